Context: an optimization exercise on an open-source flow, tuned for small area, a short achievable clock period and few clock cycles per item. The choices shown serve that exercise and are no tape-out recipe.
Function was checked by simulation only, so behaviour that the tests miss may differ from the original.
The runs stand in the order in which they began. Some may have run side by side, so a run need not build on the results above it, and the first need not be the original design.
Some runs may be left out. An edit can pass the tests and still lose a function that they never use.

`flow/config.mk`:
```
export PLATFORM = sky130hd
export DESIGN_NAME = cache
export DESIGN_NICKNAME = cache
export VERILOG_FILES = /design/flow/design.v
export SDC_FILE = /design/flow/constraint.sdc
export NUM_CORES = 4
export LEC_CHECK = 0
export CAP_MARGIN = 20
export CORE_MARGIN = 2
export CORE_UTILIZATION = 40
export SLEW_MARGIN = 20
export SYNTH_MEMORY_MAX_BITS = 65536
```
`flow/constraint.sdc`:
```
create_clock -name core_clock -period 11.0 [get_ports {clk}]
set_input_delay 2.2000 -clock core_clock [delete_from_list [all_inputs] [get_ports {clk}]]
set_output_delay 2.2000 -clock core_clock [all_outputs]
set_load 0.01 [all_outputs]
```
`flow/design.v`:
```
module mp_cache_data_array(
    clk0,csb0,web0,wmask0,addr0,din0,dout0
  );
  parameter NUM_WMASKS = 32 ;
  parameter DATA_WIDTH = 256 ;
  parameter ADDR_WIDTH = 4 ;
  parameter RAM_DEPTH = 1 << ADDR_WIDTH;
  input  clk0;  
  input   csb0;  
  input  web0;  
  input [ADDR_WIDTH-1:0]  addr0;
  input [NUM_WMASKS-1:0]   wmask0;  
  input [DATA_WIDTH-1:0]  din0;
  output [DATA_WIDTH-1:0] dout0;
  reg  web0_reg;
  reg [NUM_WMASKS-1:0]   wmask0_reg;
  reg [ADDR_WIDTH-1:0]  addr0_reg;
  reg [DATA_WIDTH-1:0]  din0_reg;
  reg [DATA_WIDTH-1:0]  dout0;
  always @(posedge clk0)
  begin
    if( !csb0 ) begin
      web0_reg <= web0;
      wmask0_reg <= wmask0;
      addr0_reg <= addr0;
      din0_reg <= din0;
    end
  end
  wire [DATA_WIDTH*RAM_DEPTH-1:0] mem_flat;
  genvar r, b;
  generate
    for (r = 0; r < RAM_DEPTH; r = r + 1) begin : row
      reg [DATA_WIDTH-1:0] q;
      for (b = 0; b < NUM_WMASKS; b = b + 1) begin : lane
        always @(posedge clk0)
          if (!web0_reg && addr0_reg == r && wmask0_reg[b])
            q[b*8 +: 8] <= din0_reg[b*8 +: 8];
      end
      assign mem_flat[r*DATA_WIDTH +: DATA_WIDTH] = q;
    end
  endgenerate
  always @ (*)
  begin : MEM_READ0
    dout0 = mem_flat[addr0_reg*DATA_WIDTH +: DATA_WIDTH];
  end
endmodule
module mp_cache_tag_array(
    clk0,csb0,web0,addr0,din0,dout0
  );
  parameter DATA_WIDTH = 24 ;
  parameter ADDR_WIDTH = 4 ;
  parameter RAM_DEPTH = 1 << ADDR_WIDTH;
  input  clk0;  
  input   csb0;  
  input  web0;  
  input [ADDR_WIDTH-1:0]  addr0;
  input [DATA_WIDTH-1:0]  din0;
  output [DATA_WIDTH-1:0] dout0;
  reg  web0_reg;
  reg [ADDR_WIDTH-1:0]  addr0_reg;
  reg [DATA_WIDTH-1:0]  din0_reg;
  reg [DATA_WIDTH-1:0]  dout0;
  always @(posedge clk0)
  begin
    if( !csb0 ) begin
      web0_reg <= web0;
      addr0_reg <= addr0;
      din0_reg <= din0;
    end
  end
  wire [DATA_WIDTH*RAM_DEPTH-1:0] mem_flat;
  genvar r;
  generate
    for (r = 0; r < RAM_DEPTH; r = r + 1) begin : row
      reg [DATA_WIDTH-1:0] q;
      always @(posedge clk0)
        if (!web0_reg && addr0_reg == r)
          q <= din0_reg;
      assign mem_flat[r*DATA_WIDTH +: DATA_WIDTH] = q;
    end
  endgenerate
  always @ (*)
  begin : MEM_READ0
    dout0 = mem_flat[addr0_reg*DATA_WIDTH +: DATA_WIDTH];
  end
endmodule
module valid_array #(
            parameter               S_INDEX     = 4,
            parameter               WIDTH       = 1
)(
    input   logic                   clk0,
    input   logic                   rst0,
    input   logic                   csb0,
    input   logic                   web0,
    input   logic   [S_INDEX-1:0]   addr0,
    input   logic   [WIDTH-1:0]     din0,
    output  logic   [WIDTH-1:0]     dout0
);
            localparam              NUM_SETS    = 2**S_INDEX;
            logic                   web0_reg;
            logic   [S_INDEX-1:0]   addr0_reg;
            logic   [WIDTH-1:0]     din0_reg;
            logic   [WIDTH-1:0]     internal_array [NUM_SETS];
    always_ff @(posedge clk0) begin
        if (rst0) begin
            web0_reg  <= 1'b1;
            addr0_reg <= 'x;
            din0_reg  <= 'x;
        end else begin
            if (!csb0) begin
                web0_reg  <= web0;
                addr0_reg <= addr0;
                din0_reg  <= din0;
            end
        end
    end
    always_ff @(posedge clk0) begin
        if (rst0) begin
            for (int i = 0; i < NUM_SETS; i++) begin
                internal_array[i] <= '0;
            end
        end else begin
            if (!web0_reg) begin
                internal_array[addr0_reg] <= din0_reg;
            end
        end
    end
    always_comb begin
        dout0 = internal_array[addr0_reg];
    end
endmodule : valid_array
module lru_array #(
            parameter               S_INDEX     = 4,
            parameter               WIDTH       = 3
)(
    input   logic                   clk0,
    input   logic                   rst0,
    input   logic                   csb0,
    input   logic                   web0,
    input   logic   [S_INDEX-1:0]   addr0,
    input   logic   [WIDTH-1:0]     din0,
    output  logic   [WIDTH-1:0]     dout0,
    input   logic                   csb1,
    input   logic                   web1,
    input   logic   [S_INDEX-1:0]   addr1,
    input   logic   [WIDTH-1:0]     din1,
    output  logic   [WIDTH-1:0]     dout1
);
            localparam              NUM_SETS    = 2**S_INDEX;
            logic                   web0_reg;
            logic   [S_INDEX-1:0]   addr0_reg;
            logic   [WIDTH-1:0]     din0_reg;
            logic                   web1_reg;
            logic   [S_INDEX-1:0]   addr1_reg;
            logic   [WIDTH-1:0]     din1_reg;
            logic   [WIDTH-1:0]     internal_array [NUM_SETS];
    always_ff @(posedge clk0) begin
        if (rst0) begin
            web0_reg  <= 1'b1;
            addr0_reg <= 'x;
            din0_reg  <= 'x;
            web1_reg  <= 1'b1;
            addr1_reg <= 'x;
            din1_reg  <= 'x;
        end else begin
            if (!csb0) begin
                web0_reg  <= web0;
                addr0_reg <= addr0;
                din0_reg  <= din0;
            end
            if (!csb1) begin
                web1_reg  <= web1;
                addr1_reg <= addr1;
                din1_reg  <= din1;
            end
        end
    end
    always_ff @(posedge clk0) begin
        if (rst0) begin
            for (int i = 0; i < NUM_SETS; i++) begin
                internal_array[i] <= '0;
            end
        end else begin
            if (!web0_reg) begin
                internal_array[addr0_reg] <= din0_reg;
            end
            if (!web1_reg) begin
                internal_array[addr1_reg] <= din1_reg;
            end
        end
    end
    always_comb begin
        dout0 = (!web1_reg && (addr0_reg==addr1_reg)) ? din1_reg : internal_array[addr0_reg];
        dout1 = internal_array[addr1_reg];
    end
endmodule : lru_array
module cache (
    input   logic           clk,
    input   logic           rst,
    input   logic   [31:0]  ufp_addr,
    input   logic   [3:0]   ufp_rmask,
    input   logic   [3:0]   ufp_wmask,
    output  logic   [31:0]  ufp_rdata,
    input   logic   [31:0]  ufp_wdata,
    output  logic           ufp_resp,
    output  logic   [31:0]  dfp_addr,
    output  logic           dfp_read,
    output  logic           dfp_write,
    input   logic   [255:0] dfp_rdata,
    output  logic   [255:0] dfp_wdata,
    input   logic           dfp_resp
);
localparam  IDLE     = 3'H0 ;
localparam  CMP_TAG  = 3'H2 ;
localparam  RESP     = 3'H3 ;
localparam  ALLOCATE = 3'H4 ;
localparam  UPDATE   = 3'H5 ;
localparam  STALL    = 3'H6 ;
localparam  WR_BACK  = 3'H7 ;
logic [2:0] state_r ;
logic [2:0] state_nxt ;
logic [31:2]   ufp_addr_r  ;
logic [31:0]   ufp_wdata_r ;
logic [3:0]    ufp_wmask_r ;
logic [3:0]    ufp_rmask_r ;
wire ufp_ready ;
logic [0:0]    ufp_addr_set  ;
logic [0:0]    ufp_addr_set_r  ;
logic [25:0]   ufp_addr_tag_r        ;
logic [2:0]    ufp_addr_offset_r   ;
logic [255:0]  data_out       ;
logic [31:0]   dfp_addr_r     ;
wire x = |ufp_addr[1:0] ;
assign ufp_addr_set     = ufp_addr[5:5] ;
assign ufp_addr_set_r   = ufp_addr_r[5:5] ;
assign ufp_addr_tag_r   = ufp_addr_r[31:6] ;
assign ufp_addr_offset_r= ufp_addr_r[4:2] ;
logic       cache_line_csb ;
logic       cache_line_rd ;
logic [0:0] cache_line_addr ;
logic [3:0] cache_line_web ;
logic [3:0] update_write ;
logic [3:0] allocate_write ;
logic [255:0]  cache_data_out [0:3] ;
logic [255:0]  cache_data_din  ;
logic [31:0]   cache_data_wmask ;
logic [26:0]   cache_tag_out  [0:3] ;
logic [26:0]   cache_tag_din  ;
logic [3:0]    cache_valid_out ;
logic [3:0]    way_hit     ;
logic [3:0]    way_dirty   ;
logic          hit         ;
logic          dirty       ;
logic [3:0]    hit_write   ;
logic [2:0]    plru_cur ;
logic [2:0]    plru_nxt ;
logic [3:0]    way_sel  ;
logic [3:0]    way_sel_r;
logic ufp_access_valid ;
logic [1:0] way_num ;
assign way_num =  ((state_r == WR_BACK || state_r == ALLOCATE) ? way_sel_r[3] : way_sel[3]) ? 2'H3 :
                  ((state_r == WR_BACK || state_r == ALLOCATE) ? way_sel_r[2] : way_sel[2]) ? 2'H2 :
                  ((state_r == WR_BACK || state_r == ALLOCATE) ? way_sel_r[1] : way_sel[1]) ? 2'H1 :
                  ((state_r == WR_BACK || state_r == ALLOCATE) ? way_sel_r[0] : way_sel[0]) ? 2'H0 : 2'H0 ;
assign ufp_ready = ((state_r == IDLE) || ufp_resp || (state_r == STALL && ufp_access_valid)) ;
always_ff@(posedge clk)
begin
   if( rst )
   begin
      ufp_addr_r <= '0 ;
      ufp_wdata_r <= '0 ;
      ufp_rmask_r <= '0 ;
      ufp_wmask_r <= '0 ;
   end
   else if(ufp_ready)
   begin
      ufp_addr_r <= ufp_addr[31:2] ;
      ufp_wdata_r <= ufp_wdata ;
      ufp_rmask_r <= ufp_rmask ;
      ufp_wmask_r <= ufp_wmask ;
   end
end
assign ufp_rdata= data_out[ ufp_addr_offset_r*32 +: 32] ;
assign ufp_resp = (state_r == CMP_TAG) && hit || state_r == RESP ;
always_ff@(posedge clk)
begin
   if( rst )
      state_r <= IDLE ;
   else
      state_r <= state_nxt ;
end
assign ufp_access_valid =  |ufp_rmask || |ufp_wmask ;
always_comb
begin
   state_nxt = state_r ;
   unique case( state_r )
   IDLE : 
   begin
      if( ufp_access_valid )
         state_nxt = CMP_TAG ;
   end
   CMP_TAG :
   begin
      if( hit )
      begin
         if( |ufp_wmask_r )
            state_nxt = STALL ;
         else if( ~ufp_access_valid )
            state_nxt = IDLE ;
      end
      else
      begin
         state_nxt = dirty ? WR_BACK : ALLOCATE ;
      end
   end
   ALLOCATE :
      if( dfp_resp )
         state_nxt = UPDATE ;
   UPDATE :
      state_nxt = RESP ;
   RESP :
      if( |ufp_wmask_r )
         state_nxt = STALL ;
      else if( ufp_access_valid )
         state_nxt = CMP_TAG ;
      else
         state_nxt = IDLE ;
   STALL :
      if( |ufp_rmask_r || |ufp_wmask_r || ufp_access_valid )
         state_nxt = CMP_TAG ;
      else
         state_nxt = IDLE ;
   WR_BACK:
      if( dfp_resp )
         state_nxt = ALLOCATE ;
   default :
      state_nxt = state_r ;
   endcase
end
always_ff@(posedge clk)
begin
   if( rst )
      dfp_addr_r <= '0 ;
   else if( ufp_ready )
      dfp_addr_r <= {ufp_addr[31:5],5'H00} ;
   else if( state_r == CMP_TAG && dirty )
      dfp_addr_r[31:6] <= cache_tag_out[way_num][25:0] ;
   else if( state_r == WR_BACK && dfp_resp )
      dfp_addr_r[31:6] <= ufp_addr_r[31:6] ;
end
assign dfp_addr[5:0] =  dfp_addr_r[5:0] ;
assign dfp_addr[31:6] = dirty ? cache_tag_out[way_num][25:0] : dfp_addr_r[31:6] ;
assign dfp_read = (state_r == ALLOCATE) || (( state_r == CMP_TAG) && ~hit && ~dirty) ;
assign dfp_write = dirty || (state_r == WR_BACK ) ;
assign dfp_wdata =  cache_data_out[way_num] ;
assign hit     = |way_hit  ;
assign dirty   = ~hit && cache_valid_out[way_num] & way_dirty[way_num] & (state_r == CMP_TAG );
assign data_out = ({256{way_hit[0]||(way_sel_r[0]&&state_r==RESP)}} & cache_data_out[0]) |
                  ({256{way_hit[1]||(way_sel_r[1]&&state_r==RESP)}} & cache_data_out[1]) |
                  ({256{way_hit[2]||(way_sel_r[2]&&state_r==RESP)}} & cache_data_out[2]) |
                  ({256{way_hit[3]||(way_sel_r[3]&&state_r==RESP)}} & cache_data_out[3]) ;
assign way_sel[0] = plru_cur[1:0] == 2'B00 ;
assign way_sel[1] = plru_cur[1:0] == 2'B10 ;
assign way_sel[2] = {plru_cur[2],plru_cur[0]} == 2'B01 ;
assign way_sel[3] = {plru_cur[2],plru_cur[0]} == 2'B11 ;
always_ff@(posedge clk)
begin
   if( rst )
      way_sel_r <= '0 ;
   else if( state_r == CMP_TAG  )
      way_sel_r <= way_sel ;
end
assign cache_line_rd  = state_r == IDLE || state_r == RESP ||
                        (state_r == CMP_TAG && hit && |ufp_rmask_r ) ||  
                        (state_r == STALL && (|ufp_rmask_r || |ufp_wmask_r || ufp_access_valid )) ;
assign cache_line_csb = ~cache_line_rd & (&cache_line_web) ;
always_comb
begin
   cache_line_addr = ufp_addr_set_r ;
   unique case( state_r )
   IDLE,
   RESP:  cache_line_addr = ufp_addr_set ;
   STALL : cache_line_addr = ufp_access_valid ? ufp_addr_set : ufp_addr_set_r ;
   CMP_TAG: cache_line_addr = |hit_write ? ufp_addr_set_r : ufp_addr_set ;
   default: cache_line_addr = ufp_addr_set_r ;
   endcase
end
assign cache_tag_din = {(|hit_write)||(|update_write),ufp_addr_tag_r} ;
assign cache_data_din = (|hit_write)||(|update_write) ? {8{ufp_wdata_r}} : dfp_rdata ;
always_comb
begin
   if( (|hit_write) || (|update_write) )
   begin
   unique case( ufp_addr_offset_r )
   3'H0 : cache_data_wmask = {{28{1'H0}},ufp_wmask_r,{ 0{1'H0}}} ;
   3'H1 : cache_data_wmask = {{24{1'H0}},ufp_wmask_r,{ 4{1'H0}}} ;
   3'H2 : cache_data_wmask = {{20{1'H0}},ufp_wmask_r,{ 8{1'H0}}} ;
   3'H3 : cache_data_wmask = {{16{1'H0}},ufp_wmask_r,{12{1'H0}}} ;
   3'H4 : cache_data_wmask = {{12{1'H0}},ufp_wmask_r,{16{1'H0}}} ;
   3'H5 : cache_data_wmask = {{ 8{1'H0}},ufp_wmask_r,{20{1'H0}}} ;
   3'H6 : cache_data_wmask = {{ 4{1'H0}},ufp_wmask_r,{24{1'H0}}} ;
   3'H7 : cache_data_wmask = {{ 0{1'H0}},ufp_wmask_r,{28{1'H0}}} ;
   endcase
   end
   else
   begin
      cache_data_wmask = '1 ;
   end
end
    generate for (genvar i = 0; i < 4; i++) begin : arrays
        mp_cache_data_array #(.ADDR_WIDTH(1)) data_array (
            .clk0       ( clk                ),
            .csb0       ( cache_line_csb     ),
            .web0       ( cache_line_web[i]  ),
            .wmask0     ( cache_data_wmask   ),
            .addr0      ( cache_line_addr    ),
            .din0       ( cache_data_din     ),
            .dout0      ( cache_data_out[i]  )
        );
        mp_cache_tag_array #(.ADDR_WIDTH(1), .DATA_WIDTH(27)) tag_array (
            .clk0       ( clk                ),
            .csb0       ( cache_line_csb     ),
            .web0       ( cache_line_web[i]  ),
            .addr0      ( cache_line_addr    ),
            .din0       ( cache_tag_din      ),
            .dout0      ( cache_tag_out[i]   )
        );
        valid_array #(.S_INDEX(1)) valid_array (
            .clk0       ( clk                ),
            .rst0       ( rst                ),
            .csb0       ( 1'H0               ),
            .web0       ( ~allocate_write[i] ),
            .addr0      ( cache_line_addr    ),
            .din0       ( 1'H1               ),
            .dout0      ( cache_valid_out[i] )
        );
        assign way_hit[i] = (state_r == CMP_TAG) && cache_valid_out[i] && (cache_tag_out[i][25:0] == ufp_addr_tag_r) ;
        assign way_dirty[i] = cache_tag_out[i][26] ;
   assign update_write[i]  = ((state_r == UPDATE) && |ufp_wmask_r && way_sel_r[i]) ;
   assign allocate_write[i]= ((state_r == ALLOCATE) && dfp_resp && way_sel_r[i]) ;
   assign hit_write[i]     = way_hit[i] && |ufp_wmask_r ;
   assign cache_line_web[i]= ~(allocate_write[i] | hit_write[i] | update_write[i]) ;
    end endgenerate
logic       lru_rp_csb  ;
logic       lru_rp_web  ;
logic [0:0] lru_rp_addr ;
logic [2:0] lru_rp_din  ;
logic [2:0] lru_rp_dout ;
logic       lru_wp_csb  ;
logic       lru_wp_web  ;
logic [0:0] lru_wp_addr ;
logic [2:0] lru_wp_din  ;
logic [2:0] lru_wp_dout ;
always_comb
begin
   plru_nxt = plru_cur ;
   if( hit )
   begin
      unique case( way_hit )
      4'B0001 : plru_nxt = {plru_cur[2],2'B11} ;
      4'B0010 : plru_nxt = {plru_cur[2],2'B01} ;
      4'B0100 : plru_nxt = {1'B1,plru_cur[1],1'B0} ;
      4'B1000 : plru_nxt = {1'B0,plru_cur[1],1'B0} ;
      default : plru_nxt = plru_cur ;
      endcase
   end
   else
   begin
      casez( plru_cur ) 
      3'B?00 : plru_nxt = {plru_cur[2],2'B11} ;
      3'B?10 : plru_nxt = {plru_cur[2],2'B01} ;
      3'B0?1 : plru_nxt = {1'B1,plru_cur[1],1'B0} ;
      3'B1?1 : plru_nxt = {1'B0,plru_cur[1],1'B0} ;
      default: plru_nxt = plru_cur ;
      endcase
   end
end
assign lru_rp_csb = ~cache_line_rd ;
assign lru_rp_web = '1 ;
assign lru_rp_addr= cache_line_addr;
assign lru_rp_din = '0 ;
assign plru_cur   = lru_rp_dout ;
assign lru_wp_csb = '0 ;
assign lru_wp_web = ~(state_r == CMP_TAG) ;
assign lru_wp_addr= ufp_addr_set_r ; 
assign lru_wp_din = plru_nxt  ;
    lru_array #(.S_INDEX(1)) lru_array (
        .clk0       ( clk  ),
        .rst0       ( rst  ),
        .csb0       ( lru_rp_csb    ),
        .web0       ( lru_rp_web    ),
        .addr0      ( lru_rp_addr   ),
        .din0       ( lru_rp_din    ),
        .dout0      ( lru_rp_dout   ),
        .csb1       ( lru_wp_csb    ),
        .web1       ( lru_wp_web    ),
        .addr1      ( lru_wp_addr   ),
        .din1       ( lru_wp_din    ),
        .dout1      ( lru_wp_dout   )
    );
endmodule
```
`flow/run.sh`:
```
#!/bin/bash
# synth_recipe.tcl (not shown) runs the flow's synth.tcl, then flattens the netlist and writes it again
# the make line also repeats each setting of config.mk as NAME=value (left out here)
make -C /OpenROAD-flow-scripts/flow DESIGN_CONFIG=/design/flow/config.mk WORK_HOME=/design/flow/orfs CLKGATE_MAP_FILE= SYNTH_SCRIPT=/design/flow/synth_recipe.tcl finish
```
==> results of run 1 <==
placed cells by master, fill, tap and decap left out, types with 37 or more instances in the layout:
| cell | count |
|---|---|
| inv_1 | 41 |
| o211ai_1 | 41 |
| and2_1 | 265 |
| a21oi_1 | 445 |
| o22ai_1 | 388 |
| dfxtp_1 | 119 |
| nor2_1 | 228 |
| clkinv_1 | 65 |
| mux2_2 | 272 |
| clkbuf_16 | 304 |
| diode_2 | 37 |
| clkbuf_1 | 48 |
| edfxtp_1 | 2591 |
| clkdlybuf4s50_1 | 645 |
| nor4_1 | 44 |
| o22a_1 | 52 |
| nor3_1 | 48 |
| clkinv_2 | 52 |
| a2bb2o_1 | 64 |
| mux2i_1 | 877 |
| buf_4 | 151 |
| a211oi_1 | 265 |
| xnor2_1 | 105 |
| nand2_1 | 950 |
| o221ai_1 | 61 |
| o21ai_0 | 178 |
logic make-up (layout without fill, tap and decap cells):
group                      count (synthesis)  in the layout
muxes                                   1182           1182
and+or+nand+nor                         1693           1693
DFF                                     2713           2713
AOI/OAI and AO/OA                       1788           1788
buffers and inverters                    637           1389
adders and majority gates                  2              2
xor gates and xnor gates                 106            106
other                                      1             42
area by class of cell:
type / instances / area [um^2] / area share (%)
sequential: 2713 / 80300 / 58.9
multi-input combinational: 4776 / 33500 / 24.5
timing repair buffer: 821 / 8110 / 5.95
clock buffer: 354 / 7820 / 5.73
tap: 3880 / 4850 / 3.56
clock inverter: 169 / 1560 / 1.14
inverter: 45 / 170 / 0.125
antenna: 37 / 92.6 / 0.0679
stage by stage:
step | util [%] | hold slack (ns) | std cells
5_1_grt | 47.2 | 0.471 | 12800
3_3_place_gp | 43.9 | 0.438 | 12200
4_1_cts | 47.2 | 0.456 | 12800
2_1_floorplan | - | 0.377 | 8126
6_report | 47.2 | 0.456 | 12800
3_5_place_dp | 43.9 | 0.448 | 12200
worst max-delay path, delay by kind of cell, from the launching register on:
family,cells,cell delay [ns]
AND/OR/NAND/NOR,4,2.26
AO/OA/AOI/OAI,3,2.07
buffers and inverters,3,1.26
flip-flops,1,0.89
multiplexers,1,0.34
XOR/XNOR,1,0.11
final timing paths:
path                                                     from                           endpoint  slack (ns)  depth (start not counted)
worst max-delay path            arrays[0].tag_array.addr0_reg                      ufp_rdata[18]        0.91                         12
worst min-delay path                           ufp_wdata_r[4]                     ufp_wdata_r[4]        0.46                          2
worst max register to register  arrays[0].tag_array.addr0_reg  arrays[1].data_array.din0_reg[62]        4.10                         14
worst min register to register                 ufp_wdata_r[4]                     ufp_wdata_r[4]        0.46                          2
per-layer routing:
metal | vias up | share of wire (%) | track usage, %
met5 | - | 0.054 | 0
met2 | 6176 | 42 | 44.3
met4 | 40 | 7.6 | 19.8
met3 | 1126 | 14 | 9.34
li1 | 32600 | - | -
met1 | 40000 | 37 | 40.9
==> impl_metrics.csv, run 1 <==
group,metric,value,unit
run_status,outcome,"complete, no violations",
logic_synthesis,ys_ff_latch,2713,
grt,grtUsageTotal,31.0,%
floorplanning,core,289000,um^2
clock_tree,cts-hold-fix-buffers,0,
timing,setup_viol,0,
critical_path,cp-start-kind,"flop",
critical_path,crit_path_max_fanout,45,
detailed_routing,antenna_left,0,
timing,finalCritPeriodShare,91.8,%
clock_tree,cts_max_level,5,
place,gp_congestion,0.984,
clock_tree,cts_repair_resize_count,0,
grt,antenna_found_initial,62,
logic_synthesis,yosys.area_share.simple,6.55,%
critical_path,cp_slowest_cell,"o21ai_4",
clock_tree,worst_skew_pair.late_latency,0.90,ns
logic_synthesis,synth_edf_count,2591,
clock_tree,cts_tree,"built",
critical_path,criticalPathCategory,"reg2out",
cells_and_area,finalInstanceArea,136000,um^2
floorplanning,rows,197,
cells_and_area,fill_cells,24900,
logic_synthesis,yosysWarnings,7,
timing,finalHoldViolCount,0,
logic_synthesis,synth_compound_area_share,10.3,%
logic_synthesis,netlist-cell-type-count,90,
logic_synthesis,syn_inst,8122,
logic_synthesis,synth_xor_area_share,0.799,%
place,post-place-ws,2.08,ns
clock_tree,clk_pin_slew,0.06,ns
cells_and_area,num-nets-final,8986,
cells_and_area,area_growth,17.3,%
floorplanning,ios,654,
clock_tree,post_cts_buffers,0,
detailed_routing,drtPass1Iterations,9,
detailed_routing,drt_iter0_drc,12900,
grt,grt_pass1_vias,74900,
floorplanning,die_y,543,um
timing,layout_min_cycle_time,10.09,ns
logic_synthesis,synth_top_cell_area_share,67.0,%
logic_synthesis,synth_most_common_cell,"edfxtp_1",
floorplanning,start_util,40.3,%
timing,worst_slack,0.907,ns
detailed_routing,vias,79900,
cells_and_area,largest_reg_flops,2048,
timing,tightest_slew,1.42,ns
place,port_buffers,646,
grt,grt-ovfl-total,0,
critical_path,required,8.80,ns
detailed_routing,wl,471000,um
logic_synthesis,synthTopCellsByArea,"edfxtp_1, mux2i_1, nand2_1, mux2_2, dfxtp_1",
critical_path,cp_common_cell,"nor4_1",
logic_synthesis,avgSynthCellArea,14.3,um^2
critical_path,crit_chain,"buf_12 -> mux2i_1 -> xnor2_1 -> nor4_1 -> nand4_1 -> o21ai_4 -> a221oi_1 -> nor3_1 -> nor4_1 -> buf_4 -> a31oi_1 -> clkdlybuf4s50_1",
floorplanning,die_x,543,um
timing,rsz0062_at_grt,"no",
clock_tree,clock_sinks,2713,
hold_path,hold_path_class,"reg2reg",
timing,clock_skew,0.0864,ns
floorplanning,fp.dieArea,295000,um^2
place,place_area,127000,um^2
grt,grt_pass1_wl,625000,um
place,dp_hpwl,322000,um
logic_synthesis,synth_fa_ha_area_share,0.0215,%
timing,max_freq,99.1,MHz
detailed_routing,drcViolationCount,0,
logic_synthesis,ys_dominant_reg_cell,"edfxtp_1",
clock_tree,cts_made_buffers,296,
critical_path,end_kind,"primary output",
clock_tree,cts-root-buf,"clkbuf_16",
timing,max_slew_margin,5.59,%
critical_path,worstPathArrival,7.89,ns
logic_synthesis,yosys.area.top_type,"edfxtp_1",
clock_tree,clockBufferDepth,4,
critical_path,cpPeakStageDelay,1.24,ns
logic_synthesis,synth_top_family_by_area,"multiplexers",
detailed_routing,viasPerCell,6.25,
timing,finalMaxSlewViolations,0,
logic_synthesis,synthMuxAreaShare,10.8,%
detailed_routing,wire_per_inst,36.8,um
grt,grt_max_degree,168,
logic_synthesis,ys_seq_area_share,69.1,%
job,drv_cap,0,
logic_synthesis,yosys-top-cells-count,"edfxtp_1, nand2_1, mux2i_1",
cells_and_area,drive_above_1_share,11.1,%
timing,finalSetupTns,0,ns
logic_synthesis,synth_async_sr_flop_share,0,%
logic_synthesis,synth.cell_area,116000,um^2
Testbench counts, summed over its fixed seeds: cycles 105,753, requests 16,000.
Power of run 1 is not shown: the default activity estimate is doubtful for this run.
==> run 2, diff against run 1 <==
==> flow/design.v (replaced) <==
module mp_cache_data_array(
    clk0,csb0,web0,wmask0,addr0,din0,dout0
  );
  parameter NUM_WMASKS = 32 ;
  parameter DATA_WIDTH = 256 ;
  parameter ADDR_WIDTH = 4 ;
  parameter RAM_DEPTH = 1 << ADDR_WIDTH;
  input  clk0;  
  input   csb0;  
  input  web0;  
  input [ADDR_WIDTH-1:0]  addr0;
  input [NUM_WMASKS-1:0]   wmask0;  
  input [DATA_WIDTH-1:0]  din0;
  output [DATA_WIDTH-1:0] dout0;
  reg  web0_reg;
  reg [NUM_WMASKS-1:0]   wmask0_reg;
  reg [ADDR_WIDTH-1:0]  addr0_reg;
  reg [DATA_WIDTH-1:0]  din0_reg;
  reg [DATA_WIDTH-1:0]  dout0;
  always @(posedge clk0)
  begin
    if( !csb0 ) begin
      web0_reg <= web0;
      wmask0_reg <= wmask0;
      addr0_reg <= addr0;
      din0_reg <= din0;
    end
  end
  wire [DATA_WIDTH*RAM_DEPTH-1:0] mem_flat;
  genvar r, b;
  generate
    for (r = 0; r < RAM_DEPTH; r = r + 1) begin : row
      reg [DATA_WIDTH-1:0] q;
      for (b = 0; b < NUM_WMASKS; b = b + 1) begin : lane
        always @(posedge clk0)
          if (!web0_reg && addr0_reg == r && wmask0_reg[b])
            q[b*8 +: 8] <= din0_reg[b*8 +: 8];
      end
      assign mem_flat[r*DATA_WIDTH +: DATA_WIDTH] = q;
    end
  endgenerate
  always @ (*)
  begin : MEM_READ0
    dout0 = mem_flat[addr0_reg*DATA_WIDTH +: DATA_WIDTH];
  end
endmodule
module mp_cache_tag_array(
    clk0,csb0,web0,addr0,din0,dout0
  );
  parameter DATA_WIDTH = 24 ;
  parameter ADDR_WIDTH = 4 ;
  parameter RAM_DEPTH = 1 << ADDR_WIDTH;
  input  clk0;  
  input   csb0;  
  input  web0;  
  input [ADDR_WIDTH-1:0]  addr0;
  input [DATA_WIDTH-1:0]  din0;
  output [DATA_WIDTH-1:0] dout0;
  reg  web0_reg;
  reg [ADDR_WIDTH-1:0]  addr0_reg;
  reg [DATA_WIDTH-1:0]  din0_reg;
  reg [DATA_WIDTH-1:0]  dout0;
  always @(posedge clk0)
  begin
    if( !csb0 ) begin
      web0_reg <= web0;
      addr0_reg <= addr0;
      din0_reg <= din0;
    end
  end
  wire [DATA_WIDTH*RAM_DEPTH-1:0] mem_flat;
  genvar r;
  generate
    for (r = 0; r < RAM_DEPTH; r = r + 1) begin : row
      reg [DATA_WIDTH-1:0] q;
      always @(posedge clk0)
        if (!web0_reg && addr0_reg == r)
          q <= din0_reg;
      assign mem_flat[r*DATA_WIDTH +: DATA_WIDTH] = q;
    end
  endgenerate
  always @ (*)
  begin : MEM_READ0
    dout0 = mem_flat[addr0_reg*DATA_WIDTH +: DATA_WIDTH];
  end
endmodule
module valid_array #(
            parameter               S_INDEX     = 4,
            parameter               WIDTH       = 1
)(
    input   logic                   clk0,
    input   logic                   rst0,
    input   logic                   csb0,
    input   logic                   web0,
    input   logic   [S_INDEX-1:0]   addr0,
    input   logic   [WIDTH-1:0]     din0,
    output  logic   [WIDTH-1:0]     dout0
);
            localparam              NUM_SETS    = 2**S_INDEX;
            logic                   web0_reg;
            logic   [S_INDEX-1:0]   addr0_reg;
            logic   [WIDTH-1:0]     din0_reg;
            logic   [WIDTH-1:0]     internal_array [NUM_SETS];
    always_ff @(posedge clk0) begin
        if (rst0) begin
            web0_reg  <= 1'b1;
            addr0_reg <= 'x;
            din0_reg  <= 'x;
        end else begin
            if (!csb0) begin
                web0_reg  <= web0;
                addr0_reg <= addr0;
                din0_reg  <= din0;
            end
        end
    end
    always_ff @(posedge clk0) begin
        if (rst0) begin
            for (int i = 0; i < NUM_SETS; i++) begin
                internal_array[i] <= '0;
            end
        end else begin
            if (!web0_reg) begin
                internal_array[addr0_reg] <= din0_reg;
            end
        end
    end
    always_comb begin
        dout0 = internal_array[addr0_reg];
    end
endmodule : valid_array
module lru_array #(
            parameter               S_INDEX     = 4,
            parameter               WIDTH       = 3
)(
    input   logic                   clk0,
    input   logic                   rst0,
    input   logic                   csb0,
    input   logic                   web0,
    input   logic   [S_INDEX-1:0]   addr0,
    input   logic   [WIDTH-1:0]     din0,
    output  logic   [WIDTH-1:0]     dout0,
    input   logic                   csb1,
    input   logic                   web1,
    input   logic   [S_INDEX-1:0]   addr1,
    input   logic   [WIDTH-1:0]     din1,
    output  logic   [WIDTH-1:0]     dout1
);
            localparam              NUM_SETS    = 2**S_INDEX;
            logic                   web0_reg;
            logic   [S_INDEX-1:0]   addr0_reg;
            logic   [WIDTH-1:0]     din0_reg;
            logic                   web1_reg;
            logic   [S_INDEX-1:0]   addr1_reg;
            logic   [WIDTH-1:0]     din1_reg;
            logic   [WIDTH-1:0]     internal_array [NUM_SETS];
    always_ff @(posedge clk0) begin
        if (rst0) begin
            web0_reg  <= 1'b1;
            addr0_reg <= 'x;
            din0_reg  <= 'x;
            web1_reg  <= 1'b1;
            addr1_reg <= 'x;
            din1_reg  <= 'x;
        end else begin
            if (!csb0) begin
                web0_reg  <= web0;
                addr0_reg <= addr0;
                din0_reg  <= din0;
            end
            if (!csb1) begin
                web1_reg  <= web1;
                addr1_reg <= addr1;
                din1_reg  <= din1;
            end
        end
    end
    always_ff @(posedge clk0) begin
        if (rst0) begin
            for (int i = 0; i < NUM_SETS; i++) begin
                internal_array[i] <= '0;
            end
        end else begin
            if (!web0_reg) begin
                internal_array[addr0_reg] <= din0_reg;
            end
            if (!web1_reg) begin
                internal_array[addr1_reg] <= din1_reg;
            end
        end
    end
    always_comb begin
        dout0 = (!web1_reg && (addr0_reg==addr1_reg)) ? din1_reg : internal_array[addr0_reg];
        dout1 = internal_array[addr1_reg];
    end
endmodule : lru_array
module cache (
    input   logic           clk,
    input   logic           rst,
    input   logic   [31:0]  ufp_addr,
    input   logic   [3:0]   ufp_rmask,
    input   logic   [3:0]   ufp_wmask,
    output  logic   [31:0]  ufp_rdata,
    input   logic   [31:0]  ufp_wdata,
    output  logic           ufp_resp,
    output  logic   [31:0]  dfp_addr,
    output  logic           dfp_read,
    output  logic           dfp_write,
    input   logic   [255:0] dfp_rdata,
    output  logic   [255:0] dfp_wdata,
    input   logic           dfp_resp
);
logic [255:0] line_q  [8];
logic [25:0]  tag_q   [8];
logic [7:0]   valid_q ;
logic [7:0]   dirty_q ;
logic [2:0]   plru_q  [2];
logic         st_wb ;       
logic         st_rd ;       
logic         resp_r ;
logic [31:0]  rdata_r ;
logic [255:0] wb_r ;
logic [25:0]  dtag_r ;      
logic [31:2]  addr_r ;
logic [31:0]  wdata_r ;
logic [3:0]   wmask_r ;
logic [7:0]   lsel_r ;      
wire ready  = ~st_wb & ~st_rd ;
wire accept = ready & ((|ufp_rmask) | (|ufp_wmask)) ;
wire is_wr  = |ufp_wmask ;
wire        in_set = ufp_addr[5] ;
wire [25:0] in_tag = ufp_addr[31:6] ;
wire [2:0]  in_off = ufp_addr[4:2] ;
logic [7:0] hit8 ;
logic [3:0] hitv ;
logic [3:0] vic ;
logic [2:0] p ;
logic [2:0] pnext ;
logic [3:0] wayv ;
logic [7:0] lsel ;
logic       hit ;
logic       vdirty ;
logic [25:0] vtag ;
always_comb
begin
   for (int l = 0; l < 8; l++)
      hit8[l] = valid_q[l] && (tag_q[l] == in_tag) ;
   hitv = in_set ? hit8[7:4] : hit8[3:0] ;
   hit  = |hitv ;
   p    = in_set ? plru_q[1] : plru_q[0] ;
   vic[0] = p[1:0] == 2'b00 ;
   vic[1] = p[1:0] == 2'b10 ;
   vic[2] = {p[2],p[0]} == 2'b01 ;
   vic[3] = {p[2],p[0]} == 2'b11 ;
   wayv = hit ? hitv : vic ;
   lsel = in_set ? {wayv, 4'b0000} : {4'b0000, wayv} ;
   vdirty = 1'b0 ;
   vtag   = '0 ;
   for (int w = 0; w < 4; w++) begin
      if (vic[w]) begin
         vdirty = vdirty | (in_set ? valid_q[4+w] & dirty_q[4+w] : valid_q[w] & dirty_q[w]) ;
         vtag   = vtag | (in_set ? tag_q[4+w] : tag_q[w]) ;
      end
   end
   pnext = p ;
   if (wayv[0]) pnext = {p[2], 2'b11} ;
   if (wayv[1]) pnext = {p[2], 2'b01} ;
   if (wayv[2]) pnext = {1'b1, p[1], 1'b0} ;
   if (wayv[3]) pnext = {1'b0, p[1], 1'b0} ;
end
logic [31:0] wword [4] ;
logic [31:0] hword ;
always_comb
begin
   hword = '0 ;
   for (int w = 0; w < 4; w++) begin
      wword[w] = in_set ? line_q[4+w][in_off*32 +: 32] : line_q[w][in_off*32 +: 32] ;
      hword = hword | ({32{hitv[w]}} & wword[w]) ;
   end
end
logic [255:0] vline ;
always_comb
begin
   vline = '0 ;
   for (int w = 0; w < 4; w++)
      vline = vline | ({256{vic[w]}} & (in_set ? line_q[4+w] : line_q[w])) ;
end
wire fill = st_rd & dfp_resp ;
logic [31:0]  wbyte ;        
logic [255:0] din ;
always_comb
begin
   for (int b = 0; b < 32; b++) begin
      if (st_rd)
         wbyte[b] = (addr_r[4:2] == b/4) && wmask_r[b%4] ;
      else
         wbyte[b] = 1'b1 ;
      din[b*8 +: 8] = wbyte[b] ? (st_rd ? wdata_r[(b%4)*8 +: 8] : ufp_wdata[(b%4)*8 +: 8])
                               : dfp_rdata[b*8 +: 8] ;
   end
end
wire hitwr = accept & hit & is_wr ;
logic [31:0] hbyte ;         
always_comb
   for (int b = 0; b < 32; b++)
      hbyte[b] = (in_off == b/4) && ufp_wmask[b%4] ;
generate for (genvar l = 0; l < 8; l++) begin : lines
   for (genvar b = 0; b < 32; b++) begin : bytes
      always_ff @(posedge clk)
         if ((fill && lsel_r[l]) || (hitwr && lsel[l] && hbyte[b]))
            line_q[l][b*8 +: 8] <= din[b*8 +: 8] ;
   end
   always_ff @(posedge clk)
      if (fill && lsel_r[l])
         tag_q[l] <= addr_r[31:6] ;
   always_ff @(posedge clk)
      if (rst)
         valid_q[l] <= 1'b0 ;
      else if (fill && lsel_r[l])
         valid_q[l] <= 1'b1 ;
   always_ff @(posedge clk)
      if (fill && lsel_r[l])
         dirty_q[l] <= |wmask_r ;
      else if (hitwr && lsel[l])
         dirty_q[l] <= 1'b1 ;
end endgenerate
always_ff @(posedge clk)
begin
   if (rst) begin
      st_wb  <= 1'b0 ;
      st_rd  <= 1'b0 ;
      resp_r <= 1'b0 ;
      plru_q[0] <= '0 ;
      plru_q[1] <= '0 ;
   end
   else begin
      resp_r <= 1'b0 ;
      if (accept) begin
         plru_q[in_set] <= pnext ;
         if (hit)
            resp_r <= 1'b1 ;
         else begin
            st_wb <= vdirty ;
            st_rd <= ~vdirty ;
         end
      end
      if (st_wb && dfp_resp) begin
         st_wb <= 1'b0 ;
         st_rd <= 1'b1 ;
      end
      if (fill) begin
         st_rd  <= 1'b0 ;
         resp_r <= 1'b1 ;
      end
   end
end
always_ff @(posedge clk)
begin
   if (ready) begin
      addr_r  <= ufp_addr[31:2] ;
      wdata_r <= ufp_wdata ;
      wmask_r <= ufp_wmask ;
      lsel_r  <= lsel ;
      wb_r    <= vline ;
      dtag_r  <= vdirty ? vtag : in_tag ;
   end
   else if (st_wb && dfp_resp)
      dtag_r  <= addr_r[31:6] ;
end
always_ff @(posedge clk)
   rdata_r <= st_rd ? dfp_rdata[addr_r[4:2]*32 +: 32] : hword ;
assign ufp_resp  = resp_r ;
assign ufp_rdata = rdata_r ;
assign dfp_read  = st_rd ;
assign dfp_write = st_wb ;
assign dfp_addr  = {dtag_r, addr_r[5], 5'b00000} ;
assign dfp_wdata = wb_r ;
endmodule
==> run 2 against run 1 <==
Against the previous run:
- flip-flop and latch count shrank 44
- critical path depth shrank 5
- wire length grew 2.4%
- synthesized cell count shrank 4.8%
- non-clock buffer count grew 189
- die area grew 4.7%
- global-route usage shrank 0.73 points
- largest cell class unchanged
==> impl_metrics.csv, run 2 <==
group,metric,value,unit
detailed_routing,wl_met2,196000,um
detailed_routing,wire_per_inst,38.0,um
logic_synthesis,ys_ff_latch,2669,
floorplanning,ios,654,
place,dp_hpwl,333000,um
timing,tightest_slew,1.24,ns
clock_tree,worst_skew_pair.late_latency,0.95,ns
cells_and_area,drive_above_1_share,18.3,%
detailed_routing,antenna_left,0,
clock_tree,cts-root-buf,"clkbuf_16",
place,port_buffers,646,
logic_synthesis,synth_xor_area_share,1.50,%
timing,finalSetupTns,0,ns
job,drv_cap,0,
timing,finalCritPeriodShare,58.1,%
timing,setup_viol,0,
grt,grt_pass1_wl,642000,um
logic_synthesis,synth_fa_ha_area_share,0,%
floorplanning,fp.dieArea,309000,um^2
clock_tree,cts_max_level,5,
critical_path,crit_path_max_fanout,129,
grt,grt-ovfl-total,0,
timing,clock_skew,0.0709,ns
logic_synthesis,syn_inst,7733,
logic_synthesis,yosys.area_share.simple,3.80,%
cells_and_area,num-nets-final,8785,
clock_tree,post_cts_buffers,0,
critical_path,required,11.64,ns
clock_tree,clk_pin_slew,0.06,ns
place,gp_congestion,1.02,
grt,grtUsageTotal,30.3,%
grt,grt_max_degree,133,
cells_and_area,largest_register,"line_q",
clock_tree,cts_tree,"built",
timing,max_freq,157,MHz
detailed_routing,dr_wl_met3,71400,um
cells_and_area,area_growth,17.7,%
critical_path,worstPathArrival,7.03,ns
critical_path,cp-start-kind,"input pin",
logic_synthesis,netlist-cell-type-count,59,
logic_synthesis,avgSynthCellArea,15.7,um^2
logic_synthesis,yosys.area.top_type,"edfxtp_1",
logic_synthesis,ys_seq_area_share,65.5,%
logic_synthesis,synth.cell_area,122000,um^2
detailed_routing,viasPerCell,6.38,
cells_and_area,largest_reg_flops,2048,
detailed_routing,top_layer_used,"met5",
logic_synthesis,ys_dominant_reg_cell,"edfxtp_1",
logic_synthesis,synth_edf_count,2626,
cells_and_area,layout_commonest_cell,"edfxtp_1",
logic_synthesis,synth_top_family_by_area,"multiplexers",
floorplanning,core,303000,um^2
floorplanning,die_y,556,um
place,place_inst,12100,
run_status,outcome,"complete, no violations",
logic_synthesis,yosysWarnings,4,
critical_path,end_kind,"flop",
timing,finalMaxSlewViolations,0,
cells_and_area,final_cell_mix,"edfxtp_1, mux2i_1, clkdlybuf4s50_1",
logic_synthesis,synthMuxAreaShare,18.8,%
grt,grt_pass1_vias,75300,
detailed_routing,wl,482000,um
clock_tree,clock_sinks,2669,
timing,max_slew_margin,14.9,%
logic_synthesis,synth_top_cell_area_share,64.8,%
timing,layout_min_cycle_time,6.39,ns
detailed_routing,vias,81000,
floorplanning,die_x,556,um
clock_tree,cts-hold-fix-buffers,0,
logic_synthesis,synthTopCellsByArea,"edfxtp_1, mux2i_1, mux4_2, o22ai_1, a21oi_1",
timing,rsz0062_at_grt,"no",
clock_tree,cts_made_buffers,300,
detailed_routing,drtPass1Iterations,6,
detailed_routing,drt_iter0_drc,13500,
detailed_routing,drcViolationCount,0,
grt,antenna_found_initial,83,
logic_synthesis,synth_compound_area_share,7.88,%
logic_synthesis,synth_async_sr_flop_share,0,%
hold_path,hold_path_class,"reg2reg",
cells_and_area,fin_cells,12700,
clock_tree,cts_repair_resize_count,0,
logic_synthesis,yosys-top-cells-count,"edfxtp_1, mux2i_1, o22ai_1",
cells_and_area,fill_cells,26100,
logic_synthesis,synth_most_common_cell,"edfxtp_1",
floorplanning,start_util,40.2,%
detailed_routing,wl_met1,193000,um
timing,finalHoldViolCount,0,
floorplanning,rows,202,
critical_path,criticalPathCategory,"in2reg",
clock_tree,clockBufferDepth,4,
[run 2: cell types whose count changed after synthesis, sizes merged, moves of 122 or more]
cell / previous run / this run
mux4: 33 / 438
and2: 265 / 16
or2: 4 / 258
a21oi: 447 / 325
o22ai: 389 / 626
o21ai: 188 / 327
a211oi: 269 / 4
nand2: 980 / 193
mux2i: 877 / 1294
mux2: 272 / 3
[run 2: area by class of cell]
class,instances,area [um^2],share of cell area (%)
sequential,2669,79700,55.6
multi-input combinational,4456,39300,27.4
timing repair buffer,1010,9460,6.60
clock buffer,370,7940,5.54
tap,3978,4980,3.47
clock inverter,170,1790,1.25
inverter,17,78.8,0.0550
antenna,25,62.6,0.0437
[run 2: cell families after synthesis]
logic type	after synthesis
and+or+nand+nor	961
AOI/OAI and AO/OA	1547
DFF	2669
xor gates and xnor gates	208
buffers and inverters	612
other	1
muxes	1735
[run 2: through the flow]
stage	area (um^2)	utilization (%)	worst slack, ns	hold WS, ns
after floorplan	122000	-	0.805	0.432
final	143000	47.3	4.61	0.463
after global routing	143000	47.3	4.58	0.511
after global placement	133000	44.0	3.89	0.446
after CTS	143000	47.3	4.87	0.465
after detailed placement	133000	44.1	3.89	0.452
[run 2: worst paths after layout]
check | end | startpoint | cells after the start | slack (ns)
worst max-delay path | wb_r[43] | ufp_addr[5] | 7 | 4.61
worst min-delay path | valid_q[3] | valid_q[3] | 2 | 0.46
worst max register to register | line_q[6][35] | st_rd | 5 | 6.41
worst min register to register | valid_q[3] | valid_q[3] | 2 | 0.46
[run 2: critical path, stage by stage]
cell and delay, ns:
buf_16 0.35, buf_12 0.62, o21a_4 0.81, buf_12 0.69, buf_4 0.97, o22ai_1 0.28
or2_2 0.38
[run 2: routing by layer]
metal | vias up | track usage [%]
met5 | - | 0.266
met4 | 64 | 11.0
met3 | 885 | 11.1
met2 | 5971 | 41.5
met1 | 41500 | 43.6
li1 | 32600 | -
Testbench counts for the RTL of run 2, summed over its fixed seeds: cycles 93,084, requests 16,000.
Power of run 2 is not shown: the default activity estimate is doubtful for this run.
==> run 3, diff against run 2 <==
--- a/flow/design.v
+++ b/flow/design.v
@@ -221,3 +221,4 @@
 logic [31:0]  rdata_r ;
-logic [255:0] wb_r ;
+logic [255:0] wb_r ;        
+logic [7:0]   osel_r ;      
 logic [25:0]  dtag_r ;      
@@ -270,18 +271,8 @@
 end
-logic [31:0] wword [4] ;
-logic [31:0] hword ;
+logic [255:0] sline ;
 always_comb
 begin
-   hword = '0 ;
-   for (int w = 0; w < 4; w++) begin
-      wword[w] = in_set ? line_q[4+w][in_off*32 +: 32] : line_q[w][in_off*32 +: 32] ;
-      hword = hword | ({32{hitv[w]}} & wword[w]) ;
-   end
-end
-logic [255:0] vline ;
-always_comb
-begin
-   vline = '0 ;
-   for (int w = 0; w < 4; w++)
-      vline = vline | ({256{vic[w]}} & (in_set ? line_q[4+w] : line_q[w])) ;
+   sline = '0 ;
+   for (int l = 0; l < 8; l++)
+      sline = sline | ({256{lsel[l]}} & line_q[l]) ;
 end
@@ -363,3 +354,4 @@
       lsel_r  <= lsel ;
-      wb_r    <= vline ;
+      wb_r    <= sline ;
+      osel_r  <= 8'b1 << in_off ;
       dtag_r  <= vdirty ? vtag : in_tag ;
@@ -368,5 +360,11 @@
       dtag_r  <= addr_r[31:6] ;
+   else if (fill)
+      wb_r    <= din ;
+end
+always_comb
+begin
+   rdata_r = '0 ;
+   for (int k = 0; k < 8; k++)
+      rdata_r = rdata_r | ({32{osel_r[k]}} & wb_r[k*32 +: 32]) ;
 end
-always_ff @(posedge clk)
-   rdata_r <= st_rd ? dfp_rdata[addr_r[4:2]*32 +: 32] : hword ;
 assign ufp_resp  = resp_r ;
==> run 3 against run 2 <==
Against the previous run:
- flip-flop and latch count shrank 24
- setup slack worse by 0.82 ns
- still clean on timing, DRC and antenna
- critical path type unchanged
- die area fell by 6.5%
- non-clock buffer count shrank 149
- sequential share of layout area is 3.4 points higher
- clock skew up 0.027 ns
- synthesized cell count shrank 3.0%
- clock-buffer cell count is 17 lower
- largest cell class unchanged
==> impl_metrics.csv, run 3 <==
group,metric,value,unit
run_status,outcome,"complete, no violations",
logic_synthesis,yosys-top-cells-count,"edfxtp_1, mux2i_1, a21oi_1",
detailed_routing,drcViolationCount,0,
critical_path,cp_num_cells,11,
detailed_routing,wire_per_inst,40.2,um
timing,setup_viol,0,
critical_path,end_kind,"flop",
clock_tree,clk_pin_slew,0.06,ns
timing,finalSetupTns,0,ns
place,place_area,125000,um^2
grt,grt_pass1_wl,639000,um
logic_synthesis,synthTopCellsByArea,"edfxtp_1, mux2i_1, mux2_2, a221oi_2, a21oi_1",
grt,antenna_found_initial,72,
job,drv_cap,0,
critical_path,crit_path_max_fanout,45,
clock_tree,cts_tree,"built",
timing,finalCritPeriodShare,65.5,%
clock_tree,clock_sinks,2645,
logic_synthesis,ys_dominant_reg_cell,"edfxtp_1",
floorplanning,die_x,537,um
clock_tree,post_cts_buffers,0,
critical_path,cp_num_buf_inv,3,
cells_and_area,drive_above_1_share,15.3,%
clock_tree,worst_skew_pair.late_latency,0.96,ns
timing,tightest_slew,1.35,ns
critical_path,required,11.54,ns
floorplanning,ios,654,
critical_path,cpPeakStageDelay,1.11,ns
floorplanning,fp.dieArea,289000,um^2
grt,grt_max_degree,109,
place,place_inst,11500,
cells_and_area,fill_cells,24200,
clock_tree,cts-hold-fix-buffers,0,
timing,rsz0062_at_grt,"no",
logic_synthesis,synth_async_sr_flop_share,0,%
cells_and_area,multi_input_area,33000,um^2
cells_and_area,register_area,79300,um^2
logic_synthesis,synth_edf_count,2634,
timing,finalMaxSlewViolations,0,
timing,layout_min_cycle_time,7.21,ns
cells_and_area,layout_commonest_cell,"edfxtp_1",
floorplanning,core,283000,um^2
hold_path,hold_path_class,"reg2reg",
cells_and_area,final_cell_mix,"edfxtp_1, clkdlybuf4s50_1, mux2i_1",
floorplanning,die_y,537,um
logic_synthesis,avgSynthCellArea,15.2,um^2
logic_synthesis,yosys.area.top_type,"edfxtp_1",
hold_path,hold_depth,2,
timing,clock_skew,0.0982,ns
cells_and_area,largest_register,"line_q",
detailed_routing,viasPerCell,6.61,
cells_and_area,largest_reg_flops,2048,
grt,grt-ovfl-total,0,
logic_synthesis,ys_seq_area_share,69.7,%
timing,finalHoldViolCount,0,
detailed_routing,vias,80200,
critical_path,crit_chain,"clkdlybuf4s50_1 -> xor2_1 -> nor4_1 -> nand3_1 -> o22ai_4 -> nor2_4 -> buf_4 -> a21oi_4 -> a31oi_4 -> buf_4 -> a21oi_1",
logic_synthesis,netlist-cell-type-count,67,
timing,max_freq,139,MHz
timing,max_slew_margin,10.1,%
logic_synthesis,synth_most_common_cell,"edfxtp_1",
critical_path,cp_slowest_cell,"a21oi_1",
clock_tree,cts_max_level,5,
logic_synthesis,synth.cell_area,114000,um^2
cells_and_area,fin_cells,12100,
detailed_routing,drt_iter0_drc,12400,
critical_path,ff2ff_path_depth,10,
grt,grt_pass1_vias,74000,
floorplanning,start_util,40.3,%
clock_tree,clockBufferDepth,4,
detailed_routing,drtPass1Iterations,7,
clock_tree,cts_repair_resize_count,0,
logic_synthesis,yosysWarnings,3,
logic_synthesis,ys_ff_latch,2645,
critical_path,criticalPathCategory,"in2reg",
place,gp_congestion,0.980,
cells_and_area,num-nets-final,8434,
floorplanning,rows,195,
critical_path,worstPathArrival,7.75,ns
place,port_buffers,646,
detailed_routing,wl,487000,um
logic_synthesis,syn_inst,7503,
cells_and_area,finalInstanceArea,134000,um^2
clock_tree,cts-root-buf,"clkbuf_16",
critical_path,crit_family,"compound AO/OA/AOI/OAI gates",
cells_and_area,area_growth,18.1,%
critical_path,cp-start-kind,"input pin",
logic_synthesis,synth_top_cell_area_share,69.5,%
grt,grtUsageTotal,32.7,%
critical_path,cp_common_cell,"buf_4",
place,dp_hpwl,308000,um
detailed_routing,antenna_left,0,
clock_tree,cts_made_buffers,289,
## run 3: changes by cell type after synthesis, moves of 205 or more
cell,change
mux2i_1,-693
mux4_2,-412
o22a_1,+229
mux2_2,+276
or2_2,-255
nand2_1,+265
a21oi_1,+223
o22ai_1,-623
a221o_1,+233
o21ai_0,-205
## run 3: worst paths after layout
kind	start	end	slack, ns
max reg2reg	tag_q[7][16]	line_q[6][100]	5.52
min	valid_q[1]	valid_q[1]	0.47
max	ufp_addr[22]	line_q[6][100]	3.79
min reg2reg	valid_q[1]	valid_q[1]	0.47
## run 3: per-layer routing
layer | GRT usage [%] | share of wire (%)
met1 | 41.2 | 35
met2 | 46.3 | 42
met3 | 12.0 | 14
met4 | 23.0 | 8.0
met5 | 0.625 | 0.059
## run 3: final cells by class
cell class	instances	share of cell area, %
inverters	21	0.0661
well taps	3743	3.48
multi-input cells	4285	24.5
repair buffers	861	6.14
flip-flops and latches	2645	59.0
diodes	82	0.153
clock buffers	353	5.65
clock inverters	145	0.982
## run 3: worst min-delay path: stages (launching register included)
cell and delay (ns):
dfxtp_1 0.32, nor2_1 0.04, nor2_1 0.07
## run 3: per-stage QoR
stage | utilization, % | hold WS [ns] | setup WS [ns]
floorplan | - | 0.432 | 1.28
global placement | 44.2 | 0.442 | 3.13
detailed placement | 44.3 | 0.455 | 3.01
CTS | 47.4 | 0.470 | 3.97
global route | 47.5 | 0.520 | 3.81
finish | 47.6 | 0.469 | 3.79
## run 3: logic make-up (layout without fill, tap and decap cells)
group,count (synthesis),count (layout),share of synthesized area [%]
multiplexers,906,906,8.56
AO/OA/AOI/OAI,1869,1869,13.0
flip-flops,2645,2645,69.7
XOR/XNOR,208,208,1.60
other,1,87,0.00330
AND/OR/NAND/NOR,1297,1297,4.99
buffers and inverters,577,1380,2.18
Testbench counts for the RTL of run 3, summed over its fixed seeds: cycles 93,084, requests 16,000.
Power of run 3 is not shown: the default activity estimate is doubtful for this run.
==> run 4, diff against run 3 <==
--- a/flow/design.v
+++ b/flow/design.v
@@ -220,5 +220,5 @@
 logic         resp_r ;
+logic         wrhit_r ;     
 logic [31:0]  rdata_r ;
-logic [255:0] wb_r ;        
-logic [7:0]   osel_r ;      
+logic [255:0] wb_r ;
 logic [25:0]  dtag_r ;      
@@ -241,2 +241,3 @@
 logic [7:0] lsel ;
+logic [7:0] vsel ;
 logic       hit ;
@@ -257,9 +258,8 @@
    lsel = in_set ? {wayv, 4'b0000} : {4'b0000, wayv} ;
+   vsel = in_set ? {vic, 4'b0000} : {4'b0000, vic} ;
    vdirty = 1'b0 ;
    vtag   = '0 ;
-   for (int w = 0; w < 4; w++) begin
-      if (vic[w]) begin
-         vdirty = vdirty | (in_set ? valid_q[4+w] & dirty_q[4+w] : valid_q[w] & dirty_q[w]) ;
-         vtag   = vtag | (in_set ? tag_q[4+w] : tag_q[w]) ;
-      end
+   for (int l = 0; l < 8; l++) begin
+      vdirty = vdirty | (vsel[l] & valid_q[l] & dirty_q[l]) ;
+      vtag   = vtag | ({26{vsel[l]}} & tag_q[l]) ;
    end
@@ -271,8 +271,25 @@
 end
-logic [255:0] sline ;
+logic [31:0] wword [4] ;
+logic [31:0] hword ;
+logic        fwd ;
 always_comb
 begin
-   sline = '0 ;
+   hword = '0 ;
+   for (int w = 0; w < 4; w++) begin
+      wword[w] = in_set ? line_q[4+w][in_off*32 +: 32] : line_q[w][in_off*32 +: 32] ;
+      hword = hword | ({32{hitv[w]}} & wword[w]) ;
+   end
+   fwd = wrhit_r && (ufp_addr[31:2] == addr_r) ;
+   for (int b = 0; b < 4; b++)
+      if (fwd && wmask_r[b])
+         hword[b*8 +: 8] = wdata_r[b*8 +: 8] ;
+end
+logic [7:0]   wsel ;
+logic [255:0] vline ;
+always_comb
+begin
+   wsel  = ready ? vsel : lsel_r ;
+   vline = '0 ;
    for (int l = 0; l < 8; l++)
-      sline = sline | ({256{lsel[l]}} & line_q[l]) ;
+      vline = vline | ({256{wsel[l]}} & line_q[l]) ;
 end
@@ -280,2 +297,3 @@
 logic [31:0]  wbyte ;        
+logic [31:0]  we ;           
 logic [255:0] din ;
@@ -284,15 +302,7 @@
    for (int b = 0; b < 32; b++) begin
-      if (st_rd)
-         wbyte[b] = (addr_r[4:2] == b/4) && wmask_r[b%4] ;
-      else
-         wbyte[b] = 1'b1 ;
-      din[b*8 +: 8] = wbyte[b] ? (st_rd ? wdata_r[(b%4)*8 +: 8] : ufp_wdata[(b%4)*8 +: 8])
-                               : dfp_rdata[b*8 +: 8] ;
+      wbyte[b] = (addr_r[4:2] == b/4) && wmask_r[b%4] ;
+      we[b]    = fill || (wrhit_r && wbyte[b]) ;
+      din[b*8 +: 8] = wbyte[b] ? wdata_r[(b%4)*8 +: 8] : dfp_rdata[b*8 +: 8] ;
    end
 end
-wire hitwr = accept & hit & is_wr ;
-logic [31:0] hbyte ;         
-always_comb
-   for (int b = 0; b < 32; b++)
-      hbyte[b] = (in_off == b/4) && ufp_wmask[b%4] ;
 generate for (genvar l = 0; l < 8; l++) begin : lines
@@ -300,3 +310,3 @@
       always_ff @(posedge clk)
-         if ((fill && lsel_r[l]) || (hitwr && lsel[l] && hbyte[b]))
+         if (lsel_r[l] && we[b])
             line_q[l][b*8 +: 8] <= din[b*8 +: 8] ;
@@ -314,3 +324,3 @@
          dirty_q[l] <= |wmask_r ;
-      else if (hitwr && lsel[l])
+      else if (wrhit_r && lsel_r[l])
          dirty_q[l] <= 1'b1 ;
@@ -320,5 +330,6 @@
    if (rst) begin
-      st_wb  <= 1'b0 ;
-      st_rd  <= 1'b0 ;
-      resp_r <= 1'b0 ;
+      st_wb   <= 1'b0 ;
+      st_rd   <= 1'b0 ;
+      resp_r  <= 1'b0 ;
+      wrhit_r <= 1'b0 ;
       plru_q[0] <= '0 ;
@@ -327,7 +338,10 @@
    else begin
-      resp_r <= 1'b0 ;
+      resp_r  <= 1'b0 ;
+      wrhit_r <= 1'b0 ;
       if (accept) begin
          plru_q[in_set] <= pnext ;
-         if (hit)
-            resp_r <= 1'b1 ;
+         if (hit) begin
+            resp_r  <= 1'b1 ;
+            wrhit_r <= is_wr ;
+         end
          else begin
@@ -354,4 +368,2 @@
       lsel_r  <= lsel ;
-      wb_r    <= sline ;
-      osel_r  <= 8'b1 << in_off ;
       dtag_r  <= vdirty ? vtag : in_tag ;
@@ -360,10 +372,7 @@
       dtag_r  <= addr_r[31:6] ;
-   else if (fill)
-      wb_r    <= din ;
 end
-always_comb
+always_ff @(posedge clk)
 begin
-   rdata_r = '0 ;
-   for (int k = 0; k < 8; k++)
-      rdata_r = rdata_r | ({32{osel_r[k]}} & wb_r[k*32 +: 32]) ;
+   wb_r    <= vline ;
+   rdata_r <= st_rd ? dfp_rdata[addr_r[4:2]*32 +: 32] : hword ;
 end
--- a/flow/config.mk
+++ b/flow/config.mk
@@ -10,2 +10,3 @@
 export CORE_UTILIZATION = 40
+export SETUP_SLACK_MARGIN = 5
 export SLEW_MARGIN = 20
==> run 4 against run 3 <==
Against the previous run:
- largest cell class unchanged
- maximum frequency grew 23%
- flip-flop and latch count rose by 25
- critical path type unchanged
- synthesized cell count decreased by 8.2%
- still clean on timing, DRC and antenna
- sequential share of layout area down 2.3 points
- cell count down 5.0%
- cell area is 1.3% higher
- first-iteration DRC count rose by 13%
- clock-buffer cell count grew 28
==> impl_metrics.csv, run 4 <==
group,metric,value,unit
run_status,outcome,"complete, no violations",
cells_and_area,drive_above_1_share,21.1,%
clock_tree,cts_made_buffers,295,
grt,grt-ovfl-total,0,
cells_and_area,fin_cells,11500,
cells_and_area,final_cell_mix,"edfxtp_1, a22oi_1, clkdlybuf4s50_1",
hold_path,holdCritStartpoint,"valid_q[3]",
floorplanning,core,288000,um^2
logic_synthesis,synth.cell_area,116000,um^2
timing,finalSetupTns,0,ns
timing,finalMaxSlewViolations,0,
logic_synthesis,ys_ff_latch,2670,
grt,grt_max_degree,141,
floorplanning,die_y,542,um
logic_synthesis,avgSynthCellArea,16.8,um^2
timing,finalHoldViolCount,0,
place,dp_hpwl,323000,um
place,gp_congestion,0.974,
timing,rsz0062_at_grt,"no",
timing,holdWs,0.467,ns
logic_synthesis,synthTopCellsByArea,"edfxtp_1, mux4_2, a22oi_1, dfxtp_1, mux2_2",
grt,grt_pass1_wl,636000,um
critical_path,timing.rr.start,"addr_r[2]",
clock_tree,post_cts_buffers,0,
timing,worst_slack,5.13,ns
detailed_routing,drcViolationCount,0,
place,place_inst,11000,
cells_and_area,largest_register,"line_q",
floorplanning,die_x,542,um
critical_path,crit_chain,"buf_8 -> buf_4 -> buf_4 -> buf_4 -> mux4_2 -> a22oi_1 -> nand2_1 -> o2bb2ai_1 -> o21ai_0 -> nand2_1",
logic_synthesis,synth_most_common_cell,"edfxtp_1",
place,port_buffers,646,
grt,antenna_found_initial,94,
logic_synthesis,yosysWarnings,4,
cells_and_area,layout_commonest_cell,"edfxtp_1",
clock_tree,clk_pin_slew,0.06,ns
cells_and_area,largest_reg_flops,2048,
logic_synthesis,synth_async_sr_flop_share,0,%
clock_tree,clockBufferDepth,4,
timing,tightest_slew,1.25,ns
timing,layout_min_cycle_time,5.87,ns
clock_tree,cts_tree,"built",
timing,max_slew_margin,16.8,%
logic_synthesis,ys_seq_area_share,66.7,%
critical_path,criticalPathCategory,"in2reg",
grt,grtUsageTotal,31.6,%
critical_path,end_kind,"flop",
clock_tree,clock_sinks,2670,
logic_synthesis,synth_top_cell_area_share,61.5,%
clock_tree,cts_max_level,5,
cells_and_area,area_growth,17.7,%
detailed_routing,wl,477000,um
detailed_routing,drt_iter0_drc,14100,
logic_synthesis,yosys.area.top_type,"edfxtp_1",
detailed_routing,drtPass1Iterations,6,
timing,setup_viol,0,
hold_path,hold_path_class,"reg2reg",
critical_path,crit_path_max_fanout,68,
timing,finalCritPeriodShare,53.4,%
critical_path,cp_slowest_cell,"buf_4",
floorplanning,rows,197,
detailed_routing,viasPerCell,6.79,
logic_synthesis,netlist-cell-type-count,66,
logic_synthesis,synth_edf_count,2370,
critical_path,cp-start-kind,"input pin",
grt,grt_pass1_vias,74400,
logic_synthesis,syn_inst,6888,
clock_tree,cts-hold-fix-buffers,0,
job,drv_cap,0,
detailed_routing,vias,78300,
clock_tree,worst_skew_pair.late_latency,0.94,ns
floorplanning,ios,654,
floorplanning,start_util,40.2,%
timing,max_freq,170,MHz
cells_and_area,num-nets-final,7816,
place,post-place-ws,4.41,ns
detailed_routing,wire_per_inst,41.4,um
critical_path,cp-startpoint,"ufp_addr[5]",
clock_tree,cts_repair_resize_count,0,
critical_path,cp_common_cell,"buf_4",
logic_synthesis,ys_dominant_reg_cell,"edfxtp_1",
floorplanning,fp.dieArea,293000,um^2
detailed_routing,antenna_left,0,
critical_path,cpPeakStageDelay,0.81,ns
critical_path,required,11.80,ns
clock_tree,cts-root-buf,"clkbuf_16",
critical_path,worstPathArrival,6.67,ns
logic_synthesis,yosys-top-cells-count,"edfxtp_1, a22oi_1, mux4_2",
timing,clock_skew,0.0869,ns
-- run 4: changes by cell type after synthesis, sizes merged, moves of 194 or more --
cell / previous run / this run
a22oi: 156 / 1132
mux4: 26 / 630
a21oi: 551 / 36
mux2i: 601 / 98
nand2: 458 / 141
dfxtp: 11 / 300
edfxtp: 2634 / 2370
a221o: 233 / 0
o22a: 229 / 0
a31oi: 208 / 14
-- run 4: per-stage QoR --
| step | utilization, % | instance area, um^2 |
|---|---|---|
| floorplan | - | 116000 |
| global placement | 43.8 | 126000 |
| detailed placement | 43.9 | 126000 |
| CTS | 47.2 | 136000 |
| global route | 47.3 | 136000 |
| finish | 47.3 | 136000 |
-- run 4: area by class of cell --
class	count	area [um^2]
Tap cell	3781	4730
Fill cell	24400	152000
Clock buffer	381	8060
Sequential cell	2670	77200
Multi-Input combinational cell	3664	36300
Inverter	18	70.1
Antenna cell	34	85.1
Timing Repair Buffer	836	8090
Clock inverter	145	1630
-- run 4: path summary, 6_finish.rpt --
kind | end | slack, ns | depth (start not counted)
min reg2reg | valid_q[3] | 0.47 | 2
max | rdata_r[19] | 5.13 | 10
max reg2reg | line_q[1][111] | 6.09 | 7
min | valid_q[3] | 0.47 | 2
-- run 4: cells by family after synthesis --
family | share of synthesized area (%)
AND/OR/NAND/NOR | 4.24
multiplexers | 15.8
flip-flops | 66.7
other | 0.00324
XOR/XNOR | 1.81
AO/OA/AOI/OAI | 9.26
buffers and inverters | 2.19
-- run 4: worst max-delay path: cells and delay by family --
kind	cells	cell delay, ns
buffers and inverters	4	2.58
AND/OR/NAND/NOR	2	0.19
AO/OA/AOI/OAI	3	0.94
multiplexers	1	0.46
-- run 4: per-layer routing --
metal  up-vias  track usage (%)  share of wire [%]
met3       937             13.0                 17
met5         -                0              0.057
li1      30000                -                  -
met4        46             15.6                5.7
met2      6992             43.1                 41
met1     40300             43.2                 37
Testbench counts for the RTL of run 4, summed over its fixed seeds: cycles 93,084, requests 16,000.
Power of run 4 is not shown: the default activity estimate is doubtful for this run.
==> run 5, diff against run 4 <==
==> flow/flow/run.sh (new file) <==
#!/bin/bash
# Standard layout, with repair_timing aiming for 6 ns of setup slack.
set -euo pipefail
bash standard.sh SETUP_SLACK_MARGIN=6 finish > flow.log 2>&1
==> flow/standard.sh (new file) <==
#!/bin/bash
# synth_recipe.tcl (not shown) runs the flow's synth.tcl, then flattens the netlist and writes it again
# the make line also repeats each setting of config.mk as NAME=value (left out here)
make -C /OpenROAD-flow-scripts/flow DESIGN_CONFIG=/design/flow/config.mk WORK_HOME=/design/flow/orfs CLKGATE_MAP_FILE= SYNTH_SCRIPT=/design/flow/synth_recipe.tcl "${@:-finish}"
--- a/flow/config.mk
+++ b/flow/config.mk
@@ -10,3 +10,2 @@
 export CORE_UTILIZATION = 40
-export SETUP_SLACK_MARGIN = 5
 export SLEW_MARGIN = 20
removed: flow/run.sh
==> run 5 against run 4 <==
Against the previous run:
- setup slack improved by 0.67 ns
- wire length is 0.42% higher
- maximum frequency is 13% higher
- non-clock buffer count decreased by 7
- flip-flop and latch count unchanged
- clock-buffer cell count unchanged
- synthesized cell count did not move
- register-to-register slack improved by 0.06 ns
- hold slack lost 0.0051 ns
- clock skew down 0.0031 ns
- first-iteration DRC count increased by 2.0%
- synthesized area unchanged
- highest routed layer unchanged
==> impl_metrics.csv, run 5 <==
group,metric,value,unit
timing,finalMaxSlewViolations,0,
critical_path,cp_num_buf_inv,3,
timing,setup_viol,0,
timing,finalSetupTns,0,ns
floorplanning,rows,197,
cells_and_area,final_util,47.5,%
critical_path,crit_chain,"clkdlybuf4s50_1 -> nand2_1 -> nand2b_2 -> nand2_2 -> buf_4 -> nor2_1 -> buf_4",
logic_synthesis,synth_most_common_cell,"edfxtp_1",
logic_synthesis,yosysWarnings,4,
critical_path,criticalPathCategory,"in2reg",
floorplanning,fp.dieArea,293000,um^2
detailed_routing,wire_per_inst,41.6,um
cells_and_area,largest_reg_flops,2048,
cells_and_area,largest_register,"line_q",
floorplanning,die_y,542,um
timing,max_slew_margin,16.8,%
clock_tree,cts-root-buf,"clkbuf_16",
critical_path,cp_slowest_cell,"buf_4",
clock_tree,clk_pin_slew,0.06,ns
place,place_area,126000,um^2
timing,clock_skew,0.0837,ns
floorplanning,core,288000,um^2
timing,tightest_slew,1.25,ns
clock_tree,cts_tree,"built",
logic_synthesis,yosys.area.top_type,"edfxtp_1",
logic_synthesis,avgSynthCellArea,16.8,um^2
clock_tree,cts_made_buffers,295,
logic_synthesis,ys_dominant_reg_cell,"edfxtp_1",
detailed_routing,drtPass1Iterations,6,
timing,layout_min_cycle_time,5.20,ns
clock_tree,post_cts_buffers,0,
grt,grtUsageTotal,31.6,%
timing,finalCritPeriodShare,47.3,%
place,dp_hpwl,323000,um
grt,grt_pass1_wl,636000,um
hold_path,hold_path_class,"reg2reg",
cells_and_area,final_cell_mix,"edfxtp_1, a22oi_1, clkdlybuf4s50_1",
cells_and_area,area_growth,18.1,%
timing,rsz0062_at_grt,"yes",
clock_tree,cts-hold-fix-buffers,0,
cells_and_area,layout_commonest_cell,"edfxtp_1",
critical_path,crit_family,"buffers and inverters",
logic_synthesis,yosys-top-cells-count,"edfxtp_1, a22oi_1, mux4_2",
critical_path,cp_common_cell,"buf_4",
clock_tree,clock_sinks,2670,
floorplanning,die_x,542,um
floorplanning,ios,654,
critical_path,worstPathArrival,5.83,ns
logic_synthesis,synth_edf_count,2370,
logic_synthesis,synth_async_sr_flop_share,0,%
floorplanning,start_util,40.2,%
detailed_routing,viasPerCell,6.81,
grt,grt_max_degree,141,
timing,finalHoldViolCount,0,
critical_path,cpPeakStageDelay,0.93,ns
critical_path,end_kind,"flop",
detailed_routing,vias,78400,
cells_and_area,num-nets-final,7810,
clock_tree,clockBufferDepth,4,
critical_path,cp-start-kind,"input pin",
detailed_routing,drt_iter0_drc,14400,
place,port_buffers,646,
cells_and_area,finalInstanceArea,137000,um^2
logic_synthesis,synthTopCellsByArea,"edfxtp_1, mux4_2, a22oi_1, dfxtp_1, mux2_2",
logic_synthesis,netlist-cell-type-count,66,
logic_synthesis,ys_ff_latch,2670,
critical_path,crit_path_max_fanout,33,
job,drv_cap,0,
critical_path,required,11.62,ns
timing,max_freq,192,MHz
detailed_routing,drcViolationCount,0,
detailed_routing,wl,479000,um
clock_tree,cts_max_level,5,
run_status,outcome,"complete, no violations",
grt,antenna_found_initial,98,
detailed_routing,antenna_left,0,
place,gp_congestion,0.974,
cells_and_area,drive_above_1_share,22.8,%
logic_synthesis,syn_inst,6888,
grt,grt_pass1_vias,74300,
logic_synthesis,ys_seq_area_share,66.7,%
logic_synthesis,synth_top_cell_area_share,61.5,%
clock_tree,worst_skew_pair.late_latency,0.94,ns
logic_synthesis,synth.cell_area,116000,um^2
grt,grt-ovfl-total,0,
==> run 5: cell types whose count changed in the layout (fill, tap and decap cells not counted), sizes merged <==
cell / before / now
clkdlybuf4s50: 642 / 641
mux2: 271 / 272
dlymetal6s2s: 0 / 1
buf: 194 / 185
clkbuf: 381 / 383
diode: 34 / 32
==> run 5: metal layers <==
metal	vias to the layer above	part of all wire, %	GRT usage (%)
met4	50	5.7	15.3
met3	983	17	13.1
met5	-	0.10	0.477
met1	40300	37	43.1
li1	30000	-	-
met2	7063	41	43.2
==> run 5: layout make-up <==
cell class,instances,area (um^2)
diodes,32,80.1
inverters,18,70.1
multi-input cells,3665,36700
flip-flops and latches,2670,77200
repair buffers,829,8180
clock inverters,145,1630
well taps,3781,4730
fillers,24400,151000
clock buffers,381,8060
==> run 5: cells by family after synthesis <==
| kind of cell | share of synthesized area [%] |
|---|---|
| buf+inv | 2.19 |
| mux | 15.8 |
| xor+xnor | 1.81 |
| compound gates | 9.26 |
| simple gates | 4.24 |
| flops | 66.7 |
| other cells | 0.00324 |
==> run 5: repair_timing <==
action	in CTS	in global routing
gates cloned	0	3
endpoints found under the setup margin	1314	306
resized for setup	139	46
==> run 5: tightest hold or removal path, cell delays in order (launching register included) <==
cell	delay (ns)
dfxtp_1	0.32
nor2_1	0.05
nor2_1	0.07
==> run 5: worst paths after layout <==
kind | startpoint | slack [ns] | end | cells past startpoint
hold reg to reg | valid_q[3] | 0.46 | valid_q[3] | 2
hold / removal | valid_q[3] | 0.46 | valid_q[3] | 2
setup reg to reg | addr_r[2] | 6.15 | line_q[1][113] | 8
setup / recovery | dfp_resp | 5.80 | line_q[7][79] | 7
==> run 5: through the flow <==
step	worst slack, ns	hold slack [ns]	instances
floorplan	6.73	0.432	6892
global placement	4.41	0.444	11000
detailed placement	4.41	0.452	11000
CTS	5.86	0.465	11500
global route	5.97	0.504	11500
finish	5.80	0.462	11500
Power of run 5 is not shown: the default activity estimate is doubtful for this run.
==> run 6, diff against run 5 <==
--- a/flow/design.v
+++ b/flow/design.v
@@ -237,2 +237,3 @@
 logic [3:0] vic ;
+logic [3:0] vic0, vic1 ;    
 logic [2:0] p ;
@@ -252,6 +253,3 @@
    p    = in_set ? plru_q[1] : plru_q[0] ;
-   vic[0] = p[1:0] == 2'b00 ;
-   vic[1] = p[1:0] == 2'b10 ;
-   vic[2] = {p[2],p[0]} == 2'b01 ;
-   vic[3] = {p[2],p[0]} == 2'b11 ;
+   vic  = in_set ? vic1 : vic0 ;
    wayv = hit ? hitv : vic ;
@@ -271,3 +269,3 @@
 end
-logic [31:0] wword [4] ;
+logic [7:0]  hsel ;
 logic [31:0] hword ;
@@ -276,7 +274,6 @@
 begin
+   hsel  = {{4{in_set}} & hit8[7:4], {4{~in_set}} & hit8[3:0]} ;
    hword = '0 ;
-   for (int w = 0; w < 4; w++) begin
-      wword[w] = in_set ? line_q[4+w][in_off*32 +: 32] : line_q[w][in_off*32 +: 32] ;
-      hword = hword | ({32{hitv[w]}} & wword[w]) ;
-   end
+   for (int l = 0; l < 8; l++)
+      hword = hword | ({32{hsel[l]}} & line_q[l][in_off*32 +: 32]) ;
    fwd = wrhit_r && (ufp_addr[31:2] == addr_r) ;
@@ -286,10 +283,25 @@
 end
-logic [7:0]   wsel ;
-logic [255:0] vline ;
+logic [3:0]   wsel0, wsel1 ;
+logic         wset ;
+logic [255:0] vline0, vline1, vline ;
 always_comb
 begin
-   wsel  = ready ? vsel : lsel_r ;
-   vline = '0 ;
-   for (int l = 0; l < 8; l++)
-      vline = vline | ({256{wsel[l]}} & line_q[l]) ;
+   vic0[0] = plru_q[0][1:0] == 2'b00 ;
+   vic0[1] = plru_q[0][1:0] == 2'b10 ;
+   vic0[2] = {plru_q[0][2],plru_q[0][0]} == 2'b01 ;
+   vic0[3] = {plru_q[0][2],plru_q[0][0]} == 2'b11 ;
+   vic1[0] = plru_q[1][1:0] == 2'b00 ;
+   vic1[1] = plru_q[1][1:0] == 2'b10 ;
+   vic1[2] = {plru_q[1][2],plru_q[1][0]} == 2'b01 ;
+   vic1[3] = {plru_q[1][2],plru_q[1][0]} == 2'b11 ;
+   wsel0 = ready ? vic0 : lsel_r[3:0] ;
+   wsel1 = ready ? vic1 : lsel_r[7:4] ;
+   wset  = ready ? in_set : addr_r[5] ;
+   vline0 = '0 ;
+   vline1 = '0 ;
+   for (int w = 0; w < 4; w++) begin
+      vline0 = vline0 | ({256{wsel0[w]}} & line_q[w]) ;
+      vline1 = vline1 | ({256{wsel1[w]}} & line_q[4+w]) ;
+   end
+   vline = wset ? vline1 : vline0 ;
 end
==> flow/flow/run.sh (replaced) <==
#!/bin/bash
# Standard layout (settings from config.mk) with two changes: ports are
# buffered with buf_1 (resized later where timing needs it), and
# repair_timing aims for 7.2 ns of setup slack so that it keeps improving
# the achieved period.  make's output goes to flow.log.
set -euo pipefail
bash standard.sh SETUP_SLACK_MARGIN=7.2 "BUFFER_PORTS_ARGS=-buffer_cell sky130_fd_sc_hd__buf_1" finish > flow.log 2>&1
--- a/flow/config.mk
+++ b/flow/config.mk
@@ -7,6 +7,8 @@
 export LEC_CHECK = 0
-export CAP_MARGIN = 20
+export CAP_MARGIN = 35
 export CORE_MARGIN = 2
 export CORE_UTILIZATION = 40
-export SLEW_MARGIN = 20
+export CTS_CLUSTER_DIAMETER = 80
+export CTS_CLUSTER_SIZE = 20
+export SLEW_MARGIN = 35
 export SYNTH_MEMORY_MAX_BITS = 65536
==> run 6 against run 5 <==
Against the previous run:
- sequential share of layout area fell by 0.14 points
- synthesized cell count rose by 4.6%
- clock skew fell by 0.012 ns
- register-to-register slack gained 1.0 ns
- setup slack better by 1.2 ns
- via count grew 6.2%
- cell count rose by 3.3%
- cell area up 0.30%
- hold slack improved by 0.027 ns
- flip-flop and latch count unchanged
- utilization shrank 0.38 points
- largest cell class unchanged
==> impl_metrics.csv, run 6 <==
group,metric,value,unit
grt,grt_max_degree,170,
run_status,outcome,"complete, no violations",
clock_tree,clockBufferDepth,4,
grt,grt-ovfl-total,0,
grt,grtUsageTotal,33.3,%
cells_and_area,area_growth,17.0,%
logic_synthesis,synth_most_common_cell,"edfxtp_1",
critical_path,cp_num_cells,7,
critical_path,crit_chain,"buf_1 -> buf_4 -> nand2_1 -> nand2b_2 -> nand2_2 -> buf_6 -> nor2_2",
floorplanning,die_x,545,um
timing,finalCritPeriodShare,36.4,%
grt,grt_pass1_wl,680000,um
clock_tree,cts_tree,"built",
logic_synthesis,ys_dominant_reg_cell,"edfxtp_1",
critical_path,reg2reg_slack,7.15,ns
critical_path,crit_family,"simple AND/OR/NAND/NOR gates",
hold_path,holdCritStartpoint,"valid_q[6]",
timing,clock_skew,0.0718,ns
timing,max_freq,250,MHz
cells_and_area,drive_above_1_share,25.3,%
job,drv_cap,0,
logic_synthesis,yosys.area.top_type,"edfxtp_1",
critical_path,cp-start-kind,"input pin",
timing,setup_viol,0,
cells_and_area,finalInstanceArea,137000,um^2
critical_path,timing.rr.start,"addr_r[4]",
detailed_routing,viasPerCell,6.99,
critical_path,crit_path_max_fanout,33,
clock_tree,clock_sinks,2670,
place,post-place-ws,4.63,ns
clock_tree,cts_made_buffers,171,
place,port_buffers,646,
logic_synthesis,ys_ff_latch,2670,
logic_synthesis,synth_xor_area_share,1.78,%
timing,rsz0062_at_grt,"yes",
critical_path,required,11.51,ns
logic_synthesis,yosysWarnings,3,
clock_tree,cts_max_level,4,
clock_tree,clk_pin_slew,0.08,ns
detailed_routing,drtPass1Iterations,6,
timing,max_slew_margin,21.8,%
floorplanning,start_util,40.2,%
cells_and_area,num-nets-final,8160,
logic_synthesis,yosys-top-cells-count,"edfxtp_1, a22oi_1, mux4_2",
grt,grt_pass1_vias,79100,
timing,finalSetupTns,0,ns
critical_path,r2r-end,"line_q[5][135]",
timing,holdWs,0.489,ns
grt,antenna_found_initial,58,
place,dp_hpwl,322000,um
clock_tree,cts-root-buf,"clkbuf_16",
logic_synthesis,synth_compound_area_share,10.3,%
logic_synthesis,synth_top_family_by_area,"multiplexers",
floorplanning,die_y,545,um
clock_tree,cts-hold-fix-buffers,0,
hold_path,hold_path_class,"reg2reg",
logic_synthesis,synth_fa_ha_area_share,0,%
hold_path,hold_path_end,"valid_q[6]",
floorplanning,core,291000,um^2
timing,finalHoldViolCount,0,
cells_and_area,final_cell_mix,"edfxtp_1, a22oi_1, buf_1",
logic_synthesis,yosys.area_share.simple,3.89,%
detailed_routing,vias,83300,
logic_synthesis,avgSynthCellArea,16.3,um^2
detailed_routing,antenna_left,0,
detailed_routing,drcViolationCount,0,
clock_tree,worst_skew_pair.late_latency,0.94,ns
place,place_area,125000,um^2
critical_path,cp_slowest_cell,"nor2_2",
cells_and_area,largest_register,"line_q",
cells_and_area,layout_commonest_cell,"edfxtp_1",
floorplanning,rows,198,
logic_synthesis,synthMuxAreaShare,16.0,%
critical_path,cpPeakStageDelay,0.92,ns
critical_path,criticalPathCategory,"in2reg",
logic_synthesis,ys_seq_area_share,65.9,%
detailed_routing,wl,523000,um
cells_and_area,fill_cells,24800,
logic_synthesis,synth_top_cell_area_share,60.8,%
logic_synthesis,syn_inst,7206,
timing,layout_min_cycle_time,4.00,ns
timing,worst_slack,7.00,ns
critical_path,end_kind,"flop",
hold_path,hold_depth,2,
logic_synthesis,netlist-cell-type-count,59,
detailed_routing,drt_iter0_drc,15700,
detailed_routing,wire_per_inst,44.0,um
timing,tightest_slew,1.17,ns
cells_and_area,largest_reg_flops,2048,
logic_synthesis,synth_async_sr_flop_share,0,%
floorplanning,fp.dieArea,297000,um^2
critical_path,ff2ff_path_depth,6,
logic_synthesis,synthTopCellsByArea,"edfxtp_1, mux4_2, a22oi_1, dfxtp_1, mux2i_1",
timing,finalMaxSlewViolations,0,
critical_path,cp_num_buf_inv,3,
logic_synthesis,synth_edf_count,2370,
floorplanning,ios,654,
logic_synthesis,synth.cell_area,117000,um^2
critical_path,worstPathArrival,4.51,ns
place,gp_congestion,0.960,
-- run 6: cell types whose count changed in the layout (fill, tap and decap cells not counted), moves of 96 or more --
cell / change
nor2_2: -127
nand4_1: -257
a31oi_1: +238
mux2i_1: +179
buf_1: +604
clkdlybuf4s50_1: -641
and3_1: +256
clkbuf_16: -96
nor2_4: +157
-- run 6: cell families (layout without fill, tap and decap cells) --
| logic type | Yosys count | count (layout) |
|---|---|---|
| compound gates | 1672 | 1672 |
| buf+inv | 610 | 1365 |
| xor+xnor | 238 | 238 |
| other cells | 1 | 44 |
| mux | 1120 | 1120 |
| flops | 2670 | 2670 |
| simple gates | 895 | 895 |
-- run 6: what timing repair did --
action / CTS / global route
endpoints found under the setup margin: 1756 / 260
pin swaps: 42 / 63
gates cloned: 44 / 32
setup buffers: 69 / 41
gates resized for setup: 445 / 197
-- run 6: per-layer routing --
layer / routed length, um / track usage (%) / up-vias
met5: 320 / 0.176 / -
met4: 39700 / 21.0 / 28
met3: 76800 / 10.9 / 1640
met2: 228000 / 49.5 / 8156
met1: 178000 / 42.0 / 42200
li1: - / - / 31200
-- run 6: cell type report --
type                       count  area, um^2  area share [%]
sequential                  2670       77200            56.3
multi-input combinational   3930       40900            29.8
timing repair buffer        1045        8580            6.26
tap                         3900        4880            3.56
clock buffer                 265        4820            3.52
clock inverter                44         533           0.389
antenna                       39        97.6          0.0712
inverter                      11        51.3          0.0374
-- run 6: worst reg2reg max path, cell delays in order (launching register included) --
cell	delay, ns
edfxtp_1	0.39
buf_4	0.59
buf_4	0.64
nand2_1	0.23
nor2_4	0.53
nor2_1	0.33
nor2_2	0.77
-- run 6: stage by stage --
| stage | util [%] | cells |
|---|---|---|
| after floorplan | - | 7210 |
| after global placement | 42.8 | 11400 |
| after detailed placement | 43.0 | 11400 |
| after CTS | 46.2 | 11800 |
| after global routing | 47.1 | 11900 |
| final | 47.1 | 11900 |
-- run 6: worst max path at each step --
stage	from	endpoint	slack, ns
4_1_cts	ufp_addr[4]	rdata_r[15]	7.15
6_report	dfp_resp	line_q[0][219]	7.00
5_1_grt	ufp_addr[5]	st_rd	7.15
3_3_place_gp	ufp_addr[22]	lsel_r[0]	4.49
2_1_floorplan	ufp_addr[14]	lsel_r[0]	6.66
3_5_place_dp	ufp_addr[2]	rdata_r[23]	4.63
Testbench counts for the RTL of run 6, summed over its fixed seeds: cycles 93,084, requests 16,000.
Power of run 6 is not shown: the default activity estimate is doubtful for this run.
==> run 7, diff against run 6 <==
--- a/flow/config.mk
+++ b/flow/config.mk
@@ -9,3 +9,3 @@
 export CORE_MARGIN = 2
-export CORE_UTILIZATION = 40
+export CORE_UTILIZATION = 50
 export CTS_CLUSTER_DIAMETER = 80
==> run 7 against run 6 <==
Against the previous run:
- clock skew down 0.030 ns
- maximum frequency down 0.32%
- clock-buffer cell count down 14
- hold slack worse by 0.0064 ns
- die area down 20%
- sequential share of layout area up 0.15 points
- largest cell class unchanged
- wire length down 2.1%
- setup slack worse by 0.013 ns
- critical path depth up 3
- still clean on timing, DRC and antenna
- critical endpoint is now rdata_r[6]
- synthesized cell count unchanged
- highest routed layer unchanged
- cell area down 0.30%
==> impl_metrics.csv, run 7 <==
group,metric,value,unit
critical_path,cpPeakStageDelay,0.44,ns
floorplanning,start_util,50.3,%
critical_path,required,11.81,ns
clock_tree,cts_made_buffers,161,
floorplanning,die_x,488,um
grt,antenna_found_initial,31,
logic_synthesis,synthTopCellsByArea,"edfxtp_1, mux4_2, a22oi_1, dfxtp_1, mux2i_1",
timing,finalHoldViolCount,0,
place,place_area,125000,um^2
hold_path,hold_depth,2,
hold_path,hold_path_end,"valid_q[2]",
cells_and_area,area_growth,16.6,%
hold_path,holdCritStartpoint,"valid_q[2]",
critical_path,ff2ff_path_depth,8,
place,port_buffers,646,
cells_and_area,largest_reg_flops,2048,
critical_path,crit_chain,"buf_4 -> xor2_2 -> nor4_1 -> nand4_1 -> or2_4 -> buf_12 -> buf_16 -> o22ai_1 -> or4_4 -> o221a_1",
cells_and_area,largest_register,"line_q",
cells_and_area,num-nets-final,8209,
grt,grt_pass1_vias,77800,
cells_and_area,layout_commonest_cell,"edfxtp_1",
critical_path,worstPathArrival,4.83,ns
logic_synthesis,synth_most_common_cell,"edfxtp_1",
clock_tree,worst_skew_pair.late_latency,0.90,ns
floorplanning,rows,177,
timing,layout_min_cycle_time,4.01,ns
clock_tree,cts_tree,"built",
cells_and_area,drive_above_1_share,26.0,%
run_status,outcome,"complete, no violations",
clock_tree,clk_pin_slew,0.08,ns
detailed_routing,drt_iter0_drc,15400,
logic_synthesis,netlist-cell-type-count,59,
place,dp_hpwl,313000,um
logic_synthesis,ys_dominant_reg_cell,"edfxtp_1",
grt,grt_pass1_wl,671000,um
critical_path,cp_num_buf_inv,3,
grt,grt_max_degree,126,
detailed_routing,drtPass1Iterations,9,
hold_path,hold_path_class,"reg2reg",
timing,finalCritPeriodShare,36.5,%
logic_synthesis,syn_inst,7206,
critical_path,criticalPathCategory,"in2reg",
logic_synthesis,synth_top_cell_area_share,60.8,%
logic_synthesis,ys_ff_latch,2670,
timing,rsz0062_at_grt,"yes",
detailed_routing,antenna_left,0,
detailed_routing,wire_per_inst,45.8,um
timing,finalMaxSlewViolations,0,
critical_path,cp-start-kind,"input pin",
cells_and_area,final_cell_mix,"edfxtp_1, a22oi_1, buf_1",
logic_synthesis,yosysWarnings,3,
detailed_routing,wl,512000,um
timing,tightest_slew,1.03,ns
logic_synthesis,yosys.area.top_type,"edfxtp_1",
clock_tree,cts_max_level,4,
detailed_routing,vias,83300,
floorplanning,ios,654,
logic_synthesis,avgSynthCellArea,16.3,um^2
floorplanning,die_y,488,um
cells_and_area,final_util,58.7,%
logic_synthesis,ys_seq_area_share,65.9,%
timing,finalSetupTns,0,ns
floorplanning,core,233000,um^2
place,gp_congestion,0.959,
critical_path,timing.rr.start,"st_wb",
detailed_routing,viasPerCell,7.46,
timing,holdWs,0.483,ns
cells_and_area,finalInstanceArea,137000,um^2
clock_tree,cts-hold-fix-buffers,0,
logic_synthesis,synth_async_sr_flop_share,0,%
critical_path,end_kind,"flop",
logic_synthesis,synth.cell_area,117000,um^2
detailed_routing,drcViolationCount,0,
critical_path,cp_slowest_cell,"nor4_1",
critical_path,crit_family,"simple AND/OR/NAND/NOR gates",
clock_tree,clock_sinks,2670,
grt,grtUsageTotal,42.0,%
critical_path,r2r-end,"wb_r[38]",
timing,max_slew_margin,31.2,%
grt,grt-ovfl-total,0,
clock_tree,clockBufferDepth,3,
timing,max_freq,249,MHz
logic_synthesis,yosys-top-cells-count,"edfxtp_1, a22oi_1, mux4_2",
job,drv_cap,0,
timing,setup_viol,0,
critical_path,crit_path_max_fanout,11,
logic_synthesis,synth_edf_count,2370,
critical_path,cp_num_cells,10,
critical_path,reg2reg_slack,7.17,ns
clock_tree,cts-root-buf,"clkbuf_16",
timing,clock_skew,0.0421,ns
floorplanning,fp.dieArea,238000,um^2
run 7: kinds of logic (layout without fill, tap and decap cells):
family                    count (synthesis)  count (layout)  synth area share (%)
muxes                                  1120            1120                  16.0
xor gates and xnor gates                238             238                  1.78
other                                     1              36               0.00320
and+or+nand+nor                         895             902                  3.89
buffers and inverters                   610            1398                  2.16
DFF                                    2670            2670                  65.9
AOI/OAI and AO/OA                      1672            1673                  10.3
run 7: metrics by stage:
step | instances | worst slack [ns]
floorplan | 7210 | 6.66
global placement | 10600 | 4.61
detailed placement | 10600 | 4.68
CTS | 11100 | 6.94
global route | 11100 | 7.04
finish | 11200 | 6.99
run 7: worst register-to-register path: stages (launching register included):
cell     delay, ns
dfxtp_1       0.41
or2_2         0.58
o31ai_4       0.36
buf_12        0.18
buf_6         0.39
buf_8         0.57
a22oi_1       0.26
and3_1        0.20
a31oi_1       0.69
run 7: repair_timing:
item                                     CTS  global route
endpoints found under the hold margin      0             0
cloned                                    54            12
setup buffers                            103            59
endpoints found under the setup margin  2407           439
gates resized for setup                  535           145
pin swaps                                 49            84
run 7: per-layer routing:
layer / GRT usage (%) / part of all wire (%) / vias up
met1: 55.3 / 34 / 42300
met3: 16.9 / 16 / 1489
met4: 24.6 / 7.5 / 14
met2: 58.5 / 42 / 8131
met5: 0 / 0.021 / -
li1: - / - / 31300
run 7: final cells by class:
class | count | area [um^2]
fillers | 17700 | 96100
repair inverters | 1 | 8.76
repair buffers | 1095 | 9210
inverters | 11 | 60.1
flip-flops and latches | 2670 | 77200
multi-input cells | 3938 | 41300
clock inverters | 40 | 357
well taps | 3132 | 3920
diodes | 31 | 77.6
clock buffers | 251 | 4490
run 7: worst max path at each step:
| stage | startpoint | to |
|---|---|---|
| 2_1_floorplan | ufp_addr[14] | lsel_r[0] |
| 3_3_place_gp | ufp_addr[6] | rdata_r[6] |
| 3_5_place_dp | ufp_addr[30] | rdata_r[4] |
| 4_1_cts | ufp_addr[2] | rdata_r[19] |
| 5_1_grt | ufp_addr[10] | rdata_r[6] |
| 6_report | ufp_addr[29] | rdata_r[6] |
Power of run 7 is not shown: the default activity estimate is doubtful for this run.
==> run 8, diff against run 7 <==
--- a/flow/design.v
+++ b/flow/design.v
@@ -315,3 +315,3 @@
       wbyte[b] = (addr_r[4:2] == b/4) && wmask_r[b%4] ;
-      we[b]    = fill || (wrhit_r && wbyte[b]) ;
+      we[b]    = st_rd || (wrhit_r && wbyte[b]) ;
       din[b*8 +: 8] = wbyte[b] ? wdata_r[(b%4)*8 +: 8] : dfp_rdata[b*8 +: 8] ;
@@ -326,3 +326,3 @@
    always_ff @(posedge clk)
-      if (fill && lsel_r[l])
+      if (st_rd && lsel_r[l])
          tag_q[l] <= addr_r[31:6] ;
@@ -331,6 +331,6 @@
          valid_q[l] <= 1'b0 ;
-      else if (fill && lsel_r[l])
+      else if (st_rd && lsel_r[l])
          valid_q[l] <= 1'b1 ;
    always_ff @(posedge clk)
-      if (fill && lsel_r[l])
+      if (st_rd && lsel_r[l])
          dirty_q[l] <= |wmask_r ;
--- a/flow/config.mk
+++ b/flow/config.mk
@@ -9,3 +9,3 @@
 export CORE_MARGIN = 2
-export CORE_UTILIZATION = 50
+export CORE_UTILIZATION = 40
 export CTS_CLUSTER_DIAMETER = 80
==> run 8 against run 7 <==
Against the previous run:
- still clean on timing, DRC and antenna
- via count is 1.5% lower
- clock-buffer cell count rose by 1
- flip-flop and latch count unchanged
- global-route usage fell by 10 points
- non-clock buffer count down 28
- utilization decreased by 13 points
- cell count grew 8.5%
- synthesized area is essentially flat
- sequential share of layout area increased by 1.1 points
- synthesized cell count increased by 3.1%
- critical path depth did not move
- maximum frequency up 2.3%
- critical path type unchanged
- largest cell class unchanged
==> impl_metrics.csv, run 8 <==
group,metric,value,unit
run_status,outcome,"complete, no violations",
logic_synthesis,ys_dominant_reg_cell,"edfxtp_1",
cells_and_area,area_growth,14.5,%
hold_path,hold_depth,2,
logic_synthesis,yosys-top-cells-count,"edfxtp_1, a22oi_1, mux4_2",
critical_path,crit_chain,"buf_4 -> xor2_1 -> nor4_4 -> and4_1 -> nand4_1 -> buf_12 -> buf_12 -> o22ai_1 -> nor3_2 -> a21oi_2",
timing,finalHoldViolCount,0,
floorplanning,start_util,40.2,%
logic_synthesis,ys_ff_latch,2670,
critical_path,cp-startpoint,"ufp_addr[11]",
critical_path,crit_path_max_fanout,21,
grt,antenna_found_initial,45,
grt,grtUsageTotal,31.9,%
timing,worst_slack,7.08,ns
timing,finalSetupTns,0,ns
logic_synthesis,yosys.area.top_type,"edfxtp_1",
critical_path,cp_num_buf_inv,3,
timing,rsz0062_at_grt,"yes",
timing,clock_skew,0.0795,ns
floorplanning,rows,198,
logic_synthesis,yosysWarnings,3,
cells_and_area,drive_above_1_share,21.1,%
floorplanning,ios,654,
logic_synthesis,synth_xor_area_share,1.79,%
grt,grt_max_degree,144,
logic_synthesis,avgSynthCellArea,15.8,um^2
detailed_routing,drcViolationCount,0,
detailed_routing,antenna_left,0,
place,port_buffers,646,
detailed_routing,drt_iter0_drc,14600,
cells_and_area,finalInstanceArea,134000,um^2
clock_tree,worst_skew_pair.late_latency,0.90,ns
floorplanning,fp.dieArea,297000,um^2
detailed_routing,drtPass1Iterations,6,
logic_synthesis,synth_async_sr_flop_share,0,%
hold_path,holdCritStartpoint,"valid_q[3]",
hold_path,hold_path_class,"reg2reg",
timing,setup_viol,0,
timing,max_freq,255,MHz
clock_tree,clock_sinks,2670,
timing,max_slew_margin,25.3,%
timing,finalCritPeriodShare,35.7,%
detailed_routing,vias,82100,
clock_tree,cts_made_buffers,170,
cells_and_area,final_cell_mix,"edfxtp_1, a22oi_1, buf_1",
place,dp_hpwl,326000,um
cells_and_area,num-nets-final,8394,
cells_and_area,largest_reg_flops,2048,
critical_path,cp_common_cell,"buf_12",
floorplanning,die_x,545,um
place,post-place-ws,4.59,ns
logic_synthesis,yosys.area_share.simple,4.45,%
job,drv_cap,0,
detailed_routing,wl,491000,um
hold_path,hold_path_end,"valid_q[3]",
detailed_routing,wire_per_inst,40.5,um
timing,tightest_slew,1.12,ns
critical_path,cp-start-kind,"input pin",
grt,grt_pass1_wl,649000,um
clock_tree,clockBufferDepth,4,
logic_synthesis,ys_seq_area_share,65.9,%
logic_synthesis,synth_fa_ha_area_share,0,%
logic_synthesis,synth_top_family_by_area,"multiplexers",
logic_synthesis,synthTopCellsByArea,"edfxtp_1, mux4_2, a22oi_1, dfxtp_1, mux2i_1",
critical_path,timing.rr.start,"addr_r[3]",
floorplanning,core,291000,um^2
place,gp_congestion,0.952,
critical_path,cpPeakStageDelay,0.49,ns
logic_synthesis,synth_most_common_cell,"edfxtp_1",
critical_path,crit_family,"simple AND/OR/NAND/NOR gates",
logic_synthesis,synth_compound_area_share,10.8,%
critical_path,cp_slowest_cell,"nor3_2",
critical_path,reg2reg_slack,7.11,ns
clock_tree,cts-root-buf,"clkbuf_16",
grt,grt-ovfl-total,0,
timing,finalMaxSlewViolations,0,
detailed_routing,viasPerCell,6.77,
critical_path,criticalPathCategory,"in2reg",
cells_and_area,fill_cells,25300,
critical_path,ff2ff_path_depth,8,
logic_synthesis,synth.cell_area,117000,um^2
grt,grt_pass1_vias,78200,
clock_tree,clk_pin_slew,0.09,ns
logic_synthesis,syn_inst,7429,
logic_synthesis,synth_top_cell_area_share,60.8,%
critical_path,required,11.78,ns
clock_tree,cts_max_level,4,
critical_path,r2r-end,"line_q[7][82]",
clock_tree,cts-hold-fix-buffers,0,
place,place_area,125000,um^2
logic_synthesis,netlist-cell-type-count,58,
logic_synthesis,synthMuxAreaShare,14.8,%
timing,layout_min_cycle_time,3.92,ns
floorplanning,die_y,545,um
critical_path,worstPathArrival,4.71,ns
logic_synthesis,synth_edf_count,2370,
cells_and_area,layout_commonest_cell,"edfxtp_1",
cells_and_area,largest_register,"line_q",
critical_path,end_kind,"flop",
clock_tree,cts_tree,"built",
-- run 8: cell types whose count changed after synthesis, sizes merged, moves of 35 or more --
cell / before / now
mux2: 256 / 130
a22o: 20 / 58
xor2: 151 / 198
o21ai: 32 / 185
nand2: 111 / 213
clkbuf: 427 / 462
xnor2: 87 / 41
-- run 8: layout make-up --
class                   count  area (um^2)  share of cell area [%]
diodes                     25         62.6                  0.0467
flip-flops and latches   2670        77200                    57.6
multi-input cells        4110        39100                    29.2
well taps                3900         4880                    3.64
inverters                  43          180                   0.134
repair inverters            1         8.76                 0.00654
repair buffers           1067         7220                    5.39
clock buffers             252         4760                    3.55
clock inverters            48          586                   0.437
-- run 8: how the worst max path moves through the flow --
stage                              end  cells past startpoint
after global routing         lsel_r[6]                      9
after global placement     rdata_r[28]                      9
after detailed placement   rdata_r[28]                      9
after floorplan           plru_q[0][2]                     10
after CTS                  rdata_r[16]                     11
final                      rdata_r[24]                     10
-- run 8: routing by layer --
metal / GRT usage [%] / vias up / wire [um]
met5: 0 / - / 75
met4: 18.2 / 10 / 33500
met3: 9.34 / 1241 / 68900
met2: 48.1 / 7161 / 217000
met1: 41.1 / 41800 / 172000
li1: - / 31800 / -
-- run 8: tightest hold or removal path, stage by stage (launching register included) --
cell and delay [ns]:
dfxtp_1 0.34, nor2_1 0.10, nor2_1 0.04
-- run 8: cells by family (layout without fill, tap and decap cells) --
| logic type | count (synthesis) | count (layout) |
|---|---|---|
| compound gates | 1806 | 1806 |
| xor+xnor | 239 | 239 |
| buf+inv | 658 | 1411 |
| flops | 2670 | 2670 |
| mux | 994 | 994 |
| other cells | 1 | 30 |
| simple gates | 1061 | 1066 |
-- run 8: metrics by stage --
step	utilization (%)	hold WS (ns)	instances
6_report	46.0	0.517	12100
5_1_grt	46.0	0.525	12100
4_1_cts	45.7	0.513	12100
3_5_place_dp	43.1	0.498	11700
3_3_place_gp	43.0	0.492	11700
2_1_floorplan	-	0.446	7433
-- run 8: what timing repair did --
action | CTS | global route
pin swaps | 42 | 40
buffers inserted | 42 | 8
setup endpoints to repair | 2786 | 112
gates resized for setup | 331 | 104
cloned | 19 | 9
Testbench counts for the RTL of run 8, summed over its fixed seeds: cycles 93,084, requests 16,000.
Power of run 8 is not shown: the default activity estimate is doubtful for this run.
==> run 9, diff against run 8 <==
--- a/flow/config.mk
+++ b/flow/config.mk
@@ -10,4 +10,4 @@
 export CORE_UTILIZATION = 40
-export CTS_CLUSTER_DIAMETER = 80
-export CTS_CLUSTER_SIZE = 20
+export CTS_CLUSTER_DIAMETER = 100
+export CTS_CLUSTER_SIZE = 25
 export SLEW_MARGIN = 35
==> run 9 against run 8 <==
Against the previous run:
- critical path type unchanged
- clock skew is 0.00088 ns lower
- register-to-register slack improved by 0.06 ns
- still clean
- critical endpoint is now lsel_r[6]
- synthesized area unchanged
==> impl_metrics.csv, run 9 <==
group,metric,value,unit
floorplanning,die_x,545,um
logic_synthesis,netlist-cell-type-count,58,
critical_path,setup.worst_path.end,"lsel_r[6]",
place,port_buffers,646,
grt,grt_pass1_wl,651000,um
critical_path,required,11.70,ns
logic_synthesis,yosysWarnings,3,
clock_tree,cts_max_level,4,
detailed_routing,antenna_left,0,
critical_path,reg2reg_slack,7.17,ns
logic_synthesis,ys_seq_area_share,65.9,%
cells_and_area,area_growth,13.5,%
floorplanning,rows,198,
clock_tree,clockBufferDepth,4,
grt,grt-ovfl-total,0,
cells_and_area,num-nets-final,8371,
detailed_routing,drtPass1Iterations,8,
critical_path,crit_path_max_fanout,34,
timing,finalHoldViolCount,0,
timing,max_slew_margin,24.6,%
critical_path,timing.rr.start,"st_wb",
detailed_routing,vias,81800,
timing,finalMaxSlewViolations,0,
timing,finalCritPeriodShare,35.4,%
logic_synthesis,avgSynthCellArea,15.8,um^2
place,dp_hpwl,326000,um
logic_synthesis,ys_ff_latch,2670,
detailed_routing,wl,494000,um
detailed_routing,wire_per_inst,40.9,um
grt,antenna_found_initial,45,
cells_and_area,largest_register,"line_q",
floorplanning,die_y,545,um
hold_path,hold_path_class,"reg2reg",
floorplanning,ios,654,
run_status,outcome,"complete, no violations",
floorplanning,core,291000,um^2
logic_synthesis,synth_edf_count,2370,
critical_path,criticalPathCategory,"in2reg",
detailed_routing,viasPerCell,6.78,
timing,clock_skew,0.0786,ns
clock_tree,cts-root-buf,"clkbuf_16",
cells_and_area,largest_reg_flops,2048,
critical_path,end_kind,"flop",
clock_tree,worst_skew_pair.late_latency,0.90,ns
clock_tree,cts_made_buffers,134,
floorplanning,fp.dieArea,297000,um^2
critical_path,worstPathArrival,4.59,ns
critical_path,r2r-end,"wb_r[183]",
critical_path,cp-start-kind,"input pin",
logic_synthesis,syn_inst,7429,
grt,grt_pass1_vias,77700,
logic_synthesis,synth_top_cell_area_share,60.8,%
clock_tree,cts-hold-fix-buffers,0,
timing,layout_min_cycle_time,3.89,ns
cells_and_area,drive_above_1_share,20.6,%
timing,max_freq,257,MHz
logic_synthesis,synth_async_sr_flop_share,0,%
timing,setup_viol,0,
clock_tree,cts_tree,"built",
floorplanning,start_util,40.2,%
timing,rsz0062_at_grt,"yes",
grt,grt_max_degree,129,
logic_synthesis,synthTopCellsByArea,"edfxtp_1, mux4_2, a22oi_1, dfxtp_1, mux2i_1",
grt,grtUsageTotal,32.0,%
clock_tree,clk_pin_slew,0.10,ns
place,gp_congestion,0.952,
cells_and_area,final_cell_mix,"edfxtp_1, a22oi_1, buf_1",
logic_synthesis,yosys.area.top_type,"edfxtp_1",
detailed_routing,drt_iter0_drc,14400,
critical_path,cp-startpoint,"ufp_addr[31]",
logic_synthesis,synth_most_common_cell,"edfxtp_1",
critical_path,ff2ff_path_depth,8,
clock_tree,clock_sinks,2670,
timing,tightest_slew,1.13,ns
logic_synthesis,synth.cell_area,117000,um^2
detailed_routing,drcViolationCount,0,
logic_synthesis,ys_dominant_reg_cell,"edfxtp_1",
cells_and_area,layout_commonest_cell,"edfxtp_1",
job,drv_cap,0,
logic_synthesis,yosys-top-cells-count,"edfxtp_1, a22oi_1, mux4_2",
timing,finalSetupTns,0,ns
-- run 9: cell counts after synthesis --
No cell type changed its count.
-- run 9: worst min path at each step --
stage / startpoint / to / slack, ns / depth (start not counted)
final: valid_q[2] / valid_q[2] / 0.52 / 2
after global routing: valid_q[2] / valid_q[2] / 0.53 / 2
after CTS: valid_q[2] / valid_q[2] / 0.51 / 2
after detailed placement: valid_q[2] / valid_q[2] / 0.50 / 2
after global placement: valid_q[2] / valid_q[2] / 0.49 / 2
after floorplan: valid_q[0] / valid_q[0] / 0.45 / 2
-- run 9: area by class of cell --
cell class                 instances  area, um^2
multi-input combinational       4110       39100
clock inverter                    25         348
inverter                          43         180
sequential                      2670       77200
timing repair buffer            1080        7420
antenna                           29        72.6
tap                             3900        4880
fill                           25400      158000
timing repair inverter             1        8.76
clock buffer                     206        3650
-- run 9: stage by stage --
stage                     worst slack [ns]  util [%]  cells  hold WS, ns  instance area [um^2]
after floorplan                       6.65         -   7433        0.446                118000
after global placement                4.52      43.0  11700        0.492                125000
after detailed placement              4.59      43.1  11700        0.498                125000
after CTS                             7.13      45.4  12000        0.514                132000
after global routing                  7.11      45.6  12100        0.529                133000
final                                 7.11      45.6  12100        0.521                133000
-- run 9: cell families after synthesis --
group	count (synthesis)	synth area share, %
multiplexers	994	14.8
AO/OA/AOI/OAI	1806	10.8
AND/OR/NAND/NOR	1061	4.45
XOR/XNOR	239	1.79
other	1	0.00320
buffers and inverters	658	2.30
flip-flops	2670	65.9
-- run 9: metal layers --
| metal | vias up | routed length (um) | global-route usage [%] |
|---|---|---|---|
| met2 | 7208 | 218000 | 48.2 |
| met1 | 41700 | 172000 | 41.4 |
| met3 | 1220 | 69900 | 9.40 |
| met5 | - | 26 | 0 |
| met4 | 4 | 34300 | 18.1 |
| li1 | 31700 | - | - |
-- run 9: critical path, cell delays in order --
cell and delay [ns]:
buf_6 0.16, xor2_1 0.38, nor4_2 0.15, and4_1 0.23, nand4_1 0.13, buf_12 0.45
and2_1 0.48, nand4_1 0.16, a21oi_1 0.22
-- run 9: repair_timing --
action / in CTS / in global routing
buffers inserted: 50 / 9
resized for setup: 348 / 84
gates cloned: 25 / 9
pin swaps: 47 / 26
endpoints found under the setup margin: 2729 / 111
Power of run 9 is not shown: the default activity estimate is doubtful for this run.
==> run 10, diff against run 9 <==
==> flow/flow/run.sh (replaced) <==
#!/bin/bash
# Standard layout (settings from config.mk) with two changes: ports are
# buffered with buf_1 (resized later where timing needs it), and
# repair_timing aims for 7.5 ns of setup slack so that it keeps improving
# the achieved period.  make's output goes to flow.log.
set -euo pipefail
bash standard.sh SETUP_SLACK_MARGIN=7.5 "BUFFER_PORTS_ARGS=-buffer_cell sky130_fd_sc_hd__buf_1" finish > flow.log 2>&1
--- a/flow/config.mk
+++ b/flow/config.mk
@@ -10,4 +10,4 @@
 export CORE_UTILIZATION = 40
-export CTS_CLUSTER_DIAMETER = 100
-export CTS_CLUSTER_SIZE = 25
+export CTS_CLUSTER_DIAMETER = 80
+export CTS_CLUSTER_SIZE = 20
 export SLEW_MARGIN = 35
==> run 10 against run 9 <==
Against the previous run:
- still clean on timing, DRC and antenna
- register-to-register slack gained 0.18 ns
- clock-buffer cell count increased by 54
- sequential share of layout area is 1.9 points lower
- critical endpoint is now rdata_r[22]
==> impl_metrics.csv, run 10 <==
group,metric,value,unit
timing,finalMaxSlewViolations,0,
logic_synthesis,synth_async_sr_flop_share,0,%
grt,grt_pass1_wl,654000,um
clock_tree,clk_pin_slew,0.09,ns
place,gp_congestion,0.983,
timing,layout_min_cycle_time,3.92,ns
detailed_routing,drtPass1Iterations,8,
timing,clock_skew,0.0669,ns
detailed_routing,vias,83200,
floorplanning,fp.dieArea,297000,um^2
clock_tree,clock_sinks,2670,
place,port_buffers,646,
logic_synthesis,yosysWarnings,3,
hold_path,hold_path_class,"reg2reg",
detailed_routing,wire_per_inst,40.9,um
critical_path,crit_path_max_fanout,11,
timing,tightest_slew,1.07,ns
floorplanning,die_x,545,um
timing,finalCritPeriodShare,35.6,%
cells_and_area,largest_register,"line_q",
place,dp_hpwl,325000,um
detailed_routing,viasPerCell,6.83,
run_status,outcome,"complete, no violations",
cells_and_area,final_cell_mix,"edfxtp_1, a22oi_1, mux4_2",
timing,finalHoldViolCount,0,
timing,max_freq,255,MHz
logic_synthesis,synthTopCellsByArea,"edfxtp_1, mux4_2, a22oi_1, dfxtp_1, mux2i_1",
logic_synthesis,yosys.area.top_type,"edfxtp_1",
cells_and_area,final_util,47.3,%
logic_synthesis,ys_ff_latch,2670,
cells_and_area,area_growth,17.7,%
clock_tree,cts_tree,"built",
timing,holdWs,0.515,ns
timing,max_slew_margin,28.9,%
logic_synthesis,synth_most_common_cell,"edfxtp_1",
detailed_routing,wl,498000,um
cells_and_area,fill_cells,24900,
cells_and_area,largest_reg_flops,2048,
critical_path,required,11.79,ns
logic_synthesis,synth_top_cell_area_share,60.8,%
logic_synthesis,syn_inst,7429,
grt,grt-ovfl-total,0,
logic_synthesis,ys_dominant_reg_cell,"edfxtp_1",
clock_tree,worst_skew_pair.late_latency,0.92,ns
place,post-place-ws,4.73,ns
critical_path,criticalPathCategory,"in2reg",
grt,grtUsageTotal,32.1,%
cells_and_area,drive_above_1_share,28.6,%
logic_synthesis,ys_seq_area_share,65.9,%
timing,finalSetupTns,0,ns
timing,worst_slack,7.08,ns
clock_tree,cts_max_level,4,
logic_synthesis,synth_edf_count,2370,
job,drv_cap,0,
clock_tree,cts-root-buf,"clkbuf_16",
floorplanning,die_y,545,um
floorplanning,ios,654,
detailed_routing,antenna_left,0,
logic_synthesis,yosys-top-cells-count,"edfxtp_1, a22oi_1, mux4_2",
cells_and_area,layout_commonest_cell,"edfxtp_1",
floorplanning,rows,198,
floorplanning,core,291000,um^2
logic_synthesis,synth.cell_area,117000,um^2
timing,rsz0062_at_grt,"yes",
grt,grt_max_degree,152,
grt,antenna_found_initial,54,
logic_synthesis,avgSynthCellArea,15.8,um^2
clock_tree,cts_made_buffers,170,
detailed_routing,drt_iter0_drc,15100,
grt,grt_pass1_vias,79300,
floorplanning,start_util,40.2,%
logic_synthesis,netlist-cell-type-count,58,
detailed_routing,drcViolationCount,0,
cells_and_area,num-nets-final,8460,
timing,setup_viol,0,
critical_path,cp-start-kind,"input pin",
critical_path,end_kind,"flop",
clock_tree,clockBufferDepth,4,
critical_path,worstPathArrival,4.71,ns
==> run 10: changes by cell type in the layout (fill, tap and decap cells not counted), sizes merged <==
cell / delta
diode: -11
inv: +5
bufbuf: -6
o21ai: +1
clkinv: +10
bufinv: +3
buf: +32
clkbuf: +81
clkinvlp: +4
==> run 10: kinds of logic after synthesis <==
| kind of cell | Yosys count | share of synthesized area, % |
|---|---|---|
| xor gates and xnor gates | 239 | 1.79 |
| muxes | 994 | 14.8 |
| AOI/OAI and AO/OA | 1806 | 10.8 |
| and+or+nand+nor | 1061 | 4.45 |
| DFF | 2670 | 65.9 |
| buffers and inverters | 658 | 2.30 |
| other | 1 | 0.00320 |
==> run 10: layer usage <==
| metal | vias up | GRT usage (%) | routed length (um) |
|---|---|---|---|
| li1 | 31900 | - | - |
| met1 | 42200 | 41.7 | 172000 |
| met2 | 7675 | 48.0 | 218000 |
| met3 | 1413 | 9.38 | 72500 |
| met4 | 18 | 18.1 | 35200 |
| met5 | - | 0.130 | 169 |
==> run 10: worst paths after layout <==
| kind | start | to | slack [ns] | depth (start not counted) |
|---|---|---|---|---|
| setup / recovery | ufp_addr[30] | rdata_r[22] | 7.08 | 10 |
| setup reg to reg | st_rd | wb_r[92] | 7.35 | 8 |
| hold / removal | valid_q[5] | valid_q[5] | 0.52 | 2 |
| hold reg to reg | valid_q[5] | valid_q[5] | 0.52 | 2 |
==> run 10: cell type report <==
class                   instances  area [um^2]  area share, %
inverters                      43          168          0.122
flip-flops and latches       2670        77500           56.3
well taps                    3900         4880           3.54
diodes                         18         45.0         0.0327
clock buffers                 260         4720           3.42
multi-input cells            4111        40000           29.0
repair buffers               1133         9830           7.14
clock inverters                48          619          0.449
==> run 10: timing repair <==
| item | 4_1_cts | 5_1_grt |
|---|---|---|
| resized for setup | 1027 | 362 |
| hold buffers | 0 | 0 |
| buffers inserted | 51 | 43 |
| gates cloned | 20 | 18 |
| endpoints found under the setup margin | 1367 | 591 |
| pin swaps | 65 | 76 |
==> run 10: through the flow <==
step                      cell area [um^2]  cells
final                               138000  12200
after global routing                138000  12200
after CTS                           135000  12100
after detailed placement            126000  11700
after global placement              125000  11700
after floorplan                     118000   7433
==> run 10: worst max-delay path, cell delays in order <==
cell and delay [ns]:
buf_16 0.13, xnor2_2 0.12, nand4_1 0.27, or4_4 0.63, nor4_4 0.29, buf_6 0.25, buf_4 0.14, a21o_4 0.24
nor3_1 0.14, a21oi_4 0.27
Power of run 10 is not shown: the default activity estimate is doubtful for this run.
==> run 11, diff against run 10 <==
--- a/flow/design.v
+++ b/flow/design.v
@@ -270,2 +270,4 @@
 logic [7:0]  hsel ;
+logic [7:0]  osel ;          
+logic [31:0] lword [8] ;     
 logic [31:0] hword ;
@@ -275,5 +277,11 @@
    hsel  = {{4{in_set}} & hit8[7:4], {4{~in_set}} & hit8[3:0]} ;
+   for (int k = 0; k < 8; k++)
+      osel[k] = in_off == k ;
    hword = '0 ;
-   for (int l = 0; l < 8; l++)
-      hword = hword | ({32{hsel[l]}} & line_q[l][in_off*32 +: 32]) ;
+   for (int l = 0; l < 8; l++) begin
+      lword[l] = '0 ;
+      for (int k = 0; k < 8; k++)
+         lword[l] = lword[l] | ({32{osel[k]}} & line_q[l][k*32 +: 32]) ;
+      hword = hword | ({32{hsel[l]}} & lword[l]) ;
+   end
    fwd = wrhit_r && (ufp_addr[31:2] == addr_r) ;
==> flow/flow/run.sh (replaced) <==
#!/bin/bash
# Standard layout (settings from config.mk) with two changes: ports are
# buffered with buf_1 (resized later where timing needs it), and
# repair_timing aims for 7.2 ns of setup slack so that it keeps improving
# the achieved period.  make's output goes to flow.log.
set -euo pipefail
bash standard.sh SETUP_SLACK_MARGIN=7.2 "BUFFER_PORTS_ARGS=-buffer_cell sky130_fd_sc_hd__buf_1" finish > flow.log 2>&1
--- a/flow/config.mk
+++ b/flow/config.mk
@@ -10,4 +10,4 @@
 export CORE_UTILIZATION = 40
-export CTS_CLUSTER_DIAMETER = 80
-export CTS_CLUSTER_SIZE = 20
+export CTS_CLUSTER_DIAMETER = 100
+export CTS_CLUSTER_SIZE = 25
 export SLEW_MARGIN = 35
==> run 11 against run 10 <==
Against the previous run:
- largest cell class unchanged
- non-clock buffer count rose by 5
- still clean
- critical path depth fell by 4
- utilization fell by 0.39 points
- clock-buffer cell count is 53 lower
- critical path type unchanged
- setup slack got worse by 0.048 ns
- critical endpoint is now wb_r[8]
- hold slack improved by 0.00070 ns
- cell count rose by 4.0%
==> impl_metrics.csv, run 11 <==
group,metric,value,unit
logic_synthesis,synth_top_cell_area_share,61.6,%
clock_tree,worst_skew_pair.late_latency,0.95,ns
detailed_routing,vias,97800,
logic_synthesis,yosys-top-cells-count,"edfxtp_1, a22oi_1, clkbuf_1",
detailed_routing,drcViolationCount,0,
detailed_routing,drt_iter0_drc,21500,
grt,met1_usage,51.4,%
timing,layout_min_cycle_time,3.97,ns
timing,finalMaxSlewViolations,0,
timing,finalSetupTns,0,ns
floorplanning,start_util,40.2,%
logic_synthesis,syn_inst,8101,
timing,setup_viol,0,
floorplanning,ios,654,
logic_synthesis,synth_fa_ha_area_share,0,%
grt,grt-ovfl-total,0,
clock_tree,clock_sinks,2670,
logic_synthesis,synthTopCellsByArea,"edfxtp_1, a22oi_1, dfxtp_1, mux2_2, a31oi_1",
critical_path,criticalPathCategory,"in2reg",
grt,grtUsageTotal,42.9,%
logic_synthesis,synth_xor_area_share,1.80,%
clock_tree,cts-root-buf,"clkbuf_16",
critical_path,end_kind,"flop",
logic_synthesis,ys_ff_latch,2670,
logic_synthesis,ys_seq_area_share,66.8,%
detailed_routing,wire_per_inst,52.4,um
timing,max_freq,252,MHz
grt,grtUsageMet2,57.5,%
cells_and_area,final_cell_mix,"edfxtp_1, a22oi_1, buf_1",
run_status,outcome,"complete, no violations",
logic_synthesis,yosys.area.top_type,"edfxtp_1",
critical_path,required,11.64,ns
floorplanning,rows,197,
logic_synthesis,synth_async_sr_flop_share,0,%
place,port_buffers,646,
floorplanning,core,288000,um^2
hold_path,hold_path_class,"reg2reg",
cells_and_area,layout_commonest_cell,"edfxtp_1",
grt,grt_pass1_wl,838000,um
cells_and_area,num-nets-final,9024,
detailed_routing,antenna_left,0,
hold_path,hold_depth,2,
critical_path,worstPathArrival,4.61,ns
floorplanning,die_y,541,um
logic_synthesis,yosysWarnings,4,
logic_synthesis,yosys.area_share.simple,5.44,%
cells_and_area,largest_register,"line_q",
cells_and_area,largest_reg_flops,2048,
logic_synthesis,avgSynthCellArea,14.3,um^2
floorplanning,die_x,541,um
logic_synthesis,synthMuxAreaShare,6.22,%
logic_synthesis,ys_dominant_reg_cell,"edfxtp_1",
cells_and_area,area_growth,16.9,%
logic_synthesis,synth_most_common_cell,"edfxtp_1",
logic_synthesis,synth.cell_area,116000,um^2
grt,grt_pass1_vias,88500,
critical_path,cp-start-kind,"input pin",
logic_synthesis,synth_edf_count,2370,
critical_path,ff2ff_path_depth,6,
detailed_routing,wl,664000,um
grt,antenna_found_initial,115,
timing,finalCritPeriodShare,36.1,%
job,drv_cap,0,
cells_and_area,drive_above_1_share,20.2,%
grt,globalRoute.busiestLayer,"met2",
clock_tree,cts_max_level,4,
timing,clock_skew,0.0892,ns
clock_tree,clk_pin_slew,0.10,ns
logic_synthesis,netlist-cell-type-count,76,
timing,finalHoldViolCount,0,
timing,max_slew_margin,21.7,%
grt,grtUsageMet3,22.4,%
timing,rsz0062_at_grt,"yes",
clock_tree,cts_tree,"built",
timing,tightest_slew,1.17,ns
grt,grt_max_degree,135,
floorplanning,fp.dieArea,293000,um^2
critical_path,crit_path_max_fanout,48,
clock_tree,cts-hold-fix-buffers,0,
detailed_routing,drtPass1Iterations,12,
detailed_routing,viasPerCell,7.72,
logic_synthesis,synth_compound_area_share,17.0,%
clock_tree,clockBufferDepth,4,
logic_synthesis,synth_top_family_by_area,"compound AO/OA/AOI/OAI gates",
place,gp_congestion,1.03,
place,dp_hpwl,400000,um
clock_tree,cts_made_buffers,136,
## run 11: cell count changes in the layout (fill, tap and decap cells not counted), sizes merged, moves of 68 or more
cell and change:
mux2 +231, diode +75, a21oi +78, mux2i -156, a22oi +509, mux4 -496
clkbuf -68, a221oi +197, a22o +69, o22ai -114
## run 11: cells by family (layout without fill, tap and decap cells)
group / after synthesis / after routing
AO/OA/AOI/OAI: 2686 / 2686
other: 1 / 98
AND/OR/NAND/NOR: 1225 / 1233
flip-flops: 2670 / 2670
buffers and inverters: 708 / 1389
multiplexers: 573 / 573
XOR/XNOR: 238 / 238
## run 11: worst paths after layout
kind | startpoint | endpoint | slack [ns]
min reg2reg | valid_q[6] | valid_q[6] | 0.52
max reg2reg | addr_r[2] | line_q[5][100] | 7.04
min | valid_q[6] | valid_q[6] | 0.52
max | ufp_addr[5] | wb_r[8] | 7.03
## run 11: worst max-delay path, stage by stage
cell and delay (ns):
buf_8 0.23, nand2_1 0.15, nand2_4 0.41, buf_12 0.32, buf_6 0.59, a31oi_1 0.49
## run 11: cell type report
| cell class | count | area [um^2] |
|---|---|---|
| diodes | 93 | 233 |
| well taps | 3781 | 4730 |
| repair buffers | 1138 | 9280 |
| clock buffers | 207 | 3750 |
| inverters | 12 | 57.6 |
| flip-flops and latches | 2670 | 77200 |
| clock inverters | 32 | 415 |
| multi-input cells | 4735 | 39400 |
| fillers | 25000 | 153000 |
## run 11: timing repair
| action | in CTS | in global routing |
|---|---|---|
| cloned | 39 | 19 |
| gates resized for setup | 400 | 193 |
| buffers inserted | 124 | 54 |
| hold endpoints to repair | 0 | 0 |
| pin swaps | 50 | 63 |
| endpoints found under the setup margin | 1660 | 190 |
## run 11: metrics by stage
stage | instances | hold slack [ns] | setup WS (ns) | utilization [%] | area [um^2]
after global placement | 12100 | 0.487 | 3.83 | 42.7 | 123000
final | 12700 | 0.516 | 7.03 | 46.9 | 135000
after CTS | 12500 | 0.514 | 7.06 | 46.1 | 133000
after global routing | 12600 | 0.530 | 7.08 | 46.9 | 135000
after floorplan | 8105 | 0.454 | 6.78 | - | 116000
after detailed placement | 12100 | 0.494 | 4.32 | 43.2 | 124000
## run 11: routing by layer
metal,part of all wire (%),vias up
met1,33,48400
met5,0.15,-
met4,10,96
li1,-,34500
met2,39,11600
met3,18,3150
Testbench counts for the RTL of run 11, summed over its fixed seeds: cycles 93,084, requests 16,000.
Power of run 11 is not shown: the default activity estimate is doubtful for this run.

-- separate check: timing with driven ports --
No port has a modelled driver above. Below, the same layouts with a new extraction and two added sets of constraints.
Step 1, drivers: a clkbuf_16 drives clk and a buf_2 each remaining input, both assumed.
Step 2 times the ports against the registers' clock, not the clock port: input delays grow and output delays shrink by t, the midpoint of the rising clock arrivals with the driver on.
a / b / c = no drivers / after step 1 / after step 2; a / b = the first two.
run | t (ns) | setup WS [ns] | pins driven straight from the clock port
run 1 | 0.957 | 0.907 / 0.801 / 1.758 | 1
run 2 | 1.018 | 4.612 / 4.627 / 3.609 | 1
run 3 | 1.027 | 3.793 / 3.861 / 2.833 | 1
run 4 | 1.004 | 5.131 / 5.162 / 4.157 | 1
run 5 | 1.002 | 5.799 / 5.808 / 4.806 | 1
run 6 | 1.001 | 6.999 / 6.992 / 5.991 | 1
run 7 | 0.970 | 6.986 / 6.940 / 5.971 | 1
run 8 | 0.974 | 7.076 / 7.041 / 6.068 | 1
run 9 | 0.965 | 7.105 / 7.075 / 6.110 | 1
run 10 | 0.984 | 7.080 / 7.025 / 6.060 | 1
run 11 | 1.001 | 7.032 / 6.856 / 5.855 | 1
After both steps setup and hold are still met in every run listed. For run 11, which loses most, drivers alone change the setup slack by -0.176 ns; drivers and shift together by -1.177 ns.
